Context: an optimization exercise on an open-source flow, tuned for a short achievable clock period and few clock cycles. The choices shown serve that exercise and are no tape-out recipe.
Function was checked by simulation only, so behaviour that the tests miss may differ from the original.
The runs stand in the order in which they began. Some may have run side by side, so a run need not build on the results above it, and the first need not be the original design.
The series may have gaps, and a smaller design here may also do less where the tests do not look.
Power and IR drop assume default switching activity.

**flow/config.mk**
```make
export PLATFORM = sky130hd
export DESIGN_NAME = singal_cpu
export DESIGN_NICKNAME = singal_cpu
export VERILOG_FILES = /design/flow/design.v
export SDC_FILE = /design/flow/constraint.sdc
export NUM_CORES = 8
export LEC_CHECK = 0
export ABC_CLOCK_PERIOD_IN_PS = 4000
export CAP_MARGIN = 30
export CORE_MARGIN = 2
export CORE_UTILIZATION = 35
export PLACE_DENSITY = 0.45
export SETUP_SLACK_MARGIN = 1.0
export SLEW_MARGIN = 20
```
**flow/constraint.sdc**
```tcl
create_clock -name core_clock -period 14.0 [get_ports {clk_cpu}]
set_input_delay 2.8000 -clock core_clock [delete_from_list [all_inputs] [get_ports {clk_cpu}]]
set_output_delay 2.8000 -clock core_clock [all_outputs]
set_load 0.01 [all_outputs]
```
**flow/design.v**
```verilog
`timescale 1ns / 1ps
module ADC32(input [31:0]A,input [31:0]B,input C0,output [32:0]S
    );
	assign B0=C0^1'b0;
	assign S={1'b0,A}+{B0,B}+C0;
endmodule
`timescale 1ns / 1ps
module SignalExt_32(input S,output [31:0]So
    );
assign So={32{S}};
endmodule
`timescale 1ns / 1ps
module Ext_32(input [15:0] imm_16,output[31:0] Imm_32);
    assign Imm_32={{16{imm_16[15]}},imm_16};
endmodule
`timescale 1ns / 1ps
module and32(input [31:0]A,input [31:0]B,output [31:0]res
    );
   assign res=A&B;
endmodule
`timescale 1ns / 1ps
module or32(input [31:0]A,input [31:0]B,output [31:0]res
    );
   assign res=A|B;
endmodule
`timescale 1ns / 1ps
module xor32(input [31:0]A,input [31:0]B,output [31:0]res
    );
   assign res=A^B;
endmodule
`timescale 1ns / 1ps
module srl32(input [31:0]A,input [31:0]B,output [31:0]res
    );
assign res=B>>A;
endmodule
`timescale 1ns / 1ps
module or_bit_32(
input[31:0] A,
output o
    );
assign o=~(|A[31:0]);
endmodule
`timescale 1ns / 1ps
module mux2to1_32(input  sel,input  [31:0]a, input  [31:0]b, output reg [31:0]o);
    always @(*) begin
       case (sel)
		    1'b0 : begin o <= a; end
			 1'b1 : begin o <= b; end
       endcase
    end
endmodule
`timescale 1ns / 1ps
module mux4to1_32(input  [1:0]sel,input  [31:0]a, input  [31:0]b,input  [31:0]c, input  [31:0]d, output reg [31:0]o);
always @(*) begin
       case (sel)
		    2'b00 : begin o = a; end
			 2'b01 : begin o = b; end
			 2'b10 : begin o = c; end
			 2'b11 : begin o = d; end
       endcase
    end
endmodule
`timescale 1ns / 1ps
module mux8to1_32(input  [2:0]sel,input  [31:0] x0, input  [31:0]x1,input  [31:0]x2 ,input  [31:0]x3, 
input  [31:0]x4 ,input  [31:0]x5,input  [31:0]x6,input  [31:0]x7,output reg [31:0]o);
    always @(*) begin
       case (sel[2:0])
		    3'b000 : begin o <= x0; end
			 3'b001 : begin o <= x1; end
			 3'b010 : begin o <= x2; end
			 3'b011 : begin o <= x3; end
			 3'b100 : begin o <= x4; end
			 3'b101 : begin o <= x5; end
			 3'b110 : begin o <= x6; end
			 3'b111 : begin o <= x7; end
       endcase
    end
endmodule
`timescale 1ns / 1ps
module ALU(
	input [2:0]ALU_operation, 
	input [31:0]A, 
	input [31:0]B,
	output [31:0]res,
	output zero,
	output overflow
    );
wire [31:0]X[7:0];
wire [32:0]S;
wire [31:0]So;
wire [31:0]B0;
assign X[0]=S[31:0];
assign X[1]=S[31:0];
assign X[6]={B[15:0],16'h0000};
assign X[7]={31'h00000000,S[31]};
assign X[4]=32'h00000000;  
and32 U1(.A(A[31:0]),
         .B(B[31:0]),
			.res(X[2]));
or32 U2(.A(A[31:0]),
        .B(B[31:0]),
		  .res(X[3]));
ADC32 U3(.C0(ALU_operation[0]),
         .A(A[31:0]),
         .B(B0[31:0]),
		   .S(S[32:0]));
srl32 U6(.A(A[31:0]),
         .B(B[31:0]),
		   .res(X[5]));
xor32 U7(.A(So[31:0]),
         .B(B[31:0]),
		   .res(B0[31:0]));
SignalExt_32 U8(.S(ALU_operation[0]),
             .So(So[31:0]));
mux8to1_32 U9(.sel(ALU_operation[2:0]),
           .x0(X[0]),
           .x1(X[1]),
           .x2(X[2]),
           .x3(X[3]),
           .x4(X[4]),
           .x5(X[5]),
           .x6(X[6]),
           .x7(X[7]),
			  .o(res[31:0]));
or_bit_32 U10(.A(res[31:0]),
              .o(zero));
endmodule
`timescale 1ns / 1ps
module REG32(input clk,input rst,input CE,input [31:0]D,output [31:0]Q
    );
reg [31:0]REG;
assign Q = REG;
always @(posedge clk or posedge rst) 
	 begin if(rst==1) REG<=0;
	       else if(CE==1) REG<=D;
	 end
endmodule
`timescale 1ns / 1ps
module Regs(input clk,rst,L_S,
                     input [4:0] R_addr_A,R_addr_B,Wt_addr,
							input [31:0] Wt_data,
							input [4:0] test_addr,
							output [31:0] test_data,
							output [31:0] rdata_A,rdata_B
    );
	 reg [31:0]register[1:31];
	 integer i;
	 assign rdata_A=(R_addr_A==0)?0:register[R_addr_A];
	 assign rdata_B=(R_addr_B==0)?0:register[R_addr_B];
	 assign test_data = (test_addr==0)?0:register[test_addr];
	 always @(posedge clk or posedge rst)
	 begin if(rst==1) for(i=1;i<32;i=i+1) register[i]<=0;
	       else if((Wt_addr!=0)&&(L_S==1)) register[Wt_addr]<=Wt_data;
	 end
endmodule
`timescale 1ns / 1ps
module control(input wire clk,
					input wire reset,
					input wire [5:0]opcode,
					input wire [5:0]func,
					output reg signOrZero,
					output reg regJal,
					output reg ALUSrc1,
					output reg RegWrite,
					output reg ALUSrc2,
					output reg MemWrite,
					output reg [2:0]ALUControl,
					output reg Mem2Reg,
					output reg MemRead,
					output reg BranchEq,
					output reg BranchNeq,
					output reg [1:0]PCSrc,  
					output reg RegDst
    );
always @ * begin
	if(reset==1) begin {signOrZero,regJal,ALUSrc1,ALUControl,RegWrite,ALUSrc2,MemWrite,Mem2Reg,MemRead,BranchEq,BranchNeq,PCSrc,RegDst} <= 16'h0000; end
	else begin
	{signOrZero,regJal,ALUSrc1,ALUControl,RegWrite,ALUSrc2,MemWrite,Mem2Reg,MemRead,BranchEq,BranchNeq,PCSrc,RegDst} <= 16'h0000;  
	case (opcode[5:0])
		6'h00:begin
			case(func[5:0])
				6'b100000: {signOrZero,regJal,ALUSrc1,ALUControl,RegWrite,ALUSrc2,MemWrite,Mem2Reg,MemRead,BranchEq,BranchNeq,PCSrc,RegDst} <= 16'b0000001000000001; 
				6'b100010: {signOrZero,regJal,ALUSrc1,ALUControl,RegWrite,ALUSrc2,MemWrite,Mem2Reg,MemRead,BranchEq,BranchNeq,PCSrc,RegDst} <= 16'b0000011000000001; 
				6'b100100: {signOrZero,regJal,ALUSrc1,ALUControl,RegWrite,ALUSrc2,MemWrite,Mem2Reg,MemRead,BranchEq,BranchNeq,PCSrc,RegDst} <= 16'b0000101000000001; 
				6'b100101: {signOrZero,regJal,ALUSrc1,ALUControl,RegWrite,ALUSrc2,MemWrite,Mem2Reg,MemRead,BranchEq,BranchNeq,PCSrc,RegDst} <= 16'b0000111000000001; 
				6'b101010: {signOrZero,regJal,ALUSrc1,ALUControl,RegWrite,ALUSrc2,MemWrite,Mem2Reg,MemRead,BranchEq,BranchNeq,PCSrc,RegDst} <= 16'b0001111000000001; 
				6'b000010: {signOrZero,regJal,ALUSrc1,ALUControl,RegWrite,ALUSrc2,MemWrite,Mem2Reg,MemRead,BranchEq,BranchNeq,PCSrc,RegDst} <= 16'b0011011000000001; 
				6'b001000: {signOrZero,regJal,ALUSrc1,ALUControl,RegWrite,ALUSrc2,MemWrite,Mem2Reg,MemRead,BranchEq,BranchNeq,PCSrc,RegDst} <= 16'b0000000000000110; 
			endcase
			end
		6'h08: {signOrZero,regJal,ALUSrc1,ALUControl,RegWrite,ALUSrc2,MemWrite,Mem2Reg,MemRead,BranchEq,BranchNeq,PCSrc,RegDst} <= 16'b0000001100000000;  
		6'h0c: {signOrZero,regJal,ALUSrc1,ALUControl,RegWrite,ALUSrc2,MemWrite,Mem2Reg,MemRead,BranchEq,BranchNeq,PCSrc,RegDst} <= 16'b1000101100000000;  
		6'h0d: {signOrZero,regJal,ALUSrc1,ALUControl,RegWrite,ALUSrc2,MemWrite,Mem2Reg,MemRead,BranchEq,BranchNeq,PCSrc,RegDst} <= 16'b1000111100000000;  
		6'h23: {signOrZero,regJal,ALUSrc1,ALUControl,RegWrite,ALUSrc2,MemWrite,Mem2Reg,MemRead,BranchEq,BranchNeq,PCSrc,RegDst} <= 16'b0000001101100000;  
		6'h0f: {signOrZero,regJal,ALUSrc1,ALUControl,RegWrite,ALUSrc2,MemWrite,Mem2Reg,MemRead,BranchEq,BranchNeq,PCSrc,RegDst} <= 16'b0001101100000000;  
		6'h2b: {signOrZero,regJal,ALUSrc1,ALUControl,RegWrite,ALUSrc2,MemWrite,Mem2Reg,MemRead,BranchEq,BranchNeq,PCSrc,RegDst} <= 16'b0000000110000000;  
		6'h0a: {signOrZero,regJal,ALUSrc1,ALUControl,RegWrite,ALUSrc2,MemWrite,Mem2Reg,MemRead,BranchEq,BranchNeq,PCSrc,RegDst} <= 16'b0001111100000000;  
		6'h04: {signOrZero,regJal,ALUSrc1,ALUControl,RegWrite,ALUSrc2,MemWrite,Mem2Reg,MemRead,BranchEq,BranchNeq,PCSrc,RegDst} <= 16'b0000010000010000;  
		6'h05: {signOrZero,regJal,ALUSrc1,ALUControl,RegWrite,ALUSrc2,MemWrite,Mem2Reg,MemRead,BranchEq,BranchNeq,PCSrc,RegDst} <= 16'b0000010000001000;  
		6'h02: {signOrZero,regJal,ALUSrc1,ALUControl,RegWrite,ALUSrc2,MemWrite,Mem2Reg,MemRead,BranchEq,BranchNeq,PCSrc,RegDst} <= 16'b0000000000000100;  
		6'h03: {signOrZero,regJal,ALUSrc1,ALUControl,RegWrite,ALUSrc2,MemWrite,Mem2Reg,MemRead,BranchEq,BranchNeq,PCSrc,RegDst} <= 16'b0100001000000100;  
	endcase
	end
end
endmodule
`timescale 1ns / 1ps
module Datapath(input wire cpu_clk,
					 input wire reset,
					 input wire signOrZero,
					 input wire regJal,
					 input wire ALUSrc1,
					 input wire RegWrite,
					 input wire ALUSrc2,
					 input wire MemWrite,
					 input wire [2:0]ALUControl,
					 input wire Mem2Reg,
					 input wire MemRead,
					 input wire BranchEq,
					 input wire BranchNeq,
					 input wire [1:0]PCSrc,
					 input wire RegDst,
					 input wire [31:0]mem_data_out,
					 input wire [31:0]inst_in,
					 input wire [4:0]reg_num,  
					 output [31:0]reg_data,    
					 output [31:0]mem_addr,
					 output [31:0]mem_data_in,
					 output [31:0]PC_Current,
					 output overflow,
					 output zero,
					 output [31:0]inst
    );
wire [31:0]immediate_sign_ext;	
wire [31:0]A;
wire [31:0]B;
wire [31:0]res;
wire [31:0]zeroExtImmediate;
wire [31:0]immediate_ext;
assign zeroExtImmediate = {16'h0000,inst[15:0]};
wire [31:0]pc_next;
wire [31:0]pc_plus4;
wire [31:0]pc_jump;
wire [31:0]pc_jr;
wire [31:0]pc_no_branch;
wire [31:0]pc_branch;
wire [27:0]pc_jump_tmp;
wire Branch;
assign pc_jump_tmp = {inst[25:0],2'b00};
assign pc_plus4 = PC_Current[31:0]+4;
assign pc_jump = {pc_plus4[31:28],pc_jump_tmp};
assign pc_jr = A[31:0]; 
assign pc_branch = (immediate_sign_ext<<2)+pc_plus4;
assign Branch = (BranchEq&zero)|(BranchNeq&~zero);
wire [4:0]rs;
wire [4:0]rt;
wire [4:0]rd;
wire [31:0]reg_data1;
wire [31:0]reg_data2;
wire [31:0]Wt_data;
wire [31:0]Wt_data_jal;
wire [4:0]rd_jal;
assign rs = inst[25:21];
assign rt = inst[20:16];
assign mem_addr = res[31:0];
assign mem_data_in = reg_data2[31:0]; 
REG32 PC(.clk(cpu_clk),
			.rst(reset),
			.CE(1'b1),
			.D(pc_next),
			.Q(PC_Current));
Regs U1(.clk(cpu_clk),
		  .rst(reset),
		  .L_S(RegWrite),
		  .R_addr_A(rs[4:0]),
		  .R_addr_B(rt[4:0]),
		  .Wt_addr(rd_jal[4:0]),
		  .Wt_data(Wt_data_jal[31:0]),
		  .test_addr(reg_num[4:0]),
		  .test_data(reg_data[31:0]),
		  .rdata_A(reg_data1[31:0]),
		  .rdata_B(reg_data2[31:0]));
ALU U2(.ALU_operation(ALUControl[2:0]),
		 .A(A[31:0]),
		 .B(B[31:0]),
		 .res(res[31:0]),
		 .zero(zero),
		 .overflow(overflow));
mux4to1_32 U3(.sel(PCSrc[1:0]),
				  .a(pc_plus4[31:0]),
				  .b(pc_plus4[31:0]),
				  .c(pc_jump[31:0]),
				  .d(pc_jr[31:0]),
				  .o(pc_no_branch[31:0])
					);
mux2to1_32 U4(.sel(Branch),
				  .a(pc_no_branch[31:0]),
				  .b(pc_branch[31:0]),
				  .o(pc_next[31:0]));
mux2to1_32 U6(.sel(regJal),
				  .a(Wt_data[31:0]),
				  .b(pc_plus4[31:0]),
				  .o(Wt_data_jal[31:0]));
mux2to1_32 U7(.sel(signOrZero),
				  .a(immediate_sign_ext[31:0]),
				  .b(zeroExtImmediate[31:0]),
				  .o(immediate_ext));
Ext_32 U5(.imm_16(inst[15:0]),
			 .Imm_32(immediate_sign_ext[31:0]));
mux2to1_32 RD_IN(.sel(RegDst),
					  .a(inst[20:16]),
					  .b(inst[15:11]),
					  .o(rd[4:0]));
mux2to1_32 WriteData(.sel(regJal),
							.a(rd[4:0]),
							.b(5'b11111),
							.o(rd_jal[4:0]));
mux2to1_32 ALUS1(.sel(ALUSrc1),
					  .a(reg_data1[31:0]),
					  .b({27'h0000000,inst[10:6]}),
					  .o(A[31:0]));
mux2to1_32 ALUS2(.sel(ALUSrc2),
					  .a(reg_data2[31:0]),
					  .b(immediate_ext[31:0]),
					  .o(B[31:0]));
mux2to1_32 Reg_Write(.sel(Mem2Reg),
							.a(res[31:0]),
							.b(mem_data_out[31:0]),
							.o(Wt_data[31:0]));
assign inst = inst_in;
endmodule
`timescale 1ns / 1ps
module singal_cpu(input wire clk_cpu,
						input wire reset,
						input wire [4:0] reg_num,		 
						input wire [31:0] inst_in,		 
						input wire [31:0] mem_data_out,	 
						output [31:0] pc_out,			 
						output [31:0] register,			 
						output mem_w,					 
						output [31:0] Addr_out,			 
						output [31:0] Data_out			 
    );
wire signOrZero,regJal,ALUSrc1,RegWrite,ALUSrc2,MemWrite,Mem2Reg,MemRead,BranchEq,BranchNeq,RegDst;
wire [1:0] PCSrc;
wire [2:0] ALUControl;
wire [31:0]mem_data_in;
wire [31:0]mem_addr; 
wire [31:0]inst_out;
wire overflow, zero;
control U1(.clk(clk_cpu),
			  .reset(reset),
			  .opcode(inst_out[31:26]),
			  .func(inst_out[5:0]),
			  .signOrZero(signOrZero),
			  .regJal(regJal),
			  .ALUSrc1(ALUSrc1),
			  .RegWrite(RegWrite),
			  .ALUSrc2(ALUSrc2),
			  .MemWrite(MemWrite),
			  .ALUControl(ALUControl[2:0]),
			  .Mem2Reg(Mem2Reg),
			  .MemRead(MemRead),
			  .BranchEq(BranchEq),
			  .BranchNeq(BranchNeq),
			  .PCSrc(PCSrc[1:0]),
			  .RegDst(RegDst));
Datapath Datapath(.cpu_clk(clk_cpu),
			.reset(reset),
			.signOrZero(signOrZero),
			.regJal(regJal),
			.ALUSrc1(ALUSrc1),
			.RegWrite(RegWrite),
			.ALUSrc2(ALUSrc2),
			.MemWrite(MemWrite),
			.ALUControl(ALUControl[2:0]),
			.Mem2Reg(Mem2Reg),
			.MemRead(MemRead),
			.BranchEq(BranchEq),
			.BranchNeq(BranchNeq),
			.PCSrc(PCSrc[1:0]),
			.RegDst(RegDst),
			.reg_num(reg_num[4:0]), 
			.reg_data(register[31:0]), 
			.mem_data_out(mem_data_out[31:0]),
			.inst_in(inst_in[31:0]),
			.mem_addr(mem_addr[31:0]),
			.mem_data_in(mem_data_in[31:0]),
			.PC_Current(pc_out[31:0]),
			.overflow(overflow),
			.zero(zero),
			.inst(inst_out[31:0])
			);
assign mem_w = MemWrite;
assign Addr_out = mem_addr;
assign Data_out = mem_data_in;
endmodule
```
**flow/run.sh**
```bash
#!/bin/bash
# synth_recipe.tcl (not shown) runs the flow's synth.tcl, then flattens the netlist and writes it again
# the make line also repeats each setting of config.mk as NAME=value (left out here)
make -C /OpenROAD-flow-scripts/flow DESIGN_CONFIG=/design/flow/config.mk WORK_HOME=/design/flow/orfs CLKGATE_MAP_FILE= SYNTH_SCRIPT=/design/flow/synth_recipe.tcl finish
```
==> impl_results.md, run 1 <==
* Status: timing/DRC/antenna clean
* DRC errors left at 0
* Pins over their slew limit at 0
* Startpoint types: input port
* Reg2reg path depth at 28
* # IOs at 200
* Period utilization at 92.5%
* GRT Total Usage at 53.8%
* Most instantiated cells after synthesis: nand2_1 (1239), o21ai_0 (1046), dfrtp_1 (1024), clkbuf_1 (660), and3_1 (598)
* Die Width at 437 um
* Final Hold Vio Count at 0
* Dominant cell type by area after synthesis: dfrtp_1
* Remaining Overflow, GRT at 0
* Area Growth Syn to Fin at 18.0%
* EDFF count, synth at 0
* Seq/Total Area, Yosys at 39.0%
* Yosys top cell area share at 39.0%
* # hold bufs at CTS at 0
* Peak supply drop at 0.101 mV
* Hold WC Path Type: reg2reg
* Global-route wire length before repair at 697000 um
* WL/cell at 49.9 um
* Core Area at 0.186 sq mm
* Syn avg cell area at 8.20 sq um
* Initial core utilization at 35.3%
* Antenna violations before repair at 68
* Critical path depth in cells at 25
* Layout Skew at 0.0287 ns
* Most numerous cell in the Yosys netlist: nand2_1
* Die area at 0.191 sq mm
* Fin Setup TNS at 0 ns
* Clock sinks at 1024
* Ys Warns at 14
* Buffers added on ports at 199
* Num CTS Buffers at 119
* Ranking of synthesized cells by area: dfrtp_1 (39%), o21ai_0 (8.0%), nand2_1 (7.1%)
* CP Class: in2out
* Primary FF master, synth: dfrtp_1
* Rows at 158
* Worst-Skew Late Latency at 0.85 ns
* Largest net degree at the start of global routing at 129
* Critical Path AT at 10.15 ns
* Worst path required time at 11.20 ns
* Post-route minimum period at 12.95 ns
* Synth async-reset ratio at 100%
* DIE HEIGHT at 437 um
* Via count at 81100
* Nets at 8124
* CP endpoint kind: primary output
* Max Clk Rate at 77.2 MHz
* Cell family with most CP delay: compound AO/OA/AOI/OAI gates
* Critical path peak fanout at 50
* Worst Hold Depth at 2
* # H-tree levels at 3
* Slowest stage cell, crit path: and3b_4
* CP most frequent cell: buf_4
* Max Buffers Root-to-Sink at 3
* Post-Syn Area at 0.0656 sq mm
* PD cells at 101 mW/mm^2
* Critical path's largest stage delay at 1.08 ns
* Flops & latches, synth at 1024
* Worst Max-Slew Pin Slew at 1.23 ns
* Via density at 7.61
* Layout cells sized above 1 at 11.6%
* Vias in the first global route at 72900
* Synthesized netlist cell count at 8000
* Max_slew headroom at 17.7%
* Routed Antenna Nets at 0
* Drt initial violations at 16100
* Drt first pass iters at 14
* CTS clk-pin slew, worst paths at 0.07 ns
* DRT Wirelength at 532000 um
* RSZ-0062 raised after global routing: no
* Buf+Inv Stages, Crit Path at 5
* CTS tree: done
* Total of max-cap violations at 0
* Placer Congestion at 1.11
* Root cell of the clock tree: clkbuf_16
* HPWL Detailed at 357000 um
* Pleak at 33.9 nW
* Endpoints failing setup at 0
* Pwr Total at 7.82 mW
* Synth unique cells at 102
## area by class of cell
cell class	count	area (sq um)
Fill cell	18700	108000
Multi-Input combinational cell	6141	38100
Sequential cell	1024	25600
Timing Repair Buffer	644	5910
Clock buffer	167	3460
Tap cell	2480	3100
Clock inverter	55	833
Inverter	61	234
Antenna cell	87	218
## worst reg2reg max path: cells and delay by family, from the launching register on
| family | cells | cell delay [ns] |
|---|---|---|
| fa+ha+maj | 1 | 0.38 |
| flops | 1 | 0.50 |
| buf+inv | 2 | 0.47 |
| simple gates | 8 | 2.06 |
| compound gates | 13 | 3.75 |
| mux | 2 | 0.75 |
| xor+xnor | 2 | 0.37 |
## cells in the final DEF (no fill, tap or decap), types with 37 or more instances in the layout
master,instances
nand2_1,1207
o21ai_0,1025
dfrtp_1,1024
and3_1,597
a22oi_1,481
buf_4,392
a21oi_1,358
nor2_1,274
a221oi_1,219
a22o_1,194
clkdlybuf4s50_1,188
nand4_1,187
nand3_1,172
a2111oi_0,148
clkbuf_16,122
mux2i_1,107
nor3_1,106
diode_2,87
nor2_4,75
xnor2_1,69
ha_1,60
inv_1,57
nor4_1,51
a211oi_1,43
a222oi_1,37
## kinds of logic after synthesis
kind of cell,after synthesis,share of synthesized area [%]
and+or+nand+nor,2980,22.3
AOI/OAI and AO/OA,2841,28.7
DFF,1024,39.0
buffers and inverters,836,4.98
muxes,143,2.29
xor gates and xnor gates,104,1.39
adders and majority gates,72,1.36
## registers in the layout (all words and copies together) (netlist names)
register / cells
Datapath.PC.REG: 32
Datapath.U1.register: 992
## path summary, 6_finish.rpt
check	slack (ns)	start	to
max reg2reg	5.57	Datapath.U1.register[4][9]$_DFFE_PP0P_	Datapath.PC.REG[15]$_DFF_PP0_
max	1.05	inst_in[17]	Addr_out[31]
min	0.54	Datapath.U1.register[4][2]$_DFFE_PP0P_	Datapath.U1.register[4][2]$_DFFE_PP0P_
max in group asynchronous	6.99	reset	Datapath.U1.register[31][23]$_DFFE_PP0P_
min reg2reg	0.54	Datapath.U1.register[4][2]$_DFFE_PP0P_	Datapath.U1.register[4][2]$_DFFE_PP0P_
min in group asynchronous	2.69	reset	Datapath.PC.REG[4]$_DFF_PP0_
## metal layers
| layer | vias up | GRT usage (%) | part of all wire (%) |
|---|---|---|---|
| met5 | - | 2.12 | 0.16 |
| met4 | 44 | 44.4 | 10 |
| met3 | 2968 | 27.0 | 15 |
| met2 | 8613 | 72.4 | 39 |
| met1 | 39300 | 63.1 | 35 |
| li1 | 30100 | - | - |
## report_power, final
group / internal (mW) / total (mW) / switching [mW]
clock network: 2.05 / 3.54 / 1.49
registers: 2.99 / 3.04 / 0.0512
logic: 0.326 / 1.24 / 0.911
## through the flow
stage / worst slack, ns / cell area (sq um) / cells / utilization [%] / hold WS, ns
3_3_place_gp: 0.673 / 72000 / 10300 / 38.7 / 0.495
4_1_cts: 1.06 / 76800 / 10600 / 41.3 / 0.532
3_5_place_dp: 0.630 / 72500 / 10300 / 39.0 / 0.516
5_1_grt: 1.02 / 77200 / 10600 / 41.6 / 0.567
2_1_floorplan: -6.71 / 65600 / 8000 / - / 0.471
6_report: 1.05 / 77400 / 10700 / 41.7 / 0.538
## repair_timing
item,CTS,global route
endpoints found under the hold margin,0,0
pin swaps,0,1
buffers inserted,0,2
gates cloned,0,1
gates resized for setup,4,11
setup endpoints to repair,7,6
Testbench counts, summed over its fixed seeds: cycles 170,680.
==> run 2, diff against run 1 <==
--- a/flow/design.v
+++ b/flow/design.v
@@ -332,65 +332,243 @@
 module singal_cpu(input wire clk_cpu,
-						input wire reset,
-						input wire [4:0] reg_num,		 
-						input wire [31:0] inst_in,		 
-						input wire [31:0] mem_data_out,	 
-						output [31:0] pc_out,			 
-						output [31:0] register,			 
-						output mem_w,					 
-						output [31:0] Addr_out,			 
-						output [31:0] Data_out			 
+                  input wire reset,
+                  input wire [4:0] reg_num,
+                  input wire [31:0] inst_in,
+                  input wire [31:0] mem_data_out,
+                  output [31:0] pc_out,
+                  output [31:0] register,
+                  output mem_w,
+                  output [31:0] Addr_out,
+                  output [31:0] Data_out
     );
-wire signOrZero,regJal,ALUSrc1,RegWrite,ALUSrc2,MemWrite,Mem2Reg,MemRead,BranchEq,BranchNeq,RegDst;
-wire [1:0] PCSrc;
-wire [2:0] ALUControl;
-wire [31:0]mem_data_in;
-wire [31:0]mem_addr; 
-wire [31:0]inst_out;
-wire overflow, zero;
-control U1(.clk(clk_cpu),
-			  .reset(reset),
-			  .opcode(inst_out[31:26]),
-			  .func(inst_out[5:0]),
-			  .signOrZero(signOrZero),
-			  .regJal(regJal),
-			  .ALUSrc1(ALUSrc1),
-			  .RegWrite(RegWrite),
-			  .ALUSrc2(ALUSrc2),
-			  .MemWrite(MemWrite),
-			  .ALUControl(ALUControl[2:0]),
-			  .Mem2Reg(Mem2Reg),
-			  .MemRead(MemRead),
-			  .BranchEq(BranchEq),
-			  .BranchNeq(BranchNeq),
-			  .PCSrc(PCSrc[1:0]),
-			  .RegDst(RegDst));
-Datapath Datapath(.cpu_clk(clk_cpu),
-			.reset(reset),
-			.signOrZero(signOrZero),
-			.regJal(regJal),
-			.ALUSrc1(ALUSrc1),
-			.RegWrite(RegWrite),
-			.ALUSrc2(ALUSrc2),
-			.MemWrite(MemWrite),
-			.ALUControl(ALUControl[2:0]),
-			.Mem2Reg(Mem2Reg),
-			.MemRead(MemRead),
-			.BranchEq(BranchEq),
-			.BranchNeq(BranchNeq),
-			.PCSrc(PCSrc[1:0]),
-			.RegDst(RegDst),
-			.reg_num(reg_num[4:0]), 
-			.reg_data(register[31:0]), 
-			.mem_data_out(mem_data_out[31:0]),
-			.inst_in(inst_in[31:0]),
-			.mem_addr(mem_addr[31:0]),
-			.mem_data_in(mem_data_in[31:0]),
-			.PC_Current(pc_out[31:0]),
-			.overflow(overflow),
-			.zero(zero),
-			.inst(inst_out[31:0])
-			);
-assign mem_w = MemWrite;
-assign Addr_out = mem_addr;
-assign Data_out = mem_data_in;
+reg  [9:0]  PC_lo;
+reg  [1:0]  PC_b;
+reg  [19:0] HREG, R_hi, R31h;
+reg  [15:0] KI;
+reg         Hv;                    
+reg         K_red, K_lu, K_j, K_br, K_jr, Kc_inc, Kc_br;
+reg  [31:0] rf [1:31];
+reg  [31:1] rv;                    
+reg         E_kill;                
+reg  [4:0]  E_rd;
+reg         E_load, E_store, E_br, E_jr;
+reg  [31:0] E_ca0, E_ca1, E_ca2, E_ca3, E_cb0, E_cb1, E_cb2, E_cb3;
+reg         E_sa_M, E_sa_W, E_sb_M, E_sb_W, E_s2_M, E_s2_W, E_s2_i, E_sr_M, E_sr_W;
+reg  [3:0]  E_sa_c, E_sb_c, E_s2_c, E_sr_c;
+reg  [31:0] E_imm, E_const, E_pc4, E_jrp;
+reg  [4:0]  E_sh;
+reg         E_sub;
+reg         E_s_sum, E_s_and, E_s_or, E_s_slt, E_s_srl, E_s_const;
+reg         E_bne, E_predT;
+reg  [4:0]  M_rd;
+reg  [31:0] M_res, M_sd, M_addr;
+reg         M_load, M_we;
+reg  [31:0] W_val;
+reg  [4:0]  rn_q;
+reg  [31:0] reg_q;
+assign pc_out   = {HREG, PC_lo, PC_b};
+assign Addr_out = M_addr;
+assign Data_out = M_sd;
+assign mem_w    = M_we;
+assign register = reg_q;
+wire [5:0]  op = inst_in[31:26];
+wire [5:0]  fn = inst_in[5:0];
+wire [4:0]  rs = inst_in[25:21];
+wire [4:0]  rt = inst_in[20:16];
+wire [4:0]  rd = inst_in[15:11];
+wire [15:0] imm = inst_in[15:0];
+wire isR    = (op == 6'h00);
+wire d_add  = isR & (fn == 6'h20);
+wire d_sub  = isR & (fn == 6'h22);
+wire d_and  = isR & (fn == 6'h24);
+wire d_or   = isR & (fn == 6'h25);
+wire d_slt  = isR & (fn == 6'h2a);
+wire d_srl  = isR & (fn == 6'h02);
+wire d_jr   = isR & (fn == 6'h08);
+wire d_j    = (op == 6'h02);
+wire d_jal  = (op == 6'h03);
+wire d_beq  = (op == 6'h04);
+wire d_bne  = (op == 6'h05);
+wire d_addi = (op == 6'h08);
+wire d_slti = (op == 6'h0a);
+wire d_andi = (op == 6'h0c);
+wire d_ori  = (op == 6'h0d);
+wire d_lui  = (op == 6'h0f);
+wire d_lw   = (op == 6'h23);
+wire d_sw   = (op == 6'h2b);
+wire d_rtype = d_add | d_sub | d_and | d_or | d_slt | d_srl;
+wire d_itype = d_addi | d_slti | d_andi | d_ori | d_lui | d_lw;
+wire [4:0] d_rd = d_rtype ? rd : d_itype ? rt : d_jal ? 5'd31 : 5'd0;
+wire use_rs = ~(d_lui | d_j | d_jal | d_srl);
+wire use_rt = isR | d_beq | d_bne | d_sw;
+wire imm_nz = |imm;
+wire d_br   = (d_beq | d_bne) & imm_nz;    
+wire rs_eq_rt = (rs == rt);
+wire d_predT = op[0] ? ~rs_eq_rt : (rs_eq_rt | imm[15]);    
+wire d_bcc   = (op[5:1] == 5'b00010);
+wire d_useimm = d_addi | d_slti | d_andi | d_ori | d_lw | d_sw;
+wire d_subx   = d_sub | d_slt | d_slti;         
+wire [31:0] d_imm = (d_andi | d_ori) ? {16'h0000, imm} : {{16{imm[15]}}, imm};
+wire [31:0] rfz [0:31];
+assign rfz[0] = 32'd0;
+genvar gi;
+generate for (gi = 1; gi < 32; gi = gi + 1) begin : rfz_g
+    assign rfz[gi] = rf[gi];
+end endgenerate
+wire [31:0] rvz = {rv, 1'b0};       
+wire [19:0] h_inc = HREG + {19'd0, Kc_inc};
+wire [19:0] h_br  = HREG + {{14{KI[5]}}, KI[5:0]} + {19'd0, Kc_br};
+wire [19:0] hi    = ~Hv  ? 20'd0 :
+                    K_red ? R_hi :
+                    K_lu  ? HREG :
+                    K_j   ? {h_inc[19:16], KI} :
+                    K_br  ? h_br :
+                    K_jr  ? R31h : h_inc;          
+wire        c_inc = &PC_lo;
+wire [9:0]  lo_inc = PC_lo + 10'd1;
+wire [10:0] lo_br  = {1'b0, PC_lo} + {1'b0, imm[9:0]} + 11'd1;
+wire [19:0] hi4   = hi + {19'd0, c_inc};
+wire [31:0] PC4   = {hi4, lo_inc, PC_b};
+wire [4:0]  E_rdv = E_kill ? 5'd0 : E_rd;
+wire [31:0] A = ({32{E_sa_M}} & M_res) | ({32{E_sa_W}} & W_val) |
+                ({32{E_sa_c[0]}} & E_ca0) | ({32{E_sa_c[1]}} & E_ca1) |
+                ({32{E_sa_c[2]}} & E_ca2) | ({32{E_sa_c[3]}} & E_ca3);
+wire [31:0] B = ({32{E_sb_M}} & M_res) | ({32{E_sb_W}} & W_val) |
+                ({32{E_sb_c[0]}} & E_cb0) | ({32{E_sb_c[1]}} & E_cb1) |
+                ({32{E_sb_c[2]}} & E_cb2) | ({32{E_sb_c[3]}} & E_cb3);
+wire [31:0] Bs = ({32{E_sr_M}} & M_res) | ({32{E_sr_W}} & W_val) |
+                 ({32{E_sr_c[0]}} & E_cb0) | ({32{E_sr_c[1]}} & E_cb1) |
+                 ({32{E_sr_c[2]}} & E_cb2) | ({32{E_sr_c[3]}} & E_cb3);
+wire [31:0] B2 = ({32{E_s2_M}} & M_res) | ({32{E_s2_W}} & W_val) |
+                 ({32{E_s2_c[0]}} & E_cb0) | ({32{E_s2_c[1]}} & E_cb1) |
+                 ({32{E_s2_c[2]}} & E_cb2) | ({32{E_s2_c[3]}} & E_cb3) |
+                 ({32{E_s2_i}} & E_imm);
+wire [31:0] B2x = B2 ^ {32{E_sub}};
+wire [32:0] sum33 = {A, 1'b1} + {B2x, E_sub};
+wire [31:0] sum = sum33[32:1];
+wire [31:0] ex_oth = ({32{E_s_and}}   & (A & B2)) |
+                     ({32{E_s_or}}    & (A | B2)) |
+                     ({32{E_s_slt}}   & {31'd0, sum[31]}) |
+                     ({32{E_s_srl}}   & (Bs >> E_sh)) |
+                     ({32{E_s_const}} & E_const);
+wire [31:0] ex_res = E_s_sum ? sum : ex_oth;
+wire eq     = (A == B);
+wire taken  = E_bne ? ~eq : eq;
+wire mis_br = E_br & (taken != E_predT);
+wire mis_jr = E_jr & (A != E_jrp);
+wire redirect = ~E_kill & (mis_br | mis_jr);
+wire [31:0] E_tgt = E_pc4 + {E_imm[29:0], 2'b00};
+wire [31:0] redirect_pc = E_jr ? A : E_predT ? E_pc4 : E_tgt;
+wire [31:0] r31 = (E_rdv == 5'd31) ? E_const :
+                  (M_rd == 5'd31) ? M_res : (rf[31] & {32{rv[31]}});
+wire fa_M = (rs == E_rdv) & (E_rdv != 5'd0);
+wire fb_M = (rt == E_rdv) & (E_rdv != 5'd0);
+wire fa_W = (rs == M_rd) & (M_rd != 5'd0) & ~fa_M;
+wire fb_W = (rt == M_rd) & (M_rd != 5'd0) & ~fb_M;
+wire fa_R = ~fa_M & ~fa_W & rvz[rs];
+wire fb_R = ~fb_M & ~fb_W & rvz[rt];
+wire [3:0] ca_hot = 4'b0001 << rs[4:3];
+wire [3:0] cb_hot = 4'b0001 << rt[4:3];
+wire lu   = E_load & ~E_kill & (((rs == E_rd) & use_rs) | ((rt == E_rd) & use_rt));    
+wire [31:0] wval = M_load ? mem_data_out : M_res;
+reg  [9:0]  n_lo;
+reg  [1:0]  n_b;
+always @* begin
+    n_b  = PC_b;
+    if (lu) begin
+        n_lo = PC_lo;
+    end else if (d_j | d_jal) begin
+        n_lo = inst_in[9:0]; n_b = 2'd0;
+    end else if (d_bcc & d_predT) begin
+        n_lo = lo_br[9:0];
+    end else if (d_jr) begin
+        n_lo = r31[11:2]; n_b = r31[1:0];
+    end else begin
+        n_lo = lo_inc;
+    end
+end
+integer i;
+always @(posedge clk_cpu or posedge reset) begin
+    if (reset) begin
+        PC_lo <= 10'd0; PC_b <= 2'd0; Hv <= 1'b0;
+        E_kill <= 1'b1;
+        M_rd <= 5'd0; M_load <= 1'b0; M_we <= 1'b0;
+        rv <= 31'd0;
+    end else begin
+        M_rd   <= E_rdv;
+        M_load <= E_load & ~E_kill;
+        M_we   <= E_store & ~E_kill;
+        for (i = 1; i < 32; i = i + 1)
+            if (M_rd == i) rv[i] <= 1'b1;
+        E_kill <= redirect | lu;
+        Hv     <= 1'b1;
+        if (redirect) begin
+            PC_lo <= redirect_pc[11:2]; PC_b <= redirect_pc[1:0];
+        end else begin
+            PC_lo <= n_lo; PC_b <= n_b;
+        end
+    end
+end
+always @(posedge clk_cpu) begin
+    HREG <= hi;
+    K_red <= redirect;
+    K_lu  <= lu;
+    K_j   <= d_j | d_jal;
+    K_br  <= d_bcc & d_predT;
+    K_jr  <= d_jr;
+    Kc_inc <= c_inc;
+    Kc_br  <= lo_br[10];
+    KI    <= inst_in[25:10];
+    R31h  <= r31[31:12];
+    R_hi  <= redirect_pc[31:12];
+    M_res  <= ex_res;
+    M_addr <= sum;
+    M_sd   <= B;
+    W_val  <= wval;
+    rn_q  <= reg_num;
+    reg_q <= rfz[rn_q] & {32{rvz[rn_q]}};
+    E_rd    <= d_rd;
+    E_load  <= d_lw & (rt != 5'd0);
+    E_store <= d_sw;
+    E_br    <= d_br;
+    E_jr    <= d_jr;
+    E_ca0 <= rfz[{2'd0, rs[2:0]}];
+    E_ca1 <= rfz[{2'd1, rs[2:0]}];
+    E_ca2 <= rfz[{2'd2, rs[2:0]}];
+    E_ca3 <= rfz[{2'd3, rs[2:0]}];
+    E_cb0 <= rfz[{2'd0, rt[2:0]}];
+    E_cb1 <= rfz[{2'd1, rt[2:0]}];
+    E_cb2 <= rfz[{2'd2, rt[2:0]}];
+    E_cb3 <= rfz[{2'd3, rt[2:0]}];
+    E_sa_M <= fa_M;
+    E_sa_W <= fa_W;
+    E_sa_c <= {4{fa_R}} & ca_hot;
+    E_sb_M <= fb_M;
+    E_sb_W <= fb_W;
+    E_sb_c <= {4{fb_R}} & cb_hot;
+    E_sr_M <= fb_M & d_srl;
+    E_sr_W <= fb_W & d_srl;
+    E_sr_c <= {4{fb_R & d_srl}} & cb_hot;
+    E_s2_M <= fb_M & ~d_useimm;
+    E_s2_W <= fb_W & ~d_useimm;
+    E_s2_c <= {4{fb_R & ~d_useimm}} & cb_hot;
+    E_s2_i <= d_useimm;
+    E_imm   <= d_imm;
+    E_sub   <= d_subx;
+    E_s_sum <= d_add | d_sub | d_addi | d_lw | d_sw;
+    E_s_and <= d_and | d_andi;
+    E_s_or  <= d_or | d_ori;
+    E_s_slt <= d_slt | d_slti;
+    E_s_srl <= d_srl;
+    E_s_const <= d_lui | d_jal;
+    E_const <= d_jal ? PC4 : {imm, 16'h0000};
+    E_sh    <= inst_in[10:6];
+    E_bne   <= d_bne;
+    E_predT <= d_predT;
+    E_pc4   <= PC4;
+    E_jrp   <= r31;
+end
+always @(posedge clk_cpu) begin
+    for (i = 1; i < 32; i = i + 1)
+        if (M_rd == i) rf[i] <= wval;
+end
 endmodule
==> flow/flow/run.sh (new file) <==
#!/bin/bash
set -o pipefail
bash standard.sh SETUP_SLACK_MARGIN=10 finish > flow_standard.log 2>&1
==> flow/standard.sh (new file) <==
#!/bin/bash
# synth_recipe.tcl (not shown) runs the flow's synth.tcl, then flattens the netlist and writes it again
# the make line also repeats each setting of config.mk as NAME=value (left out here)
make -C /OpenROAD-flow-scripts/flow DESIGN_CONFIG=/design/flow/config.mk WORK_HOME=/design/flow/orfs CLKGATE_MAP_FILE= SYNTH_SCRIPT=/design/flow/synth_recipe.tcl "${@:-finish}"
--- a/flow/config.mk
+++ b/flow/config.mk
@@ -7,8 +7,8 @@
 export LEC_CHECK = 0
-export ABC_CLOCK_PERIOD_IN_PS = 4000
+export ABC_CLOCK_PERIOD_IN_PS = 1000
 export CAP_MARGIN = 30
 export CORE_MARGIN = 2
-export CORE_UTILIZATION = 35
-export PLACE_DENSITY = 0.45
-export SETUP_SLACK_MARGIN = 1.0
+export CORE_UTILIZATION = 45
+export PLACE_DENSITY = 0.6
+export SETUP_SLACK_MARGIN = 5
 export SLEW_MARGIN = 20
removed: flow/run.sh
==> run 2 against run 1 <==
Area after synthesis up 26%; synthesized cell count down 6.6%; fmax rose to 3.0 times the previous value; clock skew up 0.039 ns; first-iteration DRC count up 21%; wire length down 5.2%; clock power up 45%; cell count down 2.0%; combinational power up 85%; via count up 0.87%; sequential cell count up 653; utilization up 13 points.
==> impl_results.md, run 2 <==
* Crit-path cells: buf_8 -> nand2b_1 -> nor2_4 -> buf_6 -> a22o_1 -> a221oi_1 -> nand3_1 -> nor3_1 -> a21oi_2
* WL/cell at 48.2 um (-3.3%)
* Part of the power in registers at 43.5% (+4.6 points)
* Total of max-cap violations at 0 (unchanged)
* # H-tree levels at 4 (+1)
* Drt first pass iters at 13 (-1)
* DIE HEIGHT at 433 um (-0.93%)
* Most numerous cell in the Yosys netlist: edfxtp_1
* Largest net degree at the start of global routing at 65 (-50%)
* Final Hold Vio Count at 0 (unchanged)
* Reg2reg path depth at 9 (-68%)
* Yosys top cell area share at 36.0% (-3.1 points)
* Max Clk Rate at 235 MHz (+200%)
* Period utilization at 30.4% (-62 points)
* EDFF count, synth at 992 (+992)
* Via density at 7.83 (+2.9%)
* Num CTS Buffers at 180 (+51%)
* Worst Hold Depth at 1 (-1)
* Placer Congestion at 1.07 (-3.5%)
* PD cells at 130 mW/mm^2 (+29%)
* Synthesized netlist cell count at 7472 (-6.6%)
* Critical path's largest stage delay at 0.75 ns (-0.33 ns)
* Critical path peak fanout at 35 (-30%)
* Synth unique cells at 90 (-12%)
* Post-route minimum period at 4.25 ns (-8.70 ns)
* Clock sinks at 1677 (+64%)
* Flops & latches, synth at 1677 (+64%)
* Met3 Usage GRT at 30.5% (+3.5 points)
* Met2 usage at 67.6% (-4.8 points)
* Fin Setup TNS at 0 ns (unchanged)
* Startpoint types: register
* Reg-to-reg slack, setup at 9.75 ns (+4.18 ns)
* Clock power frac at 39.0% (-6.3 points)
* Seq/Total Area, Yosys at 52.9% (+14 points)
* HP Start: E_store$_DFF_P_
* Initial core utilization at 45.3% (+10 points)
* GR peak layer: met2
* Layout Skew at 0.0682 ns (+0.0394 ns)
* Antenna violations before repair at 51 (-25%)
* RSZ-0062 raised after global routing: yes
* Ranking of synthesized cells by area: edfxtp_1 (36%), dfxtp_1 (15%), a22oi_1 (6.5%)
* Dominant cell type by area after synthesis: edfxtp_1
* Layout cells sized above 1 at 22.2% (+11 points)
* Rows at 157 (-0.63%)
* Met1 usage at 59.2% (-3.8 points)
* Commonest cells after routing, fill and taps aside: edfxtp_1 (992), a22oi_1 (707), dfxtp_1 (540), nor2_1 (520), nand2_1 (366)
* Nets at 7948 (-2.2%)
* DRC errors left at 0 (unchanged)
* CP Class: reg2reg
* Most flop-heavy register: rf
* Worst-Skew Late Latency at 0.91 ns (+0.06 ns)
* CTS clk-pin slew, worst paths at 0.06 ns (about the same)
* DRT Wirelength at 504000 um (-5.2%)
* # IOs at 200 (unchanged)
* Endpoints failing setup at 0 (unchanged)
* Switching part of the total power at 29.9% (-1.5 points)
* Vias in the first global route at 73800 (+1.3%)
* GRT Total Usage at 51.8% (-1.9 points)
* Peak supply drop at 0.101 mV (-0.69%)
* Share of power burned in combinational logic at 17.5% (+1.7 points)
* Remaining Overflow, GRT at 0 (unchanged)
* Buffers added on ports at 199 (unchanged)
* Slowest stage cell, crit path: nor2_4
* Cell family with most CP delay: simple AND/OR/NAND/NOR gates
* Worst Max-Slew Pin Slew at 1.29 ns (+0.0531 ns)
* Register area at 0.0440 sq mm (+72%)
* Status: timing/DRC/antenna clean
* CTS tree: done
* Buf+Inv Stages, Crit Path at 2 (-3)
* Most instantiated cells after synthesis: edfxtp_1 (992), a22oi_1 (722), dfxtp_1 (633), nor2_1 (609), clkbuf_1 (492)
* Core Area at 0.183 sq mm (-1.6%)
* Syn avg cell area at 11.1 sq um (+35%)
* Pleak at 37.6 nW (+11%)
* FILL cells at 15400 (-18%)
* R2r startpoint: rn_q[4]$_DFF_P_
* Critical Path AT at 4.96 ns (-5.19 ns)
* Worst path required time at 14.71 ns (+3.51 ns)
* Primary FF master, synth: edfxtp_1
* Synth async-reset ratio at 3.10% (-97 points)
* Global-route wire length before repair at 658000 um (-5.7%)
* CP endpoint kind: register
* Hold WC Path Type: reg2reg
* Pins over their slew limit at 0 (unchanged)
* Post-Syn Area at 0.0828 sq mm (+26%)
* Internal power at 9.21 mW (+72%)
* P_sw at 3.92 mW (+60%)
* Routed Antenna Nets at 0 (unchanged)
* Max_slew headroom at 14.2% (-3.5 points)
* Dpl cells at 9826 (-4.9%)
* Area Growth Syn to Fin at 21.6%
* # hold bufs at CTS at 0 (unchanged)
* Via count at 81800 (+0.87%)
* Commonest non-fill, non-tap cell in the layout: edfxtp_1
* WHS Endpoint: M_we$_DFF_PP0_
* Root cell of the clock tree: clkbuf_16
* Die Width at 433 um (-0.93%)
* Ys Warns at 2 (-12)
* Die area at 0.187 sq mm (-1.9%)
* HPWL Detailed at 313000 um (-12%)
* Final std cells w/o fill at 10400 (-2.0%)
* Drt initial violations at 19400 (+21%)
* Max Buffers Root-to-Sink at 3 (unchanged)
* Number of flip-flops in the largest register at 992 (unchanged)
* Reg2Reg Capture Point: reg_q[1]$_DFF_P_
* Area of the multi-input gates at 0.0390 sq mm (+2.5%)
[run 2: cell count changes after synthesis, moves of 110 or more]
cell	previous run	this run
edfxtp_1	0	992
dfrtp_1	1024	51
nand2_1	1239	384
o21ai_0	1046	329
dfxtp_1	0	633
and3_1	598	55
nor2_1	363	609
a22oi_1	481	722
mux2i_1	107	315
mux2_2	23	196
clkbuf_1	660	492
a2111oi_0	150	7
xor2_1	35	145
[run 2: how the worst max path moves through the flow]
stage / depth (start not counted) / startpoint / end
after global routing: 12 / inst_in[4] / PC_lo[8]$_DFFE_PP0P_
after floorplan: 11 / inst_in[1] / PC_lo[9]$_DFFE_PP0P_
after detailed placement: 12 / inst_in[21] / PC_lo[9]$_DFFE_PP0P_
final: 9 / rn_q[4]$_DFF_P_ / reg_q[1]$_DFF_P_
after global placement: 12 / inst_in[21] / PC_lo[9]$_DFFE_PP0P_
after CTS: 1 / PC_lo[9]$_DFFE_PP0P_ / pc_out[11]
[run 2: power by group through the flow]
stage / clock network (mW) / logic, mW / registers (mW)
after detailed placement: 0 / 1.86 / 5.79
final: 5.13 / 2.29 / 5.71
after global routing: 5.27 / 2.32 / 5.70
after floorplan: 0 / 1.07 / 5.66
after global placement: 0 / 1.84 / 5.78
after CTS: 5.07 / 2.07 / 5.67
[run 2: timing repair]
| action | 4_1_cts | 5_1_grt |
|---|---|---|
| cloned | 21 | 6 |
| hold endpoints to repair | 0 | 0 |
| setup buffers | 148 | 57 |
| pin swaps | 77 | 75 |
| endpoints found under the setup margin | 538 | 259 |
| resized for setup | 1092 | 204 |
[run 2: cells by family (layout without fill, tap and decap cells)]
kind of cell	after synthesis	count (layout)	share of synthesized area (%)
compound gates	2468	2468	21.2
flops	1677	1677	52.9
simple gates	1672	1673	9.30
buf+inv	709	1174	3.22
mux	622	622	9.48
xor+xnor	226	226	2.39
fa+ha+maj	97	97	1.50
other cells	1	48	0.00453
[run 2: layout make-up]
cell class | count | share of cell area (%)
antenna | 47 | 0.117
clock buffer | 248 | 5.03
clock inverter | 92 | 1.16
inverter | 136 | 0.591
multi-input combinational | 5087 | 38.7
sequential | 1677 | 43.6
tap | 2464 | 3.06
timing repair buffer | 696 | 7.65
timing repair inverter | 2 | 0.0137
[run 2: stage by stage]
stage	hold slack (ns)	power (mW)	setup slack (ns)	instance area, sq um	utilization [%]
6_report	0.438	13.1	9.75	101000	55.1
5_1_grt	0.463	13.3	9.71	101000	55.0
4_1_cts	0.439	12.8	9.73	99000	54.1
3_5_place_dp	0.431	7.65	7.39	89400	48.9
3_3_place_gp	0.434	7.63	7.32	88900	48.6
2_1_floorplan	0.382	6.74	9.21	85300	-
[run 2: routing by layer]
metal | part of all wire [%] | vias to the layer above | routed length [um]
met3 | 18 | 3142 | 93000
met1 | 32 | 39100 | 163000
li1 | - | 30000 | -
met5 | 0.30 | - | 1510
met4 | 11 | 62 | 57400
met2 | 38 | 9482 | 189000
Testbench counts for the RTL of run 2, summed over its fixed seeds: cycles 179,481.
==> run 3, diff against run 2 <==
--- a/flow/design.v
+++ b/flow/design.v
@@ -348,2 +348,5 @@
 reg         K_red, K_lu, K_j, K_br, K_jr, Kc_inc, Kc_br;
+reg  [9:0]  PCo_lo;                
+reg  [1:0]  PCo_b;
+reg  [19:0] PCo_hi;
 reg  [31:0] rf [1:31];
@@ -356,6 +359,9 @@
 reg  [3:0]  E_sa_c, E_sb_c, E_s2_c, E_sr_c;
-reg  [31:0] E_imm, E_const, E_pc4, E_jrp;
+reg  [31:0] E_imm, E_luiv, E_jrp;
+reg  [9:0]  E_loinc;
+reg  [1:0]  E_b;
+reg         E_cinc, E_jal;
 reg  [4:0]  E_sh;
 reg         E_sub;
-reg         E_s_sum, E_s_and, E_s_or, E_s_slt, E_s_srl, E_s_const;
+reg         E_s_sum, E_s_and, E_s_or, E_s_slt, E_s_srl, E_s_lui;
 reg         E_bne, E_predT;
@@ -367,3 +373,3 @@
 reg  [31:0] reg_q;
-assign pc_out   = {HREG, PC_lo, PC_b};
+assign pc_out   = {PCo_hi, PCo_lo, PCo_b};
 assign Addr_out = M_addr;
@@ -372,47 +378,7 @@
 assign register = reg_q;
-wire [5:0]  op = inst_in[31:26];
-wire [5:0]  fn = inst_in[5:0];
-wire [4:0]  rs = inst_in[25:21];
-wire [4:0]  rt = inst_in[20:16];
-wire [4:0]  rd = inst_in[15:11];
-wire [15:0] imm = inst_in[15:0];
-wire isR    = (op == 6'h00);
-wire d_add  = isR & (fn == 6'h20);
-wire d_sub  = isR & (fn == 6'h22);
-wire d_and  = isR & (fn == 6'h24);
-wire d_or   = isR & (fn == 6'h25);
-wire d_slt  = isR & (fn == 6'h2a);
-wire d_srl  = isR & (fn == 6'h02);
-wire d_jr   = isR & (fn == 6'h08);
-wire d_j    = (op == 6'h02);
-wire d_jal  = (op == 6'h03);
-wire d_beq  = (op == 6'h04);
-wire d_bne  = (op == 6'h05);
-wire d_addi = (op == 6'h08);
-wire d_slti = (op == 6'h0a);
-wire d_andi = (op == 6'h0c);
-wire d_ori  = (op == 6'h0d);
-wire d_lui  = (op == 6'h0f);
-wire d_lw   = (op == 6'h23);
-wire d_sw   = (op == 6'h2b);
-wire d_rtype = d_add | d_sub | d_and | d_or | d_slt | d_srl;
-wire d_itype = d_addi | d_slti | d_andi | d_ori | d_lui | d_lw;
-wire [4:0] d_rd = d_rtype ? rd : d_itype ? rt : d_jal ? 5'd31 : 5'd0;
-wire use_rs = ~(d_lui | d_j | d_jal | d_srl);
-wire use_rt = isR | d_beq | d_bne | d_sw;
-wire imm_nz = |imm;
-wire d_br   = (d_beq | d_bne) & imm_nz;    
-wire rs_eq_rt = (rs == rt);
-wire d_predT = op[0] ? ~rs_eq_rt : (rs_eq_rt | imm[15]);    
-wire d_bcc   = (op[5:1] == 5'b00010);
-wire d_useimm = d_addi | d_slti | d_andi | d_ori | d_lw | d_sw;
-wire d_subx   = d_sub | d_slt | d_slti;         
-wire [31:0] d_imm = (d_andi | d_ori) ? {16'h0000, imm} : {{16{imm[15]}}, imm};
-wire [31:0] rfz [0:31];
-assign rfz[0] = 32'd0;
+wire [991:0] rfbus;
 genvar gi;
-generate for (gi = 1; gi < 32; gi = gi + 1) begin : rfz_g
-    assign rfz[gi] = rf[gi];
+generate for (gi = 1; gi < 32; gi = gi + 1) begin : rfb_g
+    assign rfbus[32*gi-1 -: 32] = rf[gi];
 end endgenerate
-wire [31:0] rvz = {rv, 1'b0};       
 wire [19:0] h_inc = HREG + {19'd0, Kc_inc};
@@ -425,65 +391,53 @@
                     K_jr  ? R31h : h_inc;          
-wire        c_inc = &PC_lo;
-wire [9:0]  lo_inc = PC_lo + 10'd1;
-wire [10:0] lo_br  = {1'b0, PC_lo} + {1'b0, imm[9:0]} + 11'd1;
-wire [19:0] hi4   = hi + {19'd0, c_inc};
-wire [31:0] PC4   = {hi4, lo_inc, PC_b};
 wire [4:0]  E_rdv = E_kill ? 5'd0 : E_rd;
-wire [31:0] A = ({32{E_sa_M}} & M_res) | ({32{E_sa_W}} & W_val) |
-                ({32{E_sa_c[0]}} & E_ca0) | ({32{E_sa_c[1]}} & E_ca1) |
-                ({32{E_sa_c[2]}} & E_ca2) | ({32{E_sa_c[3]}} & E_ca3);
-wire [31:0] B = ({32{E_sb_M}} & M_res) | ({32{E_sb_W}} & W_val) |
-                ({32{E_sb_c[0]}} & E_cb0) | ({32{E_sb_c[1]}} & E_cb1) |
-                ({32{E_sb_c[2]}} & E_cb2) | ({32{E_sb_c[3]}} & E_cb3);
-wire [31:0] Bs = ({32{E_sr_M}} & M_res) | ({32{E_sr_W}} & W_val) |
-                 ({32{E_sr_c[0]}} & E_cb0) | ({32{E_sr_c[1]}} & E_cb1) |
-                 ({32{E_sr_c[2]}} & E_cb2) | ({32{E_sr_c[3]}} & E_cb3);
-wire [31:0] B2 = ({32{E_s2_M}} & M_res) | ({32{E_s2_W}} & W_val) |
-                 ({32{E_s2_c[0]}} & E_cb0) | ({32{E_s2_c[1]}} & E_cb1) |
-                 ({32{E_s2_c[2]}} & E_cb2) | ({32{E_s2_c[3]}} & E_cb3) |
-                 ({32{E_s2_i}} & E_imm);
-wire [31:0] B2x = B2 ^ {32{E_sub}};
-wire [32:0] sum33 = {A, 1'b1} + {B2x, E_sub};
-wire [31:0] sum = sum33[32:1];
-wire [31:0] ex_oth = ({32{E_s_and}}   & (A & B2)) |
-                     ({32{E_s_or}}    & (A | B2)) |
-                     ({32{E_s_slt}}   & {31'd0, sum[31]}) |
-                     ({32{E_s_srl}}   & (Bs >> E_sh)) |
-                     ({32{E_s_const}} & E_const);
-wire [31:0] ex_res = E_s_sum ? sum : ex_oth;
-wire eq     = (A == B);
-wire taken  = E_bne ? ~eq : eq;
-wire mis_br = E_br & (taken != E_predT);
-wire mis_jr = E_jr & (A != E_jrp);
-wire redirect = ~E_kill & (mis_br | mis_jr);
-wire [31:0] E_tgt = E_pc4 + {E_imm[29:0], 2'b00};
-wire [31:0] redirect_pc = E_jr ? A : E_predT ? E_pc4 : E_tgt;
+wire [31:0] ex_res, sum, B, redirect_pc, E_const;
+wire        redirect;
+sc_ex u_ex(.kill(E_kill), .br(E_br), .jr(E_jr), .bne(E_bne), .predT(E_predT),
+           .ca0(E_ca0), .ca1(E_ca1), .ca2(E_ca2), .ca3(E_ca3),
+           .cb0(E_cb0), .cb1(E_cb1), .cb2(E_cb2), .cb3(E_cb3),
+           .sa_M(E_sa_M), .sa_W(E_sa_W), .sa_c(E_sa_c),
+           .sb_M(E_sb_M), .sb_W(E_sb_W), .sb_c(E_sb_c),
+           .sr_M(E_sr_M), .sr_W(E_sr_W), .sr_c(E_sr_c),
+           .s2_M(E_s2_M), .s2_W(E_s2_W), .s2_c(E_s2_c), .s2_i(E_s2_i),
+           .imm(E_imm), .luiv(E_luiv), .jrp(E_jrp), .sh(E_sh), .sub(E_sub),
+           .s_sum(E_s_sum), .s_and(E_s_and), .s_or(E_s_or), .s_slt(E_s_slt),
+           .s_srl(E_s_srl), .s_lui(E_s_lui), .jal(E_jal),
+           .hreg(HREG), .cinc(E_cinc), .loinc(E_loinc), .pcb(E_b),
+           .M_res(M_res), .W_val(W_val),
+           .ex_res(ex_res), .sum(sum), .B(B), .redirect(redirect),
+           .redirect_pc(redirect_pc), .e_const(E_const));
 wire [31:0] r31 = (E_rdv == 5'd31) ? E_const :
                   (M_rd == 5'd31) ? M_res : (rf[31] & {32{rv[31]}});
-wire fa_M = (rs == E_rdv) & (E_rdv != 5'd0);
-wire fb_M = (rt == E_rdv) & (E_rdv != 5'd0);
-wire fa_W = (rs == M_rd) & (M_rd != 5'd0) & ~fa_M;
-wire fb_W = (rt == M_rd) & (M_rd != 5'd0) & ~fb_M;
-wire fa_R = ~fa_M & ~fa_W & rvz[rs];
-wire fb_R = ~fb_M & ~fb_W & rvz[rt];
-wire [3:0] ca_hot = 4'b0001 << rs[4:3];
-wire [3:0] cb_hot = 4'b0001 << rt[4:3];
-wire lu   = E_load & ~E_kill & (((rs == E_rd) & use_rs) | ((rt == E_rd) & use_rt));    
+wire [9:0]  n_lo, o_lo, lo_inc;
+wire [1:0]  n_b, o_b;
+wire        lu, f_j, f_br, f_jr, c_br, c_inc;
+sc_fnext u_fn(.inst(inst_in), .pc_lo(PC_lo), .pc_b(PC_b), .r31(r31[11:0]),
+              .e_rd(E_rd), .e_ld(E_load & ~E_kill),
+              .redirect(redirect), .rpc(redirect_pc[11:0]), .reset(reset),
+              .n_lo(n_lo), .n_b(n_b), .o_lo(o_lo), .o_b(o_b),
+              .lu(lu), .k_j(f_j), .k_br(f_br), .k_jr(f_jr),
+              .c_br(c_br), .c_inc(c_inc), .lo_inc(lo_inc));
+wire [4:0]  d_rd, d_sh;
+wire        d_load, d_store, d_br, d_jr, d_bne, d_predT, d_sub, d_jal;
+wire        d_sa_M, d_sa_W, d_sb_M, d_sb_W, d_sr_M, d_sr_W, d_s2_M, d_s2_W, d_s2_i;
+wire [3:0]  d_sa_c, d_sb_c, d_sr_c, d_s2_c;
+wire [31:0] d_imm, d_luiv;
+wire        d_s_sum, d_s_and, d_s_or, d_s_slt, d_s_srl, d_s_lui;
+sc_dec u_dec(.inst(inst_in), .e_rdv(E_rdv), .m_rd(M_rd), .rv(rv),
+             .rd(d_rd), .load(d_load), .store(d_store), .br(d_br), .jr(d_jr),
+             .bne(d_bne), .predT(d_predT), .sub(d_sub), .jal(d_jal), .sh(d_sh),
+             .sa_M(d_sa_M), .sa_W(d_sa_W), .sa_c(d_sa_c),
+             .sb_M(d_sb_M), .sb_W(d_sb_W), .sb_c(d_sb_c),
+             .sr_M(d_sr_M), .sr_W(d_sr_W), .sr_c(d_sr_c),
+             .s2_M(d_s2_M), .s2_W(d_s2_W), .s2_c(d_s2_c), .s2_i(d_s2_i),
+             .imm32(d_imm), .luiv(d_luiv),
+             .s_sum(d_s_sum), .s_and(d_s_and), .s_or(d_s_or), .s_slt(d_s_slt),
+             .s_srl(d_s_srl), .s_lui(d_s_lui));
+wire [31:0] c_a0, c_a1, c_a2, c_a3, c_b0, c_b1, c_b2, c_b3;
+sc_rfrd u_rf(.rf(rfbus), .ra(inst_in[23:21]), .rb(inst_in[18:16]),
+             .a0(c_a0), .a1(c_a1), .a2(c_a2), .a3(c_a3),
+             .b0(c_b0), .b1(c_b1), .b2(c_b2), .b3(c_b3));
+wire [31:0] dbg;
+sc_dbg u_dbg(.rf(rfbus), .rv(rv), .n(rn_q), .q(dbg));
 wire [31:0] wval = M_load ? mem_data_out : M_res;
-reg  [9:0]  n_lo;
-reg  [1:0]  n_b;
-always @* begin
-    n_b  = PC_b;
-    if (lu) begin
-        n_lo = PC_lo;
-    end else if (d_j | d_jal) begin
-        n_lo = inst_in[9:0]; n_b = 2'd0;
-    end else if (d_bcc & d_predT) begin
-        n_lo = lo_br[9:0];
-    end else if (d_jr) begin
-        n_lo = r31[11:2]; n_b = r31[1:0];
-    end else begin
-        n_lo = lo_inc;
-    end
-end
 integer i;
@@ -493,3 +447,3 @@
         E_kill <= 1'b1;
-        M_rd <= 5'd0; M_load <= 1'b0; M_we <= 1'b0;
+        M_rd <= 5'd0; M_load <= 1'b0;
         rv <= 31'd0;
@@ -498,3 +452,2 @@
         M_load <= E_load & ~E_kill;
-        M_we   <= E_store & ~E_kill;
         for (i = 1; i < 32; i = i + 1)
@@ -503,7 +456,15 @@
         Hv     <= 1'b1;
-        if (redirect) begin
-            PC_lo <= redirect_pc[11:2]; PC_b <= redirect_pc[1:0];
-        end else begin
-            PC_lo <= n_lo; PC_b <= n_b;
-        end
+        PC_lo  <= n_lo;
+        PC_b   <= n_b;
+    end
+end
+always @(posedge clk_cpu) begin
+    PCo_lo <= o_lo;         
+    PCo_b  <= o_b;
+    if (reset) begin
+        PCo_hi <= 20'd0;
+        M_we <= 1'b0;
+    end else begin
+        PCo_hi <= hi;
+        M_we   <= E_store & ~E_kill;
     end
@@ -514,7 +475,7 @@
     K_lu  <= lu;
-    K_j   <= d_j | d_jal;
-    K_br  <= d_bcc & d_predT;
-    K_jr  <= d_jr;
+    K_j   <= f_j;
+    K_br  <= f_br;
+    K_jr  <= f_jr;
     Kc_inc <= c_inc;
-    Kc_br  <= lo_br[10];
+    Kc_br  <= c_br;
     KI    <= inst_in[25:10];
@@ -527,42 +488,30 @@
     rn_q  <= reg_num;
-    reg_q <= rfz[rn_q] & {32{rvz[rn_q]}};
+    reg_q <= dbg;
     E_rd    <= d_rd;
-    E_load  <= d_lw & (rt != 5'd0);
-    E_store <= d_sw;
+    E_load  <= d_load;
+    E_store <= d_store;
     E_br    <= d_br;
     E_jr    <= d_jr;
-    E_ca0 <= rfz[{2'd0, rs[2:0]}];
-    E_ca1 <= rfz[{2'd1, rs[2:0]}];
-    E_ca2 <= rfz[{2'd2, rs[2:0]}];
-    E_ca3 <= rfz[{2'd3, rs[2:0]}];
-    E_cb0 <= rfz[{2'd0, rt[2:0]}];
-    E_cb1 <= rfz[{2'd1, rt[2:0]}];
-    E_cb2 <= rfz[{2'd2, rt[2:0]}];
-    E_cb3 <= rfz[{2'd3, rt[2:0]}];
-    E_sa_M <= fa_M;
-    E_sa_W <= fa_W;
-    E_sa_c <= {4{fa_R}} & ca_hot;
-    E_sb_M <= fb_M;
-    E_sb_W <= fb_W;
-    E_sb_c <= {4{fb_R}} & cb_hot;
-    E_sr_M <= fb_M & d_srl;
-    E_sr_W <= fb_W & d_srl;
-    E_sr_c <= {4{fb_R & d_srl}} & cb_hot;
-    E_s2_M <= fb_M & ~d_useimm;
-    E_s2_W <= fb_W & ~d_useimm;
-    E_s2_c <= {4{fb_R & ~d_useimm}} & cb_hot;
-    E_s2_i <= d_useimm;
+    E_ca0 <= c_a0; E_ca1 <= c_a1; E_ca2 <= c_a2; E_ca3 <= c_a3;
+    E_cb0 <= c_b0; E_cb1 <= c_b1; E_cb2 <= c_b2; E_cb3 <= c_b3;
+    E_sa_M <= d_sa_M; E_sa_W <= d_sa_W; E_sa_c <= d_sa_c;
+    E_sb_M <= d_sb_M; E_sb_W <= d_sb_W; E_sb_c <= d_sb_c;
+    E_sr_M <= d_sr_M; E_sr_W <= d_sr_W; E_sr_c <= d_sr_c;
+    E_s2_M <= d_s2_M; E_s2_W <= d_s2_W; E_s2_c <= d_s2_c; E_s2_i <= d_s2_i;
     E_imm   <= d_imm;
-    E_sub   <= d_subx;
-    E_s_sum <= d_add | d_sub | d_addi | d_lw | d_sw;
-    E_s_and <= d_and | d_andi;
-    E_s_or  <= d_or | d_ori;
-    E_s_slt <= d_slt | d_slti;
-    E_s_srl <= d_srl;
-    E_s_const <= d_lui | d_jal;
-    E_const <= d_jal ? PC4 : {imm, 16'h0000};
-    E_sh    <= inst_in[10:6];
+    E_sub   <= d_sub;
+    E_s_sum <= d_s_sum;
+    E_s_and <= d_s_and;
+    E_s_or  <= d_s_or;
+    E_s_slt <= d_s_slt;
+    E_s_srl <= d_s_srl;
+    E_s_lui <= d_s_lui;
+    E_jal   <= d_jal;
+    E_luiv  <= d_luiv;
+    E_sh    <= d_sh;
     E_bne   <= d_bne;
     E_predT <= d_predT;
-    E_pc4   <= PC4;
+    E_loinc <= lo_inc;
+    E_cinc  <= c_inc;
+    E_b     <= PC_b;
     E_jrp   <= r31;
@@ -574 +523,192 @@
 endmodule
+module sc_fnext(input [31:0] inst, input [9:0] pc_lo, input [1:0] pc_b,
+                input [11:0] r31, input [4:0] e_rd, input e_ld,
+                input redirect, input [11:0] rpc, input reset,
+                output [9:0] n_lo, output [1:0] n_b,
+                output [9:0] o_lo, output [1:0] o_b,
+                output lu, output k_j, output k_br, output k_jr,
+                output c_br, output c_inc, output [9:0] lo_inc);
+wire [5:0] op = inst[31:26];
+wire [5:0] fn = inst[5:0];
+wire [4:0] rs = inst[25:21];
+wire [4:0] rt = inst[20:16];
+wire isR   = ~op[3] & ~op[2] & ~op[1];
+wire d_J   = ~op[5] & ~op[3] & ~op[2] & op[1];           
+wire d_bcc = ~op[3] & op[2];                             
+wire d_lui = op[2] & op[1];
+wire d_sw  = op[5] & op[3];
+wire d_jr  = isR & ~fn[5] & fn[3];
+wire rs_eq_rt = (rs == rt);
+wire predT = op[0] ? ~rs_eq_rt : (rs_eq_rt | inst[15]);   
+wire use_rs = ~d_J & ~d_lui;
+wire use_rt = isR | d_bcc | d_sw;
+assign lu = e_ld & (((rs == e_rd) & use_rs) | ((rt == e_rd) & use_rt));
+assign k_j  = d_J;
+assign k_br = d_bcc & predT;
+assign k_jr = d_jr;
+assign c_inc  = &pc_lo;
+assign lo_inc = pc_lo + 10'd1;
+wire [10:0] lo_br = {1'b0, pc_lo} + {1'b0, inst[9:0]} + 11'd1;
+assign c_br = lo_br[10];
+reg [9:0] f_lo;
+reg [1:0] f_b;
+always @* begin
+    f_b = pc_b;
+    if (lu) begin
+        f_lo = pc_lo;
+    end else if (d_J) begin
+        f_lo = inst[9:0]; f_b = 2'd0;
+    end else if (d_bcc & predT) begin
+        f_lo = lo_br[9:0];
+    end else if (d_jr) begin
+        f_lo = r31[11:2]; f_b = r31[1:0];
+    end else begin
+        f_lo = lo_inc;
+    end
+end
+assign n_lo = redirect ? rpc[11:2] : f_lo;
+assign n_b  = redirect ? rpc[1:0]  : f_b;
+assign o_lo = reset ? 10'd0 : n_lo;
+assign o_b  = reset ? 2'd0  : n_b;
+endmodule
+module sc_dec(input [31:0] inst, input [4:0] e_rdv, input [4:0] m_rd, input [31:1] rv,
+              output [4:0] rd, output load, output store, output br, output jr,
+              output bne, output predT, output sub, output jal, output [4:0] sh,
+              output sa_M, output sa_W, output [3:0] sa_c,
+              output sb_M, output sb_W, output [3:0] sb_c,
+              output sr_M, output sr_W, output [3:0] sr_c,
+              output s2_M, output s2_W, output [3:0] s2_c, output s2_i,
+              output [31:0] imm32, output [31:0] luiv,
+              output s_sum, output s_and, output s_or, output s_slt,
+              output s_srl, output s_lui);
+wire [5:0]  op = inst[31:26];
+wire [5:0]  fn = inst[5:0];
+wire [4:0]  rs = inst[25:21];
+wire [4:0]  rt = inst[20:16];
+wire [15:0] imm = inst[15:0];
+wire isR    = ~op[3] & ~op[2] & ~op[1];
+wire d_J    = ~op[5] & ~op[3] & ~op[2] & op[1];       
+wire d_jal  = d_J & op[0];
+wire d_bcc  = ~op[3] & op[2];                         
+wire d_addi = op[3] & ~op[2] & ~op[1] & ~op[5];
+wire d_slti = op[3] & ~op[2] & op[1] & ~op[0];
+wire d_andi = op[3] & op[2] & ~op[1] & ~op[0];
+wire d_ori  = op[3] & op[2] & ~op[1] & op[0];
+wire d_lui  = op[2] & op[1];
+wire d_lw   = op[5] & ~op[3];
+wire d_sw   = op[5] & op[3];
+wire d_jr   = isR & ~fn[5] & fn[3];
+wire d_srl  = isR & ~fn[5] & fn[1];
+wire d_slt  = isR & fn[5] & fn[3];
+wire d_add  = isR & fn[5] & ~fn[3] & ~fn[2] & ~fn[1];
+wire d_sub  = isR & fn[5] & ~fn[3] & ~fn[2] & fn[1];
+wire d_and  = isR & fn[5] & fn[2] & ~fn[0];
+wire d_or   = isR & fn[5] & fn[2] & fn[0];
+wire d_itype = op[5] ^ op[3];                         
+wire useimm  = op[3] | op[5];                         
+wire rs_eq_rt = (rs == rt);
+wire [31:0] rvz = {rv, 1'b0};                         
+assign rd    = isR ? (d_jr ? 5'd0 : inst[15:11]) : d_itype ? rt : d_jal ? 5'd31 : 5'd0;
+assign load  = d_lw & (rt != 5'd0);
+assign store = d_sw;
+assign br    = d_bcc & (|imm);                        
+assign jr    = d_jr;
+assign bne   = op[0];
+assign predT = op[0] ? ~rs_eq_rt : (rs_eq_rt | imm[15]);
+assign sub   = d_sub | d_slt | d_slti;
+assign jal   = d_jal;
+assign sh    = inst[10:6];
+wire fa_M = (rs == e_rdv) & (e_rdv != 5'd0);
+wire fb_M = (rt == e_rdv) & (e_rdv != 5'd0);
+wire fa_W = (rs == m_rd) & (m_rd != 5'd0) & ~fa_M;
+wire fb_W = (rt == m_rd) & (m_rd != 5'd0) & ~fb_M;
+wire fa_R = ~fa_M & ~fa_W & rvz[rs];
+wire fb_R = ~fb_M & ~fb_W & rvz[rt];
+wire [3:0] ca_hot = 4'b0001 << rs[4:3];
+wire [3:0] cb_hot = 4'b0001 << rt[4:3];
+assign sa_M = fa_M;
+assign sa_W = fa_W;
+assign sa_c = {4{fa_R}} & ca_hot;
+assign sb_M = fb_M;
+assign sb_W = fb_W;
+assign sb_c = {4{fb_R}} & cb_hot;
+assign sr_M = fb_M & d_srl;
+assign sr_W = fb_W & d_srl;
+assign sr_c = {4{fb_R & d_srl}} & cb_hot;
+assign s2_M = fb_M & ~useimm;
+assign s2_W = fb_W & ~useimm;
+assign s2_c = {4{fb_R & ~useimm}} & cb_hot;
+assign s2_i = useimm;
+assign imm32 = (d_andi | d_ori) ? {16'h0000, imm} : {{16{imm[15]}}, imm};
+assign luiv  = {imm, 16'h0000};
+assign s_sum = d_add | d_sub | d_addi | d_lw | d_sw;
+assign s_and = d_and | d_andi;
+assign s_or  = d_or | d_ori;
+assign s_slt = d_slt | d_slti;
+assign s_srl = d_srl;
+assign s_lui = d_lui;
+endmodule
+module sc_rfrd(input [991:0] rf, input [2:0] ra, input [2:0] rb,
+               output [31:0] a0, output [31:0] a1, output [31:0] a2, output [31:0] a3,
+               output [31:0] b0, output [31:0] b1, output [31:0] b2, output [31:0] b3);
+wire [1023:0] r = {rf, 32'd0};
+assign a0 = r[{2'd0, ra}*32 +: 32];
+assign a1 = r[{2'd1, ra}*32 +: 32];
+assign a2 = r[{2'd2, ra}*32 +: 32];
+assign a3 = r[{2'd3, ra}*32 +: 32];
+assign b0 = r[{2'd0, rb}*32 +: 32];
+assign b1 = r[{2'd1, rb}*32 +: 32];
+assign b2 = r[{2'd2, rb}*32 +: 32];
+assign b3 = r[{2'd3, rb}*32 +: 32];
+endmodule
+module sc_dbg(input [991:0] rf, input [31:1] rv, input [4:0] n, output [31:0] q);
+wire [1023:0] r = {rf, 32'd0};
+wire [31:0] v = {rv, 1'b0};
+assign q = r[n*32 +: 32] & {32{v[n]}};
+endmodule
+module sc_ex(input kill, input br, input jr, input bne, input predT,
+             input [31:0] ca0, input [31:0] ca1, input [31:0] ca2, input [31:0] ca3,
+             input [31:0] cb0, input [31:0] cb1, input [31:0] cb2, input [31:0] cb3,
+             input sa_M, input sa_W, input [3:0] sa_c,
+             input sb_M, input sb_W, input [3:0] sb_c,
+             input sr_M, input sr_W, input [3:0] sr_c,
+             input s2_M, input s2_W, input [3:0] s2_c, input s2_i,
+             input [31:0] imm, input [31:0] luiv, input [31:0] jrp, input [4:0] sh, input sub,
+             input s_sum, input s_and, input s_or, input s_slt, input s_srl, input s_lui,
+             input jal, input [19:0] hreg, input cinc, input [9:0] loinc, input [1:0] pcb,
+             input [31:0] M_res, input [31:0] W_val,
+             output [31:0] ex_res, output [31:0] sum, output [31:0] B,
+             output redirect, output [31:0] redirect_pc, output [31:0] e_const);
+wire [31:0] pc4 = {hreg + {19'd0, cinc}, loinc, pcb};
+assign e_const = jal ? pc4 : luiv;
+wire [31:0] A = ({32{sa_M}} & M_res) | ({32{sa_W}} & W_val) |
+                ({32{sa_c[0]}} & ca0) | ({32{sa_c[1]}} & ca1) |
+                ({32{sa_c[2]}} & ca2) | ({32{sa_c[3]}} & ca3);
+assign B = ({32{sb_M}} & M_res) | ({32{sb_W}} & W_val) |
+           ({32{sb_c[0]}} & cb0) | ({32{sb_c[1]}} & cb1) |
+           ({32{sb_c[2]}} & cb2) | ({32{sb_c[3]}} & cb3);
+wire [31:0] Bs = ({32{sr_M}} & M_res) | ({32{sr_W}} & W_val) |
+                 ({32{sr_c[0]}} & cb0) | ({32{sr_c[1]}} & cb1) |
+                 ({32{sr_c[2]}} & cb2) | ({32{sr_c[3]}} & cb3);
+wire [31:0] B2 = ({32{s2_M}} & M_res) | ({32{s2_W}} & W_val) |
+                 ({32{s2_c[0]}} & cb0) | ({32{s2_c[1]}} & cb1) |
+                 ({32{s2_c[2]}} & cb2) | ({32{s2_c[3]}} & cb3) |
+                 ({32{s2_i}} & imm);
+wire [31:0] B2x = B2 ^ {32{sub}};
+wire [32:0] sum33 = {A, 1'b1} + {B2x, sub};
+assign sum = sum33[32:1];
+wire [31:0] oth = ({32{s_and}} & (A & B2)) |
+                  ({32{s_or}}  & (A | B2)) |
+                  ({32{s_slt}} & {31'd0, sum[31]}) |
+                  ({32{s_srl}} & (Bs >> sh)) |
+                  ({32{s_lui}} & luiv) |
+                  ({32{jal}}   & pc4);
+assign ex_res = s_sum ? sum : oth;
+wire eq     = (A == B);
+wire taken  = bne ? ~eq : eq;
+wire mis_br = br & (taken != predT);
+wire mis_jr = jr & (A != jrp);
+assign redirect = ~kill & (mis_br | mis_jr);
+wire [31:0] tgt = pc4 + {imm[29:0], 2'b00};
+assign redirect_pc = jr ? A : predT ? pc4 : tgt;
+endmodule
--- a/flow/config.mk
+++ b/flow/config.mk
@@ -10,5 +10,6 @@
 export CORE_MARGIN = 2
-export CORE_UTILIZATION = 45
-export PLACE_DENSITY = 0.6
+export CORE_UTILIZATION = 55
+export PLACE_DENSITY = 0.68
 export SETUP_SLACK_MARGIN = 5
 export SLEW_MARGIN = 20
+export SYNTH_HIERARCHICAL = 1
==> run 3 against run 2 <==
Wire length down 28%; setup slack better by 0.066 ns; total power up 18%; clock skew down 0.035 ns; sequential power up 16%; sequential cell count up 40; fmax up 1.6%; first-iteration DRC count down 35%; critical path depth down 3; cell count down 15%; combinational power up 72%; clock power down 3%; critical path type unchanged.
==> impl_results.md, run 3 <==
* Routed Antenna Nets at 0 (unchanged)
* Rows at 147 (-6.4%)
* Root cell of the clock tree: clkbuf_16
* # H-tree levels at 4 (unchanged)
* Largest net degree at the start of global routing at 116 (+78%)
* Startpoint types: register
* Max_slew headroom at 18.5% (+4.3 points)
* CP endpoint kind: register
* HPWL Detailed at 223000 um (-29%)
* Dpl cell area at 0.0922 sq mm (+3.1%)
* PD cells at 153 mW/mm^2 (+17%)
* Max Clk Rate at 239 MHz (+1.6%)
* Synth async-reset ratio at 2.97% (-0.13 points)
* DIE HEIGHT at 405 um (-6.4%)
* Remaining Overflow, GRT at 0 (unchanged)
* Worst Hold Depth at 0 (-1)
* Fin Setup TNS at 0 ns (unchanged)
* Drt initial violations at 12600 (-35%)
* Yosys top cell area share at 33.7% (-2.3 points)
* RSZ-0062 raised after global routing: yes
* Hold WC Path Type: reg2reg
* Placer Congestion at 1.03 (-3.3%)
* Endpoints failing setup at 0 (unchanged)
* Post-Syn Area at 0.0885 sq mm (+6.9%)
* Critical path peak fanout at 92 (+160%)
* Most numerous cell in the Yosys netlist: edfxtp_1
* Commonest cells after routing, fill and taps aside: edfxtp_1 (992), dfxtp_1 (581), mux4_2 (481), a22oi_1 (417), mux2_2 (358)
* Peak supply drop at 0.151 mV (+50%)
* Worst-Skew Late Latency at 0.86 ns (-0.05 ns)
* Most instantiated cells after synthesis: edfxtp_1 (992), dfxtp_1 (674), mux4_2 (477), a22oi_1 (429), mux2_2 (363)
* Buffers added on ports at 198 (-0.50%)
* Critical Path AT at 4.80 ns (-0.16 ns)
* Status: timing/DRC/antenna clean
* Most flop-heavy register: rf
* DRT Wirelength at 364000 um (-28%)
* Period utilization at 29.9% (-0.47 points)
* Area Growth Syn to Fin at 14.4%
* Vias in the first global route at 64600 (-12%)
* Worst path required time at 14.61 ns (-0.10 ns)
* Synthesized netlist cell count at 6424 (-14%)
* Layout cells sized above 1 at 30.1% (+7.9 points)
* DRC errors left at 0 (unchanged)
* Drt first pass iters at 12 (-1)
* Syn avg cell area at 13.8 sq um (+24%)
* Ys Warns at 9 (+7)
* Via density at 7.67 (-2.1%)
* Core Area at 0.160 sq mm (-12%)
* GRT Total Usage at 43.5% (-8.3 points)
* Reg2reg path depth at 6 (-3)
* Post-route minimum period at 4.18 ns (-0.0655 ns)
* Max Buffers Root-to-Sink at 3 (unchanged)
* Nets at 6713 (-16%)
* Total of max-cap violations at 0 (unchanged)
* Die area at 0.164 sq mm (-12%)
* Pleak at 36.6 nW (-2.7%)
* Die Width at 405 um (-6.4%)
* Ranking of synthesized cells by area: edfxtp_1 (34%), dfxtp_1 (15%), mux4_2 (12%)
* CP Class: reg2reg
* Commonest non-fill, non-tap cell in the layout: edfxtp_1
* CTS clk-pin slew, worst paths at 0.06 ns (about the same)
* EDFF count, synth at 992 (unchanged)
* Final non-filler cell area at 0.101 sq mm (+0.53%)
* Clock sinks at 1717 (+2.4%)
* Num CTS Buffers at 181 (+0.56%)
* CTS tree: done
* Worst Max-Slew Pin Slew at 1.22 ns (-0.0688 ns)
* Initial core utilization at 55.2% (+10 points)
* Number of flip-flops in the largest register at 992 (unchanged)
* Pins over their slew limit at 0 (unchanged)
* Antenna violations before repair at 37 (-27%)
* Synth unique cells at 117 (+30%)
* Flops & latches, synth at 1717 (+2.4%)
* Dominant cell type by area after synthesis: edfxtp_1
* # IOs at 200 (unchanged)
* Reg-to-reg slack, setup at 9.82 ns (+0.07 ns)
* Final Hold Vio Count at 0 (unchanged)
* Global-route wire length before repair at 497000 um (-24%)
* WL/cell at 40.8 um (-15%)
* Layout Skew at 0.0335 ns (-0.0347 ns)
* Primary FF master, synth: edfxtp_1
* Via count at 68400 (-16%)
* Seq/Total Area, Yosys at 50.3% (-2.5 points)
## run 3: changes by cell type after synthesis, moves of 141 or more
cell	delta
nor2_1	-332
mux4_1	+161
mux2_2	+167
nand2_1	-182
a21oi_1	-141
o21ai_0	-172
a22oi_1	-293
clkbuf_1	-266
mux4_2	+367
## run 3: per-stage QoR
stage                     power, mW  hold WS [ns]  utilization (%)  instances  setup WS [ns]
after CTS                      15.1         0.413             62.3       8820           9.85
after global placement         10.0         0.392             57.5       8416           7.58
after detailed placement       10.1         0.394             57.6       8426           7.53
after floorplan                8.49         0.367                -       6439           9.63
after global routing           15.8         0.421             63.2       8892           9.86
final                          15.5         0.417             63.2       8915           9.82
## run 3: path summary, 6_finish.rpt
check,start,end
setup / recovery,rn_q[1]$_DFF_P_,reg_q[3]$_DFF_P_
hold / removal,PC_b[1]$_DFF_PP0_,E_b[1]$_DFF_P_
setup reg to reg,rn_q[1]$_DFF_P_,reg_q[3]$_DFF_P_
hold reg to reg,PC_b[1]$_DFF_PP0_,E_b[1]$_DFF_P_
max in group asynchronous,reset,rv[16]$_DFFE_PP0N_
min in group asynchronous,reset,PC_lo[4]$_DFF_PP0_
## run 3: what timing repair did
item | in CTS | in global routing
gates resized for setup | 915 | 215
endpoints found under the setup margin | 480 | 215
gates cloned | 12 | 5
hold buffers | 0 | 0
pin swaps | 42 | 56
setup buffers | 39 | 32
## run 3: layout make-up
cell class,instances,area (sq um)
multi-input cells,4105,42500
diodes,53,133
clock inverters,91,945
well taps,2160,2700
flip-flops and latches,1717,44700
repair buffers,464,4850
clock buffers,252,5160
inverters,73,290
fillers,11700,58900
## run 3: logic make-up after synthesis
group	share of synthesized area, %
adder cells (fa/ha/maj)	1.45
multiplexers	24.1
flip-flops	50.3
XOR/XNOR	2.37
buffers and inverters	3.76
other	0.00849
AO/OA/AOI/OAI	11.5
AND/OR/NAND/NOR	6.51
## run 3: critical path: stages (launching register included)
cell	delay (ns)
dfxtp_4	0.81
buf_12	0.41
nor2b_4	0.48
buf_4	0.59
a221oi_1	0.21
nor4_1	0.22
a2bb2oi_1	0.98
## run 3: power breakdown
part | total, mW | switching, mW | internal, mW
Combinational | 3.93 | 2.49 | 1.44
Sequential | 6.60 | 0.507 | 6.09
Clock | 4.96 | 2.15 | 2.82
Total | 15.5 | 5.14 | 10.3
## run 3: per-module statistics from Yosys (local to each module, per instance)
module / cell area, sq um / copies in the design / cells / flip-flops and latches
sc_rfrd: 15800 / 1 / 1066 / 0
sc_ex: 11900 / 1 / 1772 / 0
sc_dbg: 8060 / 1 / 647 / 0
singal_cpu: 49000 / 1 / 2440 / 1717
sc_fnext: 1820 / 1 / 255 / 0
sc_dec: 1960 / 1 / 244 / 0
## run 3: metal layers
layer  vias to the layer above  GRT usage [%]  share of wire (%)
li1                      26300              -                  -
met1                     33900           53.5                 33
met2                      6494           60.7                 42
met3                      1631           19.4                 16
met4                        34           30.6                8.5
met5                         -           2.97               0.22
Testbench counts for the RTL of run 3, summed over its fixed seeds: cycles 179,482.
==> run 4, diff against run 3 <==
--- a/flow/design.v
+++ b/flow/design.v
@@ -371,3 +371,3 @@
 reg  [31:0] W_val;
-reg  [4:0]  rn_q;
+reg  [31:1] rn_oh;
 reg  [31:0] reg_q;
@@ -394,16 +394,21 @@
 wire        redirect;
-sc_ex u_ex(.kill(E_kill), .br(E_br), .jr(E_jr), .bne(E_bne), .predT(E_predT),
-           .ca0(E_ca0), .ca1(E_ca1), .ca2(E_ca2), .ca3(E_ca3),
-           .cb0(E_cb0), .cb1(E_cb1), .cb2(E_cb2), .cb3(E_cb3),
-           .sa_M(E_sa_M), .sa_W(E_sa_W), .sa_c(E_sa_c),
-           .sb_M(E_sb_M), .sb_W(E_sb_W), .sb_c(E_sb_c),
-           .sr_M(E_sr_M), .sr_W(E_sr_W), .sr_c(E_sr_c),
-           .s2_M(E_s2_M), .s2_W(E_s2_W), .s2_c(E_s2_c), .s2_i(E_s2_i),
-           .imm(E_imm), .luiv(E_luiv), .jrp(E_jrp), .sh(E_sh), .sub(E_sub),
-           .s_sum(E_s_sum), .s_and(E_s_and), .s_or(E_s_or), .s_slt(E_s_slt),
-           .s_srl(E_s_srl), .s_lui(E_s_lui), .jal(E_jal),
-           .hreg(HREG), .cinc(E_cinc), .loinc(E_loinc), .pcb(E_b),
-           .M_res(M_res), .W_val(W_val),
-           .ex_res(ex_res), .sum(sum), .B(B), .redirect(redirect),
-           .redirect_pc(redirect_pc), .e_const(E_const));
+wire [31:0] A, pc4;
+sc_tgt u_tgt(.hreg(HREG), .cinc(E_cinc), .loinc(E_loinc), .pcb(E_b), .imm(E_imm),
+             .jal(E_jal), .luiv(E_luiv), .A(A), .jr(E_jr), .predT(E_predT),
+             .pc4(pc4), .e_const(E_const), .redirect_pc(redirect_pc));
+sc_alu u_alu(.ca0(E_ca0), .ca1(E_ca1), .ca2(E_ca2), .ca3(E_ca3),
+             .cb0(E_cb0), .cb1(E_cb1), .cb2(E_cb2), .cb3(E_cb3),
+             .sa_M(E_sa_M), .sa_W(E_sa_W), .sa_c(E_sa_c),
+             .sr_M(E_sr_M), .sr_W(E_sr_W), .sr_c(E_sr_c),
+             .s2_M(E_s2_M), .s2_W(E_s2_W), .s2_c(E_s2_c), .s2_i(E_s2_i),
+             .imm(E_imm), .luiv(E_luiv), .sh(E_sh), .sub(E_sub),
+             .s_sum(E_s_sum), .s_and(E_s_and), .s_or(E_s_or), .s_slt(E_s_slt),
+             .s_srl(E_s_srl), .s_lui(E_s_lui), .jal(E_jal), .pc4(pc4),
+             .M_res(M_res), .W_val(W_val),
+             .A(A), .ex_res(ex_res), .sum(sum));
+sc_brc u_brc(.kill(E_kill), .br(E_br), .jr(E_jr), .bne(E_bne), .predT(E_predT),
+             .cb0(E_cb0), .cb1(E_cb1), .cb2(E_cb2), .cb3(E_cb3),
+             .sb_M(E_sb_M), .sb_W(E_sb_W), .sb_c(E_sb_c), .jrp(E_jrp),
+             .M_res(M_res), .W_val(W_val), .A(A),
+             .B(B), .redirect(redirect));
 wire [31:0] r31 = (E_rdv == 5'd31) ? E_const :
@@ -440,3 +445,4 @@
 wire [31:0] dbg;
-sc_dbg u_dbg(.rf(rfbus), .rv(rv), .n(rn_q), .q(dbg));
+sc_dbg u_dbg(.rf(rfbus), .sel(rn_oh), .q(dbg));
+wire [31:0] rn_dec = 32'd1 << reg_num;
 wire [31:0] wval = M_load ? mem_data_out : M_res;
@@ -487,3 +493,3 @@
     W_val  <= wval;
-    rn_q  <= reg_num;
+    rn_oh <= rn_dec[31:1] & rv;
     reg_q <= dbg;
@@ -663,28 +669,32 @@
 endmodule
-module sc_dbg(input [991:0] rf, input [31:1] rv, input [4:0] n, output [31:0] q);
-wire [1023:0] r = {rf, 32'd0};
-wire [31:0] v = {rv, 1'b0};
-assign q = r[n*32 +: 32] & {32{v[n]}};
+module sc_dbg(input [991:0] rf, input [31:1] sel, output reg [31:0] q);
+integer k;
+always @* begin
+    q = 32'd0;
+    for (k = 1; k < 32; k = k + 1)
+        q = q | (rf[32*k-1 -: 32] & {32{sel[k]}});
+end
 endmodule
-module sc_ex(input kill, input br, input jr, input bne, input predT,
-             input [31:0] ca0, input [31:0] ca1, input [31:0] ca2, input [31:0] ca3,
-             input [31:0] cb0, input [31:0] cb1, input [31:0] cb2, input [31:0] cb3,
-             input sa_M, input sa_W, input [3:0] sa_c,
-             input sb_M, input sb_W, input [3:0] sb_c,
-             input sr_M, input sr_W, input [3:0] sr_c,
-             input s2_M, input s2_W, input [3:0] s2_c, input s2_i,
-             input [31:0] imm, input [31:0] luiv, input [31:0] jrp, input [4:0] sh, input sub,
-             input s_sum, input s_and, input s_or, input s_slt, input s_srl, input s_lui,
-             input jal, input [19:0] hreg, input cinc, input [9:0] loinc, input [1:0] pcb,
-             input [31:0] M_res, input [31:0] W_val,
-             output [31:0] ex_res, output [31:0] sum, output [31:0] B,
-             output redirect, output [31:0] redirect_pc, output [31:0] e_const);
-wire [31:0] pc4 = {hreg + {19'd0, cinc}, loinc, pcb};
+module sc_tgt(input [19:0] hreg, input cinc, input [9:0] loinc, input [1:0] pcb,
+              input [31:0] imm, input jal, input [31:0] luiv, input [31:0] A,
+              input jr, input predT,
+              output [31:0] pc4, output [31:0] e_const, output [31:0] redirect_pc);
+assign pc4 = {hreg + {19'd0, cinc}, loinc, pcb};
 assign e_const = jal ? pc4 : luiv;
-wire [31:0] A = ({32{sa_M}} & M_res) | ({32{sa_W}} & W_val) |
-                ({32{sa_c[0]}} & ca0) | ({32{sa_c[1]}} & ca1) |
-                ({32{sa_c[2]}} & ca2) | ({32{sa_c[3]}} & ca3);
-assign B = ({32{sb_M}} & M_res) | ({32{sb_W}} & W_val) |
-           ({32{sb_c[0]}} & cb0) | ({32{sb_c[1]}} & cb1) |
-           ({32{sb_c[2]}} & cb2) | ({32{sb_c[3]}} & cb3);
+wire [31:0] tgt = pc4 + {imm[29:0], 2'b00};
+assign redirect_pc = jr ? A : predT ? pc4 : tgt;
+endmodule
+module sc_alu(input [31:0] ca0, input [31:0] ca1, input [31:0] ca2, input [31:0] ca3,
+              input [31:0] cb0, input [31:0] cb1, input [31:0] cb2, input [31:0] cb3,
+              input sa_M, input sa_W, input [3:0] sa_c,
+              input sr_M, input sr_W, input [3:0] sr_c,
+              input s2_M, input s2_W, input [3:0] s2_c, input s2_i,
+              input [31:0] imm, input [31:0] luiv, input [4:0] sh, input sub,
+              input s_sum, input s_and, input s_or, input s_slt, input s_srl, input s_lui,
+              input jal, input [31:0] pc4,
+              input [31:0] M_res, input [31:0] W_val,
+              output [31:0] A, output [31:0] ex_res, output [31:0] sum);
+assign A = ({32{sa_M}} & M_res) | ({32{sa_W}} & W_val) |
+           ({32{sa_c[0]}} & ca0) | ({32{sa_c[1]}} & ca1) |
+           ({32{sa_c[2]}} & ca2) | ({32{sa_c[3]}} & ca3);
 wire [31:0] Bs = ({32{sr_M}} & M_res) | ({32{sr_W}} & W_val) |
@@ -706,2 +716,11 @@
 assign ex_res = s_sum ? sum : oth;
+endmodule
+module sc_brc(input kill, input br, input jr, input bne, input predT,
+              input [31:0] cb0, input [31:0] cb1, input [31:0] cb2, input [31:0] cb3,
+              input sb_M, input sb_W, input [3:0] sb_c, input [31:0] jrp,
+              input [31:0] M_res, input [31:0] W_val, input [31:0] A,
+              output [31:0] B, output redirect);
+assign B = ({32{sb_M}} & M_res) | ({32{sb_W}} & W_val) |
+           ({32{sb_c[0]}} & cb0) | ({32{sb_c[1]}} & cb1) |
+           ({32{sb_c[2]}} & cb2) | ({32{sb_c[3]}} & cb3);
 wire eq     = (A == B);
@@ -711,4 +730,2 @@
 assign redirect = ~kill & (mis_br | mis_jr);
-wire [31:0] tgt = pc4 + {imm[29:0], 2'b00};
-assign redirect_pc = jr ? A : predT ? pc4 : tgt;
 endmodule
==> flow/flow/run.sh (replaced) <==
#!/bin/bash
set -o pipefail
bash standard.sh SETUP_SLACK_MARGIN=10 PRE_GLOBAL_ROUTE_TCL="$PWD/flow/rc13.tcl" finish > flow_standard.log 2>&1
==> flow/flow/rc13.tcl (new file) <==
# timing repair against wire parasitics 30% above the platform's estimate
set f 1.3
set_layer_rc -layer li1 -capacitance [expr {1.499e-04*$f}] -resistance [expr {7.176e-02*$f}]
set_layer_rc -layer met1 -capacitance [expr {1.72375E-04*$f}] -resistance [expr {8.929e-04*$f}]
set_layer_rc -layer met2 -capacitance [expr {1.36233E-04*$f}] -resistance [expr {8.929e-04*$f}]
set_layer_rc -layer met3 -capacitance [expr {2.14962E-04*$f}] -resistance [expr {1.567e-04*$f}]
set_layer_rc -layer met4 -capacitance [expr {1.48128E-04*$f}] -resistance [expr {1.567e-04*$f}]
set_layer_rc -layer met5 -capacitance [expr {1.54087E-04*$f}] -resistance [expr {1.781e-05*$f}]
set_wire_rc -signal -layer met1
set_wire_rc -clock -layer met3
==> run 4 against run 3 <==
Combinational power rose by 2%; via count rose by 6.0%; setup slack improved by 0.043 ns; largest cell class unchanged; wire length rose by 14%; hold slack improved by 0.0096 ns; total power rose by 3.0%; global-route usage rose by 5.6 points; first-iteration DRC count rose by 23%; sequential share of layout area barely moved; critical path type is now reg2out.
==> impl_results.md, run 4 <==
* Max Clk Rate at 242 MHz (+1.0%)
* Via density at 8.03 (+4.6%)
* CTS clk-pin slew, worst paths at 0.06 ns (about the same)
* Ranking of synthesized cells by area: edfxtp_1 (34%), dfxtp_1 (16%), mux4_2 (6.6%)
* Crit-path cells: buf_6
* Rows at 145 (-1.4%)
* Seq/Total Area, Yosys at 51.9% (+1.5 points)
* Largest net degree at the start of global routing at 85 (-27%)
* Syn avg cell area at 13.2 sq um (-4.1%)
* Worst Hold Depth at 0 (unchanged)
* Primary FF master, synth: edfxtp_1
* Num CTS Buffers at 180 (-0.55%)
* Reg2reg path depth at 17 (+11)
* Fin Setup TNS at 0 ns (unchanged)
* Critical Path AT at 1.34 ns (-3.46 ns)
* Dominant cell type by area after synthesis: edfxtp_1
* Simple-gate portion of the synthesized area at 7.41% (+0.90 points)
* Post-route minimum period at 4.14 ns (-0.0432 ns)
* Initial core utilization at 55.5% (+0.27 points)
* Global-route wire length before repair at 545000 um (+9.6%)
* Startpoint types: register
* Compound-Gate Fraction of Synth Area at 14.5% (+3.1 points)
* R2r startpoint: E_sa_M$_DFF_P_
* # H-tree levels at 4 (unchanged)
* Pleak at 37.0 nW (+1.2%)
* Drt first pass iters at 13 (+1)
* Dpl cell area at 0.0906 sq mm (-1.8%)
* Worst path required time at 11.20 ns (-3.41 ns)
* Cell family with most CP delay: flip-flops
* Clock sinks at 1743 (+1.5%)
* Core Area at 0.157 sq mm (-2.3%)
* Clock power frac at 32.6% (+0.6 points)
* GRT Total Usage at 49.1% (+5.6 points)
* Buffers added on ports at 198 (unchanged)
* Placer Congestion at 1.07 (+3.2%)
* Synthesized netlist cell count at 6576 (+2.4%)
* Peak supply drop at 0.127 mV (-16%)
* Final Hold Vio Count at 0 (unchanged)
* Final non-filler cell area at 0.103 sq mm (+1.5%)
* Root cell of the clock tree: clkbuf_16
* Area Growth Syn to Fin at 18.2%
* Most numerous cell in the Yosys netlist: edfxtp_1
* CP endpoint kind: primary output
* Reg-to-reg slack, setup at 10.02 ns (+0.20 ns)
* Total of max-cap violations at 0 (unchanged)
* Combinational family with the most area after synthesis: multiplexers
* CTS tree: done
* Nets at 6968 (+3.8%)
* Max_slew headroom at 28.4% (+9.9 points)
* Internal power at 10.7 mW (+3.4%)
* EDFF count, synth at 992 (unchanged)
* Layout cells sized above 1 at 29.5% (-0.54 points)
* P_sw at 5.25 mW (+2.1%)
* WL/cell at 45.8 um (+12%)
* Share of power burned in combinational logic at 25.2% (-0.2 points)
* Die area at 0.161 sq mm (-1.8%)
* CP Class: reg2out
* Reg2Reg Capture Point: PCo_lo[2]$_DFF_P_
* Buf+Inv Stages, Crit Path at 1 (-1)
* Critical path's largest stage delay at 0.36 ns (-0.62 ns)
* Pwr Total at 16.0 mW (+3.0%)
* Vias in the first global route at 66900 (+3.5%)
* Number of flip-flops in the largest register at 992 (unchanged)
* DRC errors left at 0 (unchanged)
* # IOs at 200 (unchanged)
* Fraction of synthesized area in multiplexers at 18.3% (-5.8 points)
* Die Width at 402 um (-0.89%)
* Part of the power in registers at 42.2% (-0.4 points)
* Hold WC Path Type: reg2reg
* Critical path peak fanout at 1 (-99%)
* DRT Wirelength at 413000 um (+14%)
* Commonest cells after routing, fill and taps aside: edfxtp_1 (992), a22oi_1 (718), dfxtp_1 (550), mux2_2 (327), mux4_2 (258)
* Layout Skew at 0.0987 ns (+0.0651 ns)
* DIE HEIGHT at 402 um (-0.89%)
* Pins over their slew limit at 0 (unchanged)
* Yosys top cell area share at 34.3% (+0.61 points)
* RSZ-0062 raised after global routing: yes
* Worst Max-Slew Pin Slew at 1.06 ns (-0.158 ns)
* Commonest non-fill, non-tap cell in the layout: edfxtp_1
* Status: timing/DRC/antenna clean
* Synth unique cells at 117 (unchanged)
* Adder-Cell Fraction of Synth Area at 1.55% (+0.098 points)
* Routed Antenna Nets at 0 (unchanged)
* Most flop-heavy register: rf
* Most instantiated cells after synthesis: edfxtp_1 (992), a22oi_1 (732), dfxtp_1 (700), mux2_2 (328), nand3_1 (299)
* Slowest stage cell, crit path: dfxtp_4
* Via count at 72500 (+6.0%)
* Post-Syn Area at 0.0869 sq mm (-1.8%)
* PD cells at 155 mW/mm^2 (+1.5%)
* Worst-Skew Late Latency at 0.90 ns (+0.04 ns)
* Antenna violations before repair at 50 (+35%)
* HPWL Detailed at 254000 um (+14%)
* Drt initial violations at 15500 (+23%)
* Max Buffers Root-to-Sink at 3 (unchanged)
* HP Start: PC_b[0]$_DFF_PP0_
* Remaining Overflow, GRT at 0 (unchanged)
* Flops & latches, synth at 1743 (+1.5%)
* Synth async-reset ratio at 2.93% (-0.044 points)
* Ys Warns at 10 (+1)
* Switching part of the total power at 32.9% (-0.28 points)
* WHS Endpoint: E_b[0]$_DFF_P_
* Endpoints failing setup at 0 (unchanged)
* Post-synthesis xor/xnor area fraction at 2.48% (+0.10 points)
* Period utilization at 29.6% (-0.31 points)
* # hold bufs at CTS at 0 (unchanged)
[run 4: worst max path at each step]
stage	startpoint	endpoint	depth (start not counted)
after floorplan	inst_in[0]	PCo_lo[8]$_DFF_P_	10
after global placement	inst_in[16]	E_cb0[25]$_DFF_P_	6
after detailed placement	inst_in[16]	E_cb0[24]$_DFF_P_	6
after CTS	reg_q[22]$_DFF_P_	register[22]	1
after global routing	reg_q[22]$_DFF_P_	register[22]	1
final	M_sd[16]$_DFF_P_	Data_out[16]	1
[run 4: cell families after synthesis]
logic type | count (synthesis)
XOR/XNOR | 246
AO/OA/AOI/OAI | 1657
buffers and inverters | 629
multiplexers | 969
other | 2
flip-flops | 1743
adder cells (fa/ha/maj) | 105
AND/OR/NAND/NOR | 1225
[run 4: power groups by stage]
stage / logic [mW] / clock network (mW) / registers [mW]
detailed placement: 3.29 / 0 / 6.77
CTS: 3.39 / 5.15 / 6.68
finish: 4.02 / 5.19 / 6.74
global route: 4.51 / 5.67 / 6.85
global placement: 3.26 / 0 / 6.76
floorplan: 1.90 / 0 / 6.55
[run 4: metrics by stage]
| stage | util (%) | setup slack [ns] | cells | hold slack, ns |
|---|---|---|---|---|
| floorplan | - | 9.57 | 6591 | 0.347 |
| global route | 65.6 | 9.75 | 9015 | 0.452 |
| finish | 65.6 | 9.86 | 9032 | 0.427 |
| CTS | 62.8 | 9.86 | 8850 | 0.405 |
| detailed placement | 57.9 | 7.80 | 8461 | 0.363 |
| global placement | 57.7 | 7.82 | 8448 | 0.365 |
[run 4: layout make-up]
type	instances	area [sq um]
Fill cell	11500	53800
Sequential cell	1743	45400
Multi-Input combinational cell	4221	41200
Timing Repair Buffer	565	6820
Clock buffer	267	5430
Tap cell	2058	2570
Clock inverter	74	965
Inverter	80	354
Antenna cell	23	57.6
Timing Repair inverter	1	11.3
[run 4: routing by layer]
layer | vias to the layer above | GRT usage [%] | share of wire [%]
met3 | 2291 | 24.5 | 17
met4 | 53 | 35.1 | 9.5
met1 | 35200 | 60.3 | 33
li1 | 27100 | - | -
met5 | - | 2.14 | 0.25
met2 | 7859 | 66.5 | 40
[run 4: per-module statistics from Yosys, one instance, submodules excluded]
module | area [sq um] | flip-flops and latches | cells inside
sc_rfrd | 15800 | 0 | 1066
singal_cpu | 49600 | 1743 | 2498
sc_fnext | 1530 | 0 | 212
sc_dec | 1960 | 0 | 244
sc_tgt | 3060 | 0 | 460
sc_alu | 7820 | 0 | 1125
sc_brc | 1810 | 0 | 238
sc_dbg | 5330 | 0 | 733
[run 4: timing repair]
item,4_1_cts,5_1_grt
setup buffers,35,107
resized for setup,884,464
setup endpoints to repair,477,263
pin swaps,25,117
gates cloned,13,10
Testbench counts for the RTL of run 4, summed over its fixed seeds: cycles 179,482.
==> run 5, diff against run 4 <==
--- a/flow/design.v
+++ b/flow/design.v
@@ -359,3 +359,4 @@
 reg  [3:0]  E_sa_c, E_sb_c, E_s2_c, E_sr_c;
-reg  [31:0] E_imm, E_luiv, E_jrp;
+reg  [31:0] E_imm;
+reg         E_jrok;                 
 reg  [9:0]  E_loinc;
@@ -396,3 +397,3 @@
 sc_tgt u_tgt(.hreg(HREG), .cinc(E_cinc), .loinc(E_loinc), .pcb(E_b), .imm(E_imm),
-             .jal(E_jal), .luiv(E_luiv), .A(A), .jr(E_jr), .predT(E_predT),
+             .jal(E_jal), .luiv({E_imm[15:0], 16'h0000}), .A(A), .jr(E_jr), .predT(E_predT),
              .pc4(pc4), .e_const(E_const), .redirect_pc(redirect_pc));
@@ -403,3 +404,3 @@
              .s2_M(E_s2_M), .s2_W(E_s2_W), .s2_c(E_s2_c), .s2_i(E_s2_i),
-             .imm(E_imm), .luiv(E_luiv), .sh(E_sh), .sub(E_sub),
+             .imm(E_imm), .luiv({E_imm[15:0], 16'h0000}), .sh(E_sh), .sub(E_sub),
              .s_sum(E_s_sum), .s_and(E_s_and), .s_or(E_s_or), .s_slt(E_s_slt),
@@ -410,3 +411,3 @@
              .cb0(E_cb0), .cb1(E_cb1), .cb2(E_cb2), .cb3(E_cb3),
-             .sb_M(E_sb_M), .sb_W(E_sb_W), .sb_c(E_sb_c), .jrp(E_jrp),
+             .sb_M(E_sb_M), .sb_W(E_sb_W), .sb_c(E_sb_c), .jrok(E_jrok),
              .M_res(M_res), .W_val(W_val), .A(A),
@@ -415,2 +416,4 @@
                   (M_rd == 5'd31) ? M_res : (rf[31] & {32{rv[31]}});
+wire r31_ok = (inst_in[25:21] == 5'd31) &
+              ((E_rdv == 5'd31) ? (E_jal | E_s_lui) : (M_rd == 5'd31) ? ~M_load : 1'b1);
 wire [9:0]  n_lo, o_lo, lo_inc;
@@ -428,3 +431,3 @@
 wire [3:0]  d_sa_c, d_sb_c, d_sr_c, d_s2_c;
-wire [31:0] d_imm, d_luiv;
+wire [31:0] d_imm;
 wire        d_s_sum, d_s_and, d_s_or, d_s_slt, d_s_srl, d_s_lui;
@@ -437,3 +440,3 @@
              .s2_M(d_s2_M), .s2_W(d_s2_W), .s2_c(d_s2_c), .s2_i(d_s2_i),
-             .imm32(d_imm), .luiv(d_luiv),
+             .imm32(d_imm),
              .s_sum(d_s_sum), .s_and(d_s_and), .s_or(d_s_or), .s_slt(d_s_slt),
@@ -515,3 +518,2 @@
     E_jal   <= d_jal;
-    E_luiv  <= d_luiv;
     E_sh    <= d_sh;
@@ -522,3 +524,3 @@
     E_b     <= PC_b;
-    E_jrp   <= r31;
+    E_jrok  <= r31_ok;
 end
@@ -586,3 +588,3 @@
               output s2_M, output s2_W, output [3:0] s2_c, output s2_i,
-              output [31:0] imm32, output [31:0] luiv,
+              output [31:0] imm32,
               output s_sum, output s_and, output s_or, output s_slt,
@@ -648,3 +650,2 @@
 assign imm32 = (d_andi | d_ori) ? {16'h0000, imm} : {{16{imm[15]}}, imm};
-assign luiv  = {imm, 16'h0000};
 assign s_sum = d_add | d_sub | d_addi | d_lw | d_sw;
@@ -719,3 +720,3 @@
               input [31:0] cb0, input [31:0] cb1, input [31:0] cb2, input [31:0] cb3,
-              input sb_M, input sb_W, input [3:0] sb_c, input [31:0] jrp,
+              input sb_M, input sb_W, input [3:0] sb_c, input jrok,
               input [31:0] M_res, input [31:0] W_val, input [31:0] A,
@@ -728,3 +729,3 @@
 wire mis_br = br & (taken != predT);
-wire mis_jr = jr & (A != jrp);
+wire mis_jr = jr & ~jrok;
 assign redirect = ~kill & (mis_br | mis_jr);
--- a/flow/config.mk
+++ b/flow/config.mk
@@ -11,2 +11,4 @@
 export CORE_UTILIZATION = 55
+export CTS_CLUSTER_DIAMETER = 70
+export CTS_CLUSTER_SIZE = 25
 export PLACE_DENSITY = 0.68
==> run 5 against run 4 <==
Total power down 11%; global-route usage down 0.82 points; setup slack worse by 0.011 ns; sequential power down 3.1%; utilization down 0.87 points; critical path depth unchanged; design area down 2.8%; count of clock-buffer cells in the layout down 138; wire length down 3.9%.
==> impl_results.md, run 5 <==
* Antenna violations before repair at 55 (+10%)
* Number of flip-flops in the largest register at 992 (unchanged)
* Initial core utilization at 55.5% (-0.067 points)
* Final Hold Vio Count at 0 (unchanged)
* # H-tree levels at 3 (-1)
* Flops & latches, synth at 1700 (-2.5%)
* Seq/Total Area, Yosys at 51.7% (-0.16 points)
* Area Growth Syn to Fin at 16.8%
* Critical path's largest stage delay at 0.40 ns (+0.04 ns)
* Status: timing/DRC/antenna clean
* Synth async-reset ratio at 3.00% (+0.074 points)
* Critical Path AT at 1.35 ns (about the same)
* Syn avg cell area at 13.2 sq um (-0.27%)
* Buf+Inv Stages, Crit Path at 1 (unchanged)
* Total of max-cap violations at 0 (unchanged)
* WL/cell at 44.6 um (-2.5%)
* Area of the multi-input gates at 0.0410 sq mm (-0.36%)
* DRC errors left at 0 (unchanged)
* # hold bufs at CTS at 0 (unchanged)
* Dominant cell type by area after synthesis: edfxtp_1
* DIE HEIGHT at 398 um (-0.80%)
* Max Clk Rate at 241 MHz (-0.26%)
* Core Area at 0.154 sq mm (-1.5%)
* Crit-path cells: buf_6
* Most instantiated cells after synthesis: edfxtp_1 (992), a22oi_1 (740), dfxtp_1 (657), mux2_2 (330), nand3_1 (301)
* Max Buffers Root-to-Sink at 3 (unchanged)
* Ranking of synthesized cells by area: edfxtp_1 (35%), dfxtp_1 (15%), mux4_2 (6.7%)
* Startpoint types: register
* Buffers added on ports at 198 (unchanged)
* PD cells at 143 mW/mm^2 (-8.0%)
* Via count at 72300 (-0.26%)
* Register area at 0.0445 sq mm (-2.0%)
* Hold slack final at 0.403 ns (-0.0234 ns)
* Layout Skew at 0.0512 ns (-0.0474 ns)
* Fin Setup TNS at 0 ns (unchanged)
* Post-Place Setup Slack at 6.89 ns (-0.912 ns)
* Commonest non-fill, non-tap cell in the layout: edfxtp_1
* Reg-to-reg slack, setup at 9.89 ns (-0.13 ns)
* Most numerous cell in the Yosys netlist: edfxtp_1
* HPWL Detailed at 236000 um (-7.2%)
* Slowest stage cell, crit path: dfxtp_4
* Worst path required time at 11.20 ns (about the same)
* Rows at 144 (-0.69%)
* Post-route minimum period at 4.15 ns (+0.0107 ns)
* Final setup margin at 9.85 ns (-0.0107 ns)
* Commonest cells after routing, fill and taps aside: edfxtp_1 (992), a22oi_1 (730), dfxtp_1 (513), mux2_2 (329), mux4_2 (258)
* EDFF count, synth at 992 (unchanged)
* Largest net degree at the start of global routing at 71 (-16%)
* Die area at 0.159 sq mm (-1.6%)
* Synthesized netlist cell count at 6487 (-1.4%)
* Routed Antenna Nets at 0 (unchanged)
* CTS clk-pin slew, worst paths at 0.08 ns (+0.02 ns)
* Root cell of the clock tree: clkbuf_16
* CP endpoint kind: primary output
* Worst Max-Slew Pin Slew at 1.07 ns (+0.00693 ns)
* Global-route wire length before repair at 528000 um (-3.1%)
* CTS tree: done
* Most flop-heavy register: rf
* Hold WC Path Type: reg2reg
* DRT Wirelength at 397000 um (-3.9%)
* Max_slew headroom at 28.8% (+0.44 points)
* Cell family with most CP delay: flip-flops
* Remaining Overflow, GRT at 0 (unchanged)
* Die Width at 398 um (-0.80%)
* Drt initial violations at 16300 (+4.9%)
* Post-Syn Area at 0.0855 sq mm (-1.6%)
* Drt first pass iters at 12 (-1)
* Num CTS Buffers at 112 (-38%)
* Placer Congestion at 1.12 (+5.2%)
* Ys Warns at 10 (unchanged)
* Dpl cells at 8399 (-0.73%)
* Pleak at 35.8 nW (-3.2%)
* CP Class: reg2out
* Pins over their slew limit at 0 (unchanged)
* Clock sinks at 1700 (-2.5%)
* Nets at 6885 (-1.2%)
* Worst-Skew Late Latency at 0.85 ns (-0.05 ns)
* Yosys top cell area share at 34.8% (+0.56 points)
* Primary FF master, synth: edfxtp_1
* RSZ-0062 raised after global routing: yes
* Final std cells w/o fill at 8894 (-1.5%)
* # IOs at 200 (unchanged)
* Synth unique cells at 113 (-3.4%)
* Layout cells sized above 1 at 29.0% (-0.47 points)
* Period utilization at 29.7% (+0.076 points)
* Final core occ at 64.8% (-0.87 points)
* FILL cells at 11200 (-2.2%)
* Critical path peak fanout at 1 (unchanged)
* Peak supply drop at 0.111 mV (-13%)
* Via density at 8.13 (+1.3%)
* Vias in the first global route at 66200 (-1.0%)
* Endpoints failing setup at 0 (unchanged)
* GRT Total Usage at 48.3% (-0.82 points)
-- run 5: changes by cell type after synthesis, moves of 11 or more --
cell     delta
nor2_1     +15
dfxtp_1    -43
xor2_1     +25
xnor2_1    -71
nand4_1    -17
buf_4      -35
nor4_1     +11
-- run 5: area by class of cell --
cell class                      count  share of cell area [%]
Antenna cell                       42                   0.105
Clock buffer                      129                    2.94
Clock inverter                     84                    1.12
Inverter                           82                   0.354
Multi-Input combinational cell   4225                    41.1
Sequential cell                  1700                    44.5
Tap cell                         2044                    2.56
Timing Repair Buffer              588                    7.30
-- run 5: layer usage --
metal / track usage, % / vias up / part of all wire, %
met2: 63.9 / 8100 / 39
met3: 26.4 / 2407 / 18
met4: 37.3 / 61 / 10
li1: - / 26900 / -
met1: 57.6 / 34800 / 32
met5: 5.90 / - / 0.49
-- run 5: worst paths after layout --
| check | start | depth (start not counted) | end |
|---|---|---|---|
| hold reg to reg | PC_b[1]$_DFF_PP0_ | 0 | E_b[1]$_DFF_P_ |
| max in group asynchronous | reset | 4 | E_kill$_DFF_PP1_ |
| min in group asynchronous | reset | 4 | PC_lo[9]$_DFF_PP0_ |
| hold / removal | PC_b[1]$_DFF_PP0_ | 0 | E_b[1]$_DFF_P_ |
| setup reg to reg | E_s2_W$_DFF_P_ | 17 | M_res[30]$_DFF_P_ |
| setup / recovery | PCo_lo[0]$_DFF_P_ | 1 | pc_out[2] |
-- run 5: logic make-up after synthesis --
family                     Yosys count  synth area share, %
buffers and inverters              596                 3.59
xor gates and xnor gates           200                 2.05
adders and majority gates          105                 1.57
AOI/OAI and AO/OA                 1675                 14.9
DFF                               1700                 51.7
and+or+nand+nor                   1245                 7.59
other                                2              0.00878
muxes                              964                 18.5
-- run 5: modules after synthesis, one instance, submodules excluded --
module      flip-flops and latches  copies in the design
sc_dbg                           0                     1
sc_fnext                         0                     1
sc_dec                           0                     1
sc_brc                           0                     1
sc_rfrd                          0                     1
sc_tgt                           0                     1
sc_alu                           0                     1
singal_cpu                    1700                     1
-- run 5: stage by stage --
| stage | area [sq um] | power [mW] |
|---|---|---|
| floorplan | 86100 | 8.24 |
| global placement | 89200 | 9.72 |
| detailed placement | 89400 | 9.76 |
| CTS | 94900 | 13.5 |
| global route | 99800 | 15.3 |
| finish | 99900 | 14.3 |
-- run 5: what timing repair did --
action,CTS,global route
setup endpoints to repair,463,264
setup buffers,39,121
cloned,22,9
pin swaps,50,110
gates resized for setup,835,486
-- run 5: power breakdown --
group | internal [mW] | switching [mW]
registers | 6.02 | 0.514
logic | 1.50 | 2.46
clock network | 1.69 | 2.08
total | 9.20 | 5.06
Testbench counts for the RTL of run 5, summed over its fixed seeds: cycles 179,482.
==> run 6, diff against run 5 <==
==> flow/flow/run.sh (replaced) <==
#!/bin/bash
# Standard ORFS layout (standard.sh, unchanged synthesis), with changes only to how
# timing repair works:
#  - in global routing it repairs against wire parasitics 30% above the platform's
#    estimate (flow/rc13.tcl), and then repairs once more against parasitics 50% above
#    it (flow/post_grt_repair.tcl), so that paths with long wires keep their timing once
#    the routed layout is extracted.
set -o pipefail
F="$PWD/flow"
bash standard.sh SETUP_SLACK_MARGIN=10 PRE_GLOBAL_ROUTE_TCL="$F/rc13.tcl" \
  POST_GLOBAL_ROUTE_TCL="$F/post_grt_repair.tcl" finish > flow_standard.log 2>&1
==> flow/flow/post_grt_repair.tcl (new file) <==
# A second timing repair after global routing, against wire parasitics 50% above the
# platform's estimate, then the changed nets are routed again and the guides rewritten.
global_route -start_incremental
source [file join [file dirname [info script]] rc15.tcl]
estimate_parasitics -global_routing
repair_timing -setup -setup_margin 10 -repair_tns 100 -verbose
detailed_placement
global_route -end_incremental
estimate_parasitics -global_routing
write_guides $::env(RESULTS_DIR)/route.guide
==> flow/flow/rc15.tcl (new file) <==
# timing repair against wire parasitics 50% above the platform's estimate
set f 1.5
set_layer_rc -layer li1 -capacitance [expr {1.499e-04*$f}] -resistance [expr {7.176e-02*$f}]
set_layer_rc -layer met1 -capacitance [expr {1.72375E-04*$f}] -resistance [expr {8.929e-04*$f}]
set_layer_rc -layer met2 -capacitance [expr {1.36233E-04*$f}] -resistance [expr {8.929e-04*$f}]
set_layer_rc -layer met3 -capacitance [expr {2.14962E-04*$f}] -resistance [expr {1.567e-04*$f}]
set_layer_rc -layer met4 -capacitance [expr {1.48128E-04*$f}] -resistance [expr {1.567e-04*$f}]
set_layer_rc -layer met5 -capacitance [expr {1.54087E-04*$f}] -resistance [expr {1.781e-05*$f}]
set_wire_rc -signal -layer met1
set_wire_rc -clock -layer met3
==> run 6 against run 5 <==
Still clean; first-iteration DRC count rose by 3.9%; sequential cell count did not move; register-to-register slack improved by 0.08 ns; combinational power rose by 7.1%; clock skew rose by 0.0024 ns; synthesized cell count did not move; critical path depth did not move; non-clock buffer count rose by 90; largest cell class unchanged; largest power group unchanged.
==> impl_results.md, run 6 <==
* Status: timing/DRC/antenna clean
* Seq/Total Area, Yosys at 51.7% (unchanged)
* Most flop-heavy register: rf
* Register area at 0.0445 sq mm (about the same)
* Peak supply drop at 0.111 mV (-0.22%)
* Period utilization at 29.7% (about the same)
* Antenna violations before repair at 55 (unchanged)
* # H-tree levels at 3 (unchanged)
* Core Area at 0.154 sq mm (unchanged)
* Ys Warns at 10 (unchanged)
* Layout Skew at 0.0536 ns (+0.00236 ns)
* Critical path's largest stage delay at 0.40 ns (about the same)
* Area of the multi-input gates at 0.0419 sq mm (+2.0%)
* Synth unique cells at 113 (unchanged)
* CTS tree: done
* Syn avg cell area at 13.2 sq um (unchanged)
* Routed Antenna Nets at 0 (unchanged)
* Clock sinks at 1700 (unchanged)
* Area Growth Syn to Fin at 19.1%
* Pwr Total at 14.5 mW (+2.0%)
* Startpoint types: register
* Synthesized netlist cell count at 6487 (unchanged)
* Max Buffers Root-to-Sink at 3 (unchanged)
* Via density at 8.17 (+0.50%)
* Worst path required time at 11.20 ns (about the same)
* Drt first pass iters at 14 (+2)
* Rows at 144 (unchanged)
* Pleak at 36.6 nW (+2.1%)
* Cts repair resizes at 835 (unchanged)
* Vias in the first global route at 66200 (unchanged)
* Yosys top cell area share at 34.8% (unchanged)
* Largest net degree at the start of global routing at 71 (unchanged)
* Post-Place Setup Slack at 6.89 ns (unchanged)
* Drt initial violations at 16900 (+3.9%)
* Nets at 6975 (+1.3%)
* CP Class: reg2out
* Reg2Reg Capture Point: M_res[30]$_DFF_P_
* Number of flip-flops in the largest register at 992 (unchanged)
* Dominant cell type by area after synthesis: edfxtp_1
* Reg2reg path depth at 18 (+1)
* Most instantiated cells after synthesis: edfxtp_1 (992), a22oi_1 (740), dfxtp_1 (657), mux2_2 (330), nand3_1 (301)
* Post-Syn Area at 0.0855 sq mm (unchanged)
* DRT Wirelength at 402000 um (+1.2%)
* Post-route minimum period at 4.15 ns (+0.00306 ns)
* Critical Path AT at 1.35 ns (about the same)
* # hold bufs at CTS at 0 (unchanged)
* Slowest stage cell, crit path: dfxtp_4
* Hold WC Path Type: reg2reg
* Die area at 0.159 sq mm (unchanged)
* DIE HEIGHT at 398 um (unchanged)
* Final Hold Vio Count at 0 (unchanged)
* HPWL Detailed at 236000 um (unchanged)
* R2r startpoint: E_s2_i$_DFF_P_
* Buf+Inv Stages, Crit Path at 1 (unchanged)
* CP endpoint kind: primary output
* Crit-path cells: buf_6
* Pins over their slew limit at 0 (unchanged)
* Root cell of the clock tree: clkbuf_16
* Remaining Overflow, GRT at 0 (unchanged)
* Layout cells sized above 1 at 31.3% (+2.3 points)
* Max Clk Rate at 241 MHz (about the same)
* Global-route wire length before repair at 528000 um (unchanged)
* EDFF count, synth at 992 (unchanged)
* Worst Max-Slew Pin Slew at 1.03 ns (-0.0373 ns)
* Initial core utilization at 55.5% (unchanged)
* Critical path peak fanout at 1 (unchanged)
* Flops & latches, synth at 1700 (unchanged)
* Fin Setup TNS at 0 ns (unchanged)
* Commonest non-fill, non-tap cell in the layout: edfxtp_1
* Worst-Skew Late Latency at 0.85 ns (about the same)
* Die Width at 398 um (unchanged)
* FILL cells at 11000 (-2.2%)
* # IOs at 200 (unchanged)
* Ranking of synthesized cells by area: edfxtp_1 (35%), dfxtp_1 (15%), mux4_2 (6.7%)
* Synth async-reset ratio at 3.00% (unchanged)
* Final core occ at 66.0% (+1.3 points)
* GRT Total Usage at 48.3% (unchanged)
* Buffers added on ports at 198 (unchanged)
* Endpoints failing setup at 0 (unchanged)
* Via count at 73400 (+1.5%)
* Total of max-cap violations at 0 (unchanged)
* Reg-to-reg slack, setup at 9.97 ns (+0.08 ns)
* Primary FF master, synth: edfxtp_1
* WL/cell at 44.7 um (+0.13%)
* PD cells at 143 mW/mm^2 (about the same)
* Final setup margin at 9.85 ns (-0.00306 ns)
* Max_slew headroom at 30.5% (+1.6 points)
* Num CTS Buffers at 112 (unchanged)
* Most numerous cell in the Yosys netlist: edfxtp_1
* Post-CTS Setup Bufs at 39 (unchanged)
* Cell family with most CP delay: flip-flops
* DRC errors left at 0 (unchanged)
* Critical path depth in cells at 1 (unchanged)
* Commonest cells after routing, fill and taps aside: edfxtp_1 (992), a22oi_1 (722), dfxtp_1 (497), mux2_2 (329), buf_4 (284)
* CTS clk-pin slew, worst paths at 0.08 ns (about the same)
* Placer Congestion at 1.12 (unchanged)
* Setup crit start: PCo_lo[0]$_DFF_P_
* Crit path to: pc_out[2]
[run 6: cell counts after synthesis]
No cell type changed its count.
[run 6: cell type report]
| type | count | area share (%) |
|---|---|---|
| antenna | 43 | 0.106 |
| inverter | 82 | 0.349 |
| sequential | 1700 | 43.7 |
| multi-input combinational | 4225 | 41.1 |
| clock buffer | 129 | 2.89 |
| clock inverter | 84 | 1.09 |
| tap | 2044 | 2.51 |
| timing repair buffer | 678 | 8.22 |
[run 6: logic make-up after synthesis]
family	after synthesis	synth area share [%]
compound gates	1675	14.9
xor+xnor	200	2.05
fa+ha+maj	105	1.57
buf+inv	596	3.59
flops	1700	51.7
mux	964	18.5
other cells	2	0.00878
simple gates	1245	7.59
[run 6: power by group]
group          switching, mW  total, mW  internal, mW  leakage [nW]
registers              0.518       6.54          6.02          15.1
logic                   2.57       4.24          1.67          19.5
clock network           2.08       3.77          1.69          1.97
total                   5.17       14.5          9.37          36.6
[run 6: metrics by stage]
| step | cells | cell area (sq um) | hold slack (ns) |
|---|---|---|---|
| final | 8985 | 102000 | 0.402 |
| after CTS | 8673 | 94900 | 0.402 |
| after detailed placement | 8399 | 89400 | 0.368 |
| after global placement | 8390 | 89200 | 0.360 |
| after floorplan | 6518 | 86100 | 0.347 |
[run 6: how the worst min path moves through the flow]
stage                            startpoint             end  slack, ns  cells past startpoint
after floorplan           PC_b[0]$_DFF_PP0_  E_b[0]$_DFF_P_       0.35                      0
after global placement    PC_b[1]$_DFF_PP0_  E_b[1]$_DFF_P_       0.36                      0
after detailed placement  PC_b[1]$_DFF_PP0_  E_b[1]$_DFF_P_       0.37                      0
after CTS                 PC_b[1]$_DFF_PP0_  E_b[1]$_DFF_P_       0.40                      0
final                     PC_b[1]$_DFF_PP0_  E_b[1]$_DFF_P_       0.40                      0
[run 6: metal layers]
metal	share of wire, %	GRT usage, %	up-vias
li1	-	-	27100
met1	32	57.6	35400
met2	39	63.9	8350
met3	19	26.4	2527
met4	10	37.3	38
met5	0.33	5.90	-
[run 6: Yosys stat by module (local to each module, per instance)]
module,flip-flops and latches,cells inside
sc_alu,0,1125
sc_dec,0,211
singal_cpu,1700,2486
sc_rfrd,0,1066
sc_dbg,0,733
sc_fnext,0,212
sc_tgt,0,460
sc_brc,0,194
==> run 7, diff against run 6 <==
--- a/flow/config.mk
+++ b/flow/config.mk
@@ -10,6 +10,6 @@
 export CORE_MARGIN = 2
-export CORE_UTILIZATION = 55
+export CORE_UTILIZATION = 60
 export CTS_CLUSTER_DIAMETER = 70
 export CTS_CLUSTER_SIZE = 25
-export PLACE_DENSITY = 0.68
+export PLACE_DENSITY = 0.72
 export SETUP_SLACK_MARGIN = 5
==> run 7 against run 6 <==
Critical path depth unchanged; count of clock-buffer cells in the layout is 6 lower; first-iteration DRC count increased by 6.1%; wire length rose by 4.9%; setup slack improved by 0.046 ns; synthesized cell count did not move; register-to-register slack better by 0.05 ns; fmax is 1.1% higher; cell count decreased by 1.6%; non-clock buffer count grew 17; utilization up 5.9 points; largest power group unchanged.
==> impl_results.md, run 7 <==
* Status: timing/DRC/antenna clean
* Post-synthesis xor/xnor area fraction at 2.05% (unchanged)
* Area Growth Syn to Fin at 19.1% (about the same)
* Num CTS Buffers at 108 (-3.6%)
* CP endpoint kind: primary output
* Primary FF master, synth: edfxtp_1
* Layout cells sized above 1 at 32.0% (+0.65 points)
* Hold WC Path Type: reg2reg
* Slowest stage cell, crit path: dfxtp_4
* HPWL Detailed at 247000 um (+4.8%)
* HP Start: PC_b[0]$_DFF_PP0_
* Reg2reg path depth at 20 (+2)
* Buf+Inv Stages, Crit Path at 1 (unchanged)
* Critical Path AT at 1.31 ns (-0.04 ns)
* Fraction of synthesized area in multiplexers at 18.5% (unchanged)
* Layout Skew at 0.0752 ns (+0.0216 ns)
* # H-tree levels at 3 (unchanged)
* Fin Setup TNS at 0 ns (unchanged)
* Reg2Reg Capture Point: M_res[28]$_DFF_P_
* Period utilization at 29.3% (-0.33 points)
* Most numerous cell in the Yosys netlist: edfxtp_1
* Startpoint types: register
* Post-Syn Area at 0.0855 sq mm (unchanged)
* Nets at 6988 (+0.19%)
* Compound-Gate Fraction of Synth Area at 14.9% (unchanged)
* # IOs at 200 (unchanged)
* Reg-to-reg slack, setup at 10.02 ns (+0.05 ns)
* Total of max-cap violations at 0 (unchanged)
* Most flop-heavy register: rf
* Dominant cell type by area after synthesis: edfxtp_1
* Synth async-reset ratio at 3.00% (unchanged)
* Most instantiated cells after synthesis: edfxtp_1 (992), a22oi_1 (740), dfxtp_1 (657), mux2_2 (330), nand3_1 (301)
* Max_slew headroom at 35.6% (+5.1 points)
* Global-route wire length before repair at 546000 um (+3.3%)
* # hold bufs at CTS at 0 (unchanged)
* Yosys top cell area share at 34.8% (unchanged)
* Endpoints failing setup at 0 (unchanged)
* Adder-Cell Fraction of Synth Area at 1.57% (unchanged)
* Max Clk Rate at 243 MHz (+1.1%)
* Ranking of synthesized cells by area: edfxtp_1 (35%), dfxtp_1 (15%), mux4_2 (6.7%)
* EDFF count, synth at 992 (unchanged)
* GRT Total Usage at 54.7% (+6.4 points)
* Worst-Skew Late Latency at 0.86 ns (about the same)
* Antenna violations before repair at 48 (-13%)
* Cts repair resizes at 889 (+6.5%)
* Final Hold Vio Count at 0 (unchanged)
* Pleak at 36.6 nW (+0.14%)
* Max Buffers Root-to-Sink at 3 (unchanged)
* Setup crit start: reg_q[20]$_DFF_P_
* Drt first pass iters at 25 (+11)
* WHS Endpoint: E_b[0]$_DFF_P_
* Critical path's largest stage delay at 0.36 ns (-0.04 ns)
* Vias in the first global route at 66400 (+0.29%)
* Simple-gate portion of the synthesized area at 7.59% (unchanged)
* Rows at 138 (-4.2%)
* WL/cell at 47.6 um (+6.6%)
* CTS tree: done
* Peak supply drop at 0.151 mV (+36%)
* Worst path required time at 11.20 ns (about the same)
* CTS clk-pin slew, worst paths at 0.09 ns (about the same)
* Combinational family with the most area after synthesis: multiplexers
* Synth unique cells at 113 (unchanged)
* Routed Antenna Nets at 0 (unchanged)
* Core Area at 0.142 sq mm (-8.2%)
* Drt initial violations at 17900 (+6.1%)
* Die Width at 382 um (-4.2%)
* Number of flip-flops in the largest register at 992 (unchanged)
* Remaining Overflow, GRT at 0 (unchanged)
* Critical path peak fanout at 1 (unchanged)
* Dpl cell area at 0.0891 sq mm (-0.29%)
* Crit-path cells: buf_6
* Buffers added on ports at 198 (unchanged)
* DRC errors left at 0 (unchanged)
* Pwr Total at 14.6 mW (about the same)
* Commonest non-fill, non-tap cell in the layout: edfxtp_1
* Worst Max-Slew Pin Slew at 0.967 ns (-0.0635 ns)
* Cell family with most CP delay: flip-flops
* R2r startpoint: E_s2_c[2]$_DFF_P_
* Pins over their slew limit at 0 (unchanged)
* DIE HEIGHT at 382 um (-4.2%)
* PD cells at 143 mW/mm^2 (about the same)
* DRT Wirelength at 421000 um (+4.9%)
* Clock sinks at 1700 (unchanged)
* Worst Hold Depth at 0 (unchanged)
* Commonest cells after routing, fill and taps aside: edfxtp_1 (992), a22oi_1 (710), dfxtp_1 (491), mux2_2 (328), buf_4 (278)
* Root cell of the clock tree: clkbuf_16
* Largest net degree at the start of global routing at 100 (+41%)
* Via density at 8.52 (+4.3%)
* Die area at 0.146 sq mm (-8.3%)
* Post-CTS Setup Bufs at 46 (+18%)
* Synthesized netlist cell count at 6487 (unchanged)
* Syn avg cell area at 13.2 sq um (unchanged)
* Via count at 75300 (+2.6%)
* Post-route minimum period at 4.11 ns (-0.0461 ns)
* Ys Warns at 10 (unchanged)
* Final non-filler cell area at 0.102 sq mm (about the same)
* Flops & latches, synth at 1700 (unchanged)
* Initial core utilization at 60.4% (+5.0 points)
* Placer Congestion at 1.09 (-2.6%)
* Seq/Total Area, Yosys at 51.7% (unchanged)
* CP Class: reg2out
[run 7: cell types whose count changed in the layout (fill, tap and decap cells not counted), moves of 9 or more]
cell / change
a21oi_2: +12
a22oi_1: -12
a22oi_2: +12
buf_12: +18
buf_16: -10
buf_6: +13
dfxtp_4: +11
ha_4: -9
nand3_4: +12
[run 7: cells by family after synthesis]
logic type	Yosys count
muxes	964
xor gates and xnor gates	200
other	2
adders and majority gates	105
DFF	1700
and+or+nand+nor	1245
AOI/OAI and AO/OA	1675
buffers and inverters	596
[run 7: metal layers]
layer  track usage, %  wire length [um]
met3             32.4             80500
met2             70.9            160000
met4             42.1             47600
met5             5.36              1680
met1             65.0            132000
[run 7: cell type report]
type                    count  area, sq um
repair buffers            695         8650
fillers                  9356        39700
well taps                1890         2360
clock inverters            83         1130
inverters                  82          365
multi-input cells        4225        41800
diodes                     45          113
clock buffers             123         2870
flip-flops and latches   1700        44600
[run 7: per-module statistics from Yosys (local to each module, per instance)]
module	cells inside	flip-flops and latches	cell area, sq um	copies in the design
singal_cpu	2486	1700	48900	1
sc_alu	1125	0	7820	1
sc_dbg	733	0	5330	1
sc_rfrd	1066	0	15800	1
sc_fnext	212	0	1530	1
sc_dec	211	0	1710	1
sc_brc	194	0	1370	1
sc_tgt	460	0	3060	1
[run 7: per-stage QoR]
step / utilization [%] / instances / hold WS, ns / setup WS (ns)
global placement: 62.8 / 8228 / 0.362 / 7.33
floorplan: - / 6518 / 0.347 / 9.57
CTS: 66.9 / 8505 / 0.398 / 9.90
finish: 72.0 / 8843 / 0.453 / 9.89
detailed placement: 62.9 / 8237 / 0.371 / 7.28
[run 7: worst max path at each step]
stage / endpoint / slack (ns) / cells after the start
after detailed placement: E_cb3[15]$_DFF_P_ / 7.28 / 6
final: register[20] / 9.89 / 1
after floorplan: PCo_lo[8]$_DFF_P_ / 9.57 / 10
after CTS: pc_out[7] / 9.90 / 1
after global placement: E_cb3[16]$_DFF_P_ / 7.33 / 6
[run 7: worst register-to-register path, delay by kind of cell, from the launching register on]
| kind | cells | cell delay, ns |
|---|---|---|
| buf+inv | 8 | 1.27 |
| simple gates | 2 | 0.24 |
| xor+xnor | 2 | 0.33 |
| flops | 1 | 0.34 |
| compound gates | 7 | 1.38 |
| fa+ha+maj | 1 | 0.32 |
[run 7: power breakdown]
group          leakage (nW)  switching (mW)  internal (mW)
sequential             15.1           0.560           6.02
combinational          19.6            2.58           1.64
clock                  1.94            2.08           1.67
total                  36.6            5.22           9.33

-- re-timing with driven ports --
How much do the figures lean on ideal ports? The routed layouts below were timed once more, with nothing changed but the port constraints.
Step 1: set_driving_cell puts a clkbuf_16 on clk_cpu and a buf_2 on each other input, an assumption about the parent block.
Step 2 times the ports against the registers' clock, not the clock port: input delays grow and output delays shrink by t, the midpoint of the rising clock arrivals with the driver on.
Slacks: no drivers / after step 1 / after step 2; pairs: no drivers / after step 1.
run | t (ns) | setup WS [ns] | slew at the worst register clock pin (ns)
run 1 | 0.936 | 1.053 / 0.908 / 0.908 | 0.08 / 0.08
run 2 | 0.965 | 9.751 / 9.557 / 8.593 | 0.07 / 0.07
run 3 | 0.934 | 9.816 / 9.744 / 8.809 | 0.07 / 0.07
run 4 | 0.940 | 9.860 / 9.765 / 8.957 | 0.08 / 0.08
run 5 | 0.905 | 9.849 / 9.765 / 8.882 | 0.10 / 0.10
run 6 | 0.905 | 9.846 / 9.762 / 8.884 | 0.11 / 0.11
run 7 | 0.908 | 9.892 / 9.800 / 8.891 | 0.11 / 0.11
After both steps setup and hold are still met in every run listed. The setup slack of run 2, which loses most, moves by -0.194 ns with the drivers and by -1.158 ns with both steps.
